This design comes from an exercise in tuning for small area, a short achievable clock period and few clock cycles on the open sky130 flow, not from production work. Function was checked by simulation only, so behaviour that the tests miss may differ from the original. Runs are listed by start time; runs that overlapped did not see each other's results, and the first one shown may already differ from the original design. Not every run is shown, and edits may drop behaviour that the tests do not exercise. Power figures rest on the tool's default switching activity, not on a simulated workload.

==> design.v <==
`timescale 1ns / 1ps
module Proccessor(
    input         clk,
    input         reset,
    output [31:0] imem_addr,
    input  [31:0] imem_rdata,
    output [31:0] dmem_addr,
    output [31:0] dmem_wdata,
    output [3:0]  dmem_wstrb,
    input  [31:0] dmem_rdata
);
    reg         started;         
    reg  [31:2] pc;              
    reg  [31:0] ir;
    always @(posedge clk or posedge reset)
        if (reset) started <= 1'b0;
        else       started <= 1'b1;
    wire [4:0] opc = ir[6:2];
    wire [2:0] f3  = ir[14:12];
    wire [4:0] rs1a = ir[19:15];
    wire [4:0] rs2a = ir[24:20];
    wire [4:0] rda  = ir[11:7];
    wire is_lui   = opc == 5'b01101;
    wire is_auipc = opc == 5'b00101;
    wire is_jal   = opc == 5'b11011;
    wire is_jalr  = opc == 5'b11001;
    wire is_br    = opc == 5'b11000;
    wire is_load  = opc == 5'b00000;
    wire is_store = opc == 5'b01000;
    wire is_opi   = opc == 5'b00100;
    wire is_opr   = opc == 5'b01100;
    wire is_alu   = is_opi | is_opr;
    wire [31:0] imm_i = {{21{ir[31]}}, ir[30:20]};
    wire [31:0] imm_s = {{21{ir[31]}}, ir[30:25], ir[11:7]};
    wire [31:0] imm_b = {{20{ir[31]}}, ir[7], ir[30:25], ir[11:8], 1'b0};
    wire [31:0] imm_u = {ir[31:12], 12'b0};
    wire [31:0] imm_j = {{12{ir[31]}}, ir[19:12], ir[20], ir[30:21], 1'b0};
    wire        rf_we;
    wire [31:0] wb;
    wire [31:0] rfq [0:31];
    assign rfq[0] = 32'b0;
    genvar gi;
    generate
        for (gi = 1; gi < 32; gi = gi + 1) begin : g_rf
            reg [31:0] r;
            always @(posedge clk)
                if (rf_we && rda == gi) r <= wb;
            assign rfq[gi] = r;
        end
    endgenerate
    wire [31:0] rs1 = rfq[rs1a];
    wire [31:0] rs2 = rfq[rs2a];
    wire use_rs2 = is_opr | is_br;
    wire [31:0] opb = use_rs2 ? rs2 : (is_store ? imm_s : imm_i);
    wire do_sub = is_br | (is_alu & (f3 == 3'b010 || f3 == 3'b011)) |
                  (is_opr & f3 == 3'b000 & ir[30]);
    wire [31:0] opb_x = do_sub ? ~opb : opb;
    wire [32:0] sum = {1'b0, rs1} + {1'b0, opb_x} + {32'b0, do_sub};
    wire cf = sum[32];
    wire sf = sum[31];
    wire vf = (rs1[31] ^ opb_x[31] ^ sum[31] ^ cf);
    wire lt_s = sf ^ vf;
    wire lt_u = ~cf;
    wire        shl = ~f3[2];
    wire [4:0]  shamt = opb[4:0];
    wire [31:0] rs1_rev;
    wire [31:0] sh_r;
    wire [31:0] sh_rev;
    generate
        for (gi = 0; gi < 32; gi = gi + 1) begin : g_rev
            assign rs1_rev[gi] = rs1[31 - gi];
            assign sh_rev[gi]  = sh_r[31 - gi];
        end
    endgenerate
    wire [31:0] sh_in = shl ? rs1_rev : rs1;
    wire        sh_fill = ir[30] & rs1[31] & ~shl;
    wire [32:0] sh_full = $signed({sh_fill, sh_in}) >>> shamt;
    assign sh_r = sh_full[31:0];
    wire [31:0] sh_res = shl ? sh_rev : sh_r;
    reg [31:0] alu_res;
    always @(*) begin
        case (f3)
            3'b000: alu_res = sum[31:0];
            3'b001: alu_res = sh_res;
            3'b010: alu_res = {31'b0, lt_s};
            3'b011: alu_res = {31'b0, lt_u};
            3'b100: alu_res = rs1 ^ opb;
            3'b101: alu_res = sh_res;
            3'b110: alu_res = rs1 | opb;
            default: alu_res = rs1 & opb;
        endcase
    end
    wire eq = rs1 == rs2;
    reg  br_cond;
    always @(*) begin
        case (f3)
            3'b000: br_cond = eq;
            3'b001: br_cond = ~eq;
            3'b100: br_cond = lt_s;
            3'b101: br_cond = ~lt_s;
            3'b110: br_cond = lt_u;
            3'b111: br_cond = ~lt_u;
            default: br_cond = 1'b0;
        endcase
    end
    wire [31:0] pc_imm = is_jal ? imm_j : (is_br ? imm_b : imm_u);
    wire [31:0] pc_t = {pc, 2'b00} + pc_imm;
    wire [31:2] pc_4 = pc + 30'd1;
    wire        take = is_jal | (is_br & br_cond);
    wire [31:0] next_pc = ~started ? 32'b0 :
                          is_jalr ? {sum[31:1], 1'b0} :
                          take    ? pc_t : {pc_4, 2'b00};
    assign imem_addr = next_pc;
    always @(posedge clk) begin
        ir <= imem_rdata;
        pc <= next_pc[31:2];
    end
    wire [1:0] lo = sum[1:0];
    assign dmem_addr = sum[31:0];
    assign dmem_wdata = f3[1] ? rs2 : f3[0] ? {2{rs2[15:0]}} : {4{rs2[7:0]}};
    wire [3:0] st_mask = f3[1] ? 4'b1111 :
                         f3[0] ? (lo[1] ? 4'b1100 : 4'b0011) :
                                 (4'b0001 << lo);
    assign dmem_wstrb = (started & is_store) ? st_mask : 4'b0000;
    wire [31:0] rsh = dmem_rdata >> {lo, 3'b000};
    wire [31:0] ld = f3[1] ? dmem_rdata :
                     f3[0] ? {{16{rsh[15] & ~f3[2]}}, rsh[15:0]} :
                             {{24{rsh[7] & ~f3[2]}}, rsh[7:0]};
    assign wb = is_alu   ? alu_res :
                is_load  ? ld :
                is_lui   ? imm_u :
                is_auipc ? pc_t : {pc_4, 2'b00};
    assign rf_we = started & (is_alu | is_load | is_lui | is_auipc | is_jal | is_jalr) &
                   (rda != 5'd0);
endmodule
==> run.sh <==
#!/bin/bash
# synth_recipe.tcl (not shown) runs the flow's synth.tcl, then flattens the netlist and writes it again
# the make line also repeats each setting of config.mk as NAME=value (left out here)
make -C /OpenROAD-flow-scripts/flow DESIGN_CONFIG=/design/flow/config.mk WORK_HOME=/design/flow/orfs CLKGATE_MAP_FILE= SYNTH_SCRIPT=/design/flow/synth_recipe.tcl finish
==> config.mk <==
export PLATFORM = sky130hd
export DESIGN_NAME = Proccessor
export DESIGN_NICKNAME = Proccessor
export VERILOG_FILES = /design/flow/design.v
export SDC_FILE = /design/flow/constraint.sdc
export NUM_CORES = 4
export LEC_CHECK = 0
export CAP_MARGIN = 20
export CORE_MARGIN = 2
export CORE_UTILIZATION = 30
export PLACE_DENSITY = 0.35
export SLEW_MARGIN = 20
==> constraint.sdc <==
create_clock -name core_clock -period 18.0 [get_ports {clk}]
set_input_delay 3.6000 -clock core_clock [delete_from_list [all_inputs] [get_ports {clk}]]
set_output_delay 3.6000 -clock core_clock [all_outputs]
set_load 0.01 [all_outputs]
==> results of run 1 <==
## worst max-delay path by stage
stage,end,slack [ns],cells after the start
global route,imem_addr[17],2.68,28
global placement,imem_addr[17],3.98,28
detailed placement,imem_addr[17],4.02,28
finish,imem_addr[17],2.98,28
CTS,imem_addr[17],3.11,28
floorplan,imem_addr[30],7.55,28
## where the power goes
group	switching [W]	internal (W)
logic	0.00102	0.000422
clock network	0.00115	0.00156
registers	0.0000211	0.00272
## synth_stat cells, types with 21 or more instances
cell and instances:
ha_1 125, a221oi_1 56, xor2_1 47, buf_2 97, a32oi_1 25, a31oi_1 29
nor2_1 289, or4_1 47, nand4_1 136, a2111oi_0 105, a21o_1 50, xnor2_1 103
nor2b_1 21, a211oi_1 29, edfxtp_1 992, o22ai_1 35, dfxtp_1 60, nand3_1 338
a21oi_1 202, nor4_1 26, a222oi_1 21, clkbuf_1 258, nor3_1 42, mux2i_1 99
nand2_1 233, o21ai_0 121, buf_1 33, and3_1 408, inv_1 112, mux4_2 23
a22o_1 40, a22oi_1 524
## tightest hold or removal path: stages (launching register included)
cell     delay [ns]
dfrtp_1        0.35
buf_4          0.22
o21ai_0        0.11
a21oi_1        0.08
## cells by family (layout without fill, tap and decap cells)
family | Yosys count | in the layout | synth area share [%]
buffers and inverters | 541 | 821 | 4.090
AO/OA/AOI/OAI | 1425 | 1425 | 18.17
other | 2 | 21 | 0.01308
AND/OR/NAND/NOR | 1682 | 1682 | 15.70
adder cells (fa/ha/maj) | 127 | 127 | 2.793
multiplexers | 135 | 135 | 2.887
flip-flops | 1053 | 1053 | 54.01
XOR/XNOR | 151 | 151 | 2.336
## cells in the final DEF (no fill, tap or decap), types with 20 or more instances in the layout
cell             netlist  layout
dfxtp_1               60      50
clkinv_2               1      21
or4_1                 47      47
a2111oi_0            105     103
and3_1               408     406
xor2_1                47      47
o21ai_0              121     119
ha_1                 125     125
a21oi_1              202     197
nand4_1              136     136
a211oi_1              29      28
a32oi_1               25      24
clkinv_1               3      21
nor2_4                 0      92
a21o_1                50      50
nor2_1               289     200
nor4_1                26      24
mux4_2                23      23
nand3b_1              20      20
a221oi_1              56      56
inv_1                112     110
nor3_1                42      39
o22ai_1               35      34
a222oi_1              21      21
clkbuf_1             258      30
xnor2_1              103     102
clkbuf_16              0     139
a22oi_1              524     524
mux2i_1               99      99
a22o_1                40      40
nand3_1              338     338
nand2_1              233     233
clkdlybuf4s50_1        0     162
edfxtp_1             992     992
a31oi_1               29      27
buf_4                 18     301
## through the flow
step | setup WS (ns) | std cells | utilization, % | hold WS (ns)
3_3_place_gp | 3.980 | 7667 | 33.38 | 0.8055
4_1_cts | 3.105 | 7907 | 35.66 | 0.8159
3_5_place_dp | 4.021 | 7672 | 33.43 | 0.8037
5_1_grt | 2.684 | 7909 | 35.67 | 0.8583
2_1_floorplan | 7.547 | 5116 | - | 0.6807
6_report | 2.982 | 7926 | 35.69 | 0.8088
## registers in the layout, summed over array words and instances (netlist names)
name,cells
g_rf.r,992
pc,30
ir,30
started,1
## routing by layer
metal	GRT usage [%]	up-vias	wire [µm]
met5	0	-	46
met4	25.32	6	29960
met3	9.315	1149	41220
met2	60.31	4309	172300
met1	49.57	28050	148900
li1	-	20800	-
## final cells by class
type	count	area (µm²)
diodes	19	47.55
clock buffers	172	3632
clock inverters	63	611.8
fillers	18860	122300
inverters	118	444.2
multi-input cells	3522	24980
flip-flops and latches	1053	31030
well taps	2511	3142
repair buffers	468	3981
==> impl_results.md, run 1 <==
* CP dominant cell by count: buf_4
* Number of enable flip-flop cells after synthesis at 992
* Family with the most delay on the worst path: compound AO/OA/AOI/OAI gates
* Critical path class: reg2out
* Sequential share of the synthesized area at approximately 54%
* Worst setup SP type: register
* Initial Utilization at 30.20%
* Clock sink total at 1053
* Worst Max-Slew Pin Slew at about 1.3 ns
* Peak VDD IR at 0.00009467 V
* First DRT Iteration DRCs at 9123
* Mapped Cells at a little over 5000
* Global-route wire length before repair at 506.4 mm
* Core ar. at between 0.15 and 0.2 mm²
* Worst Skew at approximately 0.055 ns
* CTS tree: built
* R2R Path End: pc[17]$_DFF_P_
* Synth top area share at approximately half
* CP required at between 10 and 15 ns
* Mean post-synth cell area at ~11 µm²
* Crit path buffers/inverters at 7
* Crit path from: ir[22]$_DFF_P_
* Synth area leader: edfxtp_1
* DR vias at 54320
* HP Class: reg2reg
* Pwr Density at around 100 mW/mm²
* Port Buffer Count at 162
* Tmin final at about 15 ns
* Max Cap Viol at 0
* Die X at 441.5 µm
* WHS Endpoint: pc[30]$_DFF_P_
* Row cnt at 160
* Initial antenna violation count at 33
* Worst R2R Start: ir[22]$_DFF_P_
* Slowest CP cell: dfxtp_1
* Mapped cell area at 0.05743 mm²
* Area Overhead vs Synth at 18.19%
* Reg2reg setup slack at 7.89 ns
* Power Total at slightly below 0.007 W
* CP max FO at 40
* Number of post-CTS setup repair buffers at 0
* Finished Cell Area at 0.06787 mm²
* Outcome: complete, no violations
* Crit share post-route at 83.43%
* Top cells by area, synth: edfxtp_1 (52%), a22oi_1 (6.9%), and3_1 (4.4%)
* Vias in the first global route at 50580
* Post-CTS Resized at 0
* Synth async-reset ratio at less than 1%
* Top Ports at 166
* GRT Util Overall at 39.31%
* Layout Nets at 5488
* Reg2reg path depth at 27
* Antenna Nets Post-Route at 0
* Max clock buf depth at 3
* Drc violations at 0
* Slew Limit Fails at 0
* Crit path largest cell delay at 0.70 ns
* Achievable Freq at 66.59 MHz
* Clk root buf: clkbuf_16
* Via density at 6.853
* RSZ-0062 raised after global routing: no
* Worst hold path startpoint: started$_DFF_PP0_
* Crit end category: output port
* Routed len/inst at 49.50 µm
* Final Hold Vio Count at 0
* Synth Net Count at about 5300
* Yosys warns at 1
* Hold Path Stages at 3
* Crit path arrival time at around 11 ns
* Post-DP HPWL at 250.1 mm
* Cts bufs inserted at roughly 130
* Final WL at 392.4 mm
* Post-CTS Hold Buffers at 0
* Leakage at about 25 nW
* Drt pass-1 iters at 7
* CTS H-Tree Depth at 4
* Clk Latency, worst-skew pair at 0.84 ns
* Library cells used by synthesis at 106
* Share of cells above drive strength 1 at 13.57%
* Clock-pin slew on the worst setup and hold paths at 0.06 ns
* Ys flop type: edfxtp_1
* Placement Cell Area at between 0.06 and 0.07 mm²
* Pin count of the biggest net entering global routing at 54
* Die height at ~440 µm
* Synthesis-stage register bit count at about 1100
* Total gr overflow at 0
* Setup_tns at 0 ns
* Worst relative slew slack at 11.15%
* GPL Wtd Cong at 0.9549
* Final setup viols at 0
* Die area at ~0.19 mm²
Testbench counts, summed over its fixed seeds: cycles 50,846.
==> inputs of run 2 (changes only) <==
--- a/design.v
+++ b/design.v
@@ -48,8 +48,15 @@
             assign rfq[gi] = r;
         end
     endgenerate
-    wire [31:0] rs1 = rfq[rs1a];
-    wire [31:0] rs2 = rfq[rs2a];
+    wire [4:0]  f_rs1 = imem_rdata[19:15];
+    wire [4:0]  f_rs2 = imem_rdata[24:20];
+    wire        byp1 = rf_we & (rda == f_rs1);
+    wire        byp2 = rf_we & (rda == f_rs2);
+    reg  [31:0] rs1, rs2;
+    always @(posedge clk) begin
+        rs1 <= byp1 ? wb : rfq[f_rs1];
+        rs2 <= byp2 ? wb : rfq[f_rs2];
+    end
     wire use_rs2 = is_opr | is_br;
     wire [31:0] opb = use_rs2 ? rs2 : (is_store ? imm_s : imm_i);
     wire do_sub = is_br | (is_alu & (f3 == 3'b010 || f3 == 3'b011)) |
==> impl_results.md, run 2 <==
* Outcome: complete, no violations
* Crit path from: ir[3]$_DFF_P_
* Final hold slack at 0.6934 ns
* Setup_tns at 0 ns
* Max Cap Viol at 0
* Routed len/inst at 48.53 µm
* Tmin final at 11.78 ns
* Biggest regs: g_rf.r (992), rs1 (32), rs2 (32)
* Drt pass-1 iters at 8
* Clk root buf: clkbuf_16
* R2R Path End: g_rf[28].r[25]$_DFFE_PP_
* Synth area leader: edfxtp_1
* Top Ports at 166
* Mapped Cells at 4904
* CTS tree: built
* Number of post-CTS setup repair buffers at 0
* Synth top area share at 51.69%
* Cell Count, Final, Fillers Out at 7704
* Synth top cells by count: edfxtp_1 (992), a22oi_1 (355), a221oi_1 (294), clkbuf_1 (293), a22o_1 (288)
* Worst setup path end: imem_addr[31]
* Die X at ~440 µm
* Crit end category: output port
* Mapped cell area at 0.05763 mm²
* Post-CTS Resized at 0
* Worst Max-Slew Pin Slew at approximately 1.3 ns
* Share of cells above drive strength 1 at 12.88%
* Vias in the first global route at 49830
* Final Hold Vio Count at 0
* Library cells used by synthesis at approximately 110
* Peak VDD IR at 0.00007984 V
* Number of enable flip-flop cells after synthesis at 992
* Worst relative slew slack at around 9.6%
* HP Class: reg2reg
* Post-DP HPWL at ~230 mm
* Initial antenna violation count at 22
* Post-CTS Hold Buffers at 0
* Max clock buf depth at 3
* Layout Nets at 5275
* Initial Utilization at 30.24%
* Via density at 6.869
* Critical path class: reg2out
* Commonest non-fill, non-tap cell in the layout: edfxtp_1
* Sequential share of the synthesized area at 56.04%
* Top reg by flops: g_rf.r
* Die area at 0.1956 mm²
* Achievable Freq at 84.90 MHz
* Row cnt at 160
* Power Total at 0.007188 W
* Yosys warns at 1
* Final core utilization at 35.76%
* Global-route wire length before repair at 485.9 mm
* Synth Net Count at 5098
* Total gr overflow at 0
* Reg2reg path depth at 17
* Crit share post-route at 65.44%
* Mean post-synth cell area at 11.75 µm²
* Synthesis-stage register bit count at 1117
* Synth async-reset ratio at less than 1%
* Worst R2R Start: ir[6]$_DFF_P_
* Pin count of the biggest net entering global routing at 56
* GRT Util Overall at a little under two fifths
* Crit path arrival time at slightly above 8 ns
* Clock-pin slew on the worst setup and hold paths at roughly 0.060 ns
* Port Buffer Count at 162
* Max FFs per register at 992
* Antenna Nets Post-Route at 0
* CTS H-Tree Depth at 4
* Cts bufs inserted at 134
* Filler cells at 18840
* Reg2reg setup slack at around 11 ns
* Drc violations at 0
* Final WL at 373.9 mm
* First DRT Iteration DRCs at 8651
* DR vias at 52920
* Final setup viols at 0
* Clk Latency, worst-skew pair at between 0.8 and 0.9 ns
* RSZ-0062 raised after global routing: no
* Ys flop type: edfxtp_1
* Clock sink total at approximately 1100
* Area Overhead vs Synth at 18.25%
* Leakage at 22.77 nW
* Count leader, synth: edfxtp_1
* CP required at 14.40 ns
* Core ar. at 0.1906 mm²
* Pwr Density at 105.5 mW/mm²
* Worst setup SP type: register
* DP Cell Count at about 7500
* Top cells by area, synth: edfxtp_1 (52%), a22oi_1 (4.6%), a221oi_1 (4.5%)
* Worst Skew at 0.03555 ns
* GPL Wtd Cong at between 0.9 and 1
* Die height at 442.3 µm
* Most frequent cells in the layout: edfxtp_1 (992), a22oi_1 (354), a221oi_1 (294)
* Slew Limit Fails at 0
* CP max FO at 50
==> run 2: changes by cell type after synthesis, sizes merged, moves of 49 or more <==
cell	change
a2111oi	-109
a221oi	+240
a22o	+249
a22oi	-169
and3	-393
buf	-75
dfxtp	+64
nand3	-100
nor2	-53
nor3	+57
o21ai	+101
xnor2	-49
xor2	+50
==> run 2: where the power goes <==
group | internal (W) | switching (W)
clock | 0.00161 | 0.00118
combinational | 0.000432 | 0.000983
sequential | 0.00289 | 0.0000896
total | 0.00494 | 0.00225
==> run 2: logic make-up (layout without fill, tap and decap cells) <==
family | count (synthesis) | count (layout) | synth area share (%)
adders and majority gates | 128 | 128 | 2.805
and+or+nand+nor | 1100 | 1100 | 9.514
AOI/OAI and AO/OA | 1830 | 1830 | 24.11
DFF | 1117 | 1117 | 56.04
other | 2 | 9 | 0.01303
muxes | 90 | 90 | 1.720
buffers and inverters | 485 | 767 | 3.450
xor gates and xnor gates | 152 | 152 | 2.343
==> run 2: layer usage <==
metal / global-route usage [%] / wire, µm / up-vias / part of all wire (%)
met5: 0 / 48 / - / 0.013
met4: 20.46 / 24740 / 8 / 6.6
met3: 7.737 / 34910 / 952 / 9.3
met2: 58.66 / 169100 / 3985 / 45
met1: 46.79 / 145100 / 27520 / 39
li1: - / - / 20450 / -
==> run 2: worst min path at each step <==
stage	startpoint	endpoint	slack (ns)	depth (start not counted)
final	g_rf[25].r[19]$_DFFE_PP_	rs1[19]$_DFF_P_	0.69	4
after detailed placement	g_rf[28].r[18]$_DFFE_PP_	rs1[18]$_DFF_P_	0.69	4
after global routing	g_rf[28].r[18]$_DFFE_PP_	rs1[18]$_DFF_P_	0.72	4
after floorplan	g_rf[27].r[14]$_DFFE_PP_	rs1[14]$_DFF_P_	0.58	4
after CTS	g_rf[25].r[19]$_DFFE_PP_	rs1[19]$_DFF_P_	0.69	4
after global placement	g_rf[25].r[19]$_DFFE_PP_	rs1[19]$_DFF_P_	0.68	4
==> run 2: cell type report <==
type,count,area [µm²],area share [%]
Clock buffer,170,3697,5.426
Tap cell,2511,3142,4.610
Clock inverter,71,688.2,1.010
Antenna cell,7,17.52,0.02570
Multi-Input combinational cell,3302,24270,35.61
Sequential cell,1117,32300,47.40
Inverter,102,387.9,0.5692
Timing Repair Buffer,424,3643,5.347
==> run 2: critical path, stage by stage (launching register included) <==
cell and delay (ns):
dfxtp_1 0.81, or3_1 0.33, nor2_4 0.12, a31oi_4 0.45, buf_4 0.51, nand2_1 0.12
and2_1 0.20, fa_1 0.45, a211oi_1 0.25, o21bai_1 0.21, o41ai_4 0.50, a211oi_2 0.18
o21ai_1 0.28, a211oi_1 0.14, o311ai_2 0.61, nand2_2 0.06, buf_4 0.35, o311ai_0 1.01
clkdlybuf4s50_1 0.71
==> run 2: stage by stage <==
| stage | setup WS [ns] | area (µm²) |
|---|---|---|
| final | 6.221 | 68150 |
| after global routing | 5.929 | 68130 |
| after CTS | 6.233 | 68120 |
| after detailed placement | 7.143 | 63740 |
| after global placement | 7.159 | 63660 |
| after floorplan | 9.628 | 57630 |
Testbench counts for the RTL of run 2, summed over its fixed seeds: cycles 50,846.
==> inputs of run 3 (changes only) <==
==> design.v (replaced) <==
`timescale 1ns / 1ps
module Proccessor(
    input         clk,
    input         reset,
    output [31:0] imem_addr,
    input  [31:0] imem_rdata,
    output [31:0] dmem_addr,
    output [31:0] dmem_wdata,
    output [3:0]  dmem_wstrb,
    input  [31:0] dmem_rdata
);
    wire [31:0] fw = imem_rdata;
    wire [4:0]  f_opc = fw[6:2];
    wire [2:0]  f_f3  = fw[14:12];
    wire [4:0]  f_rs1 = fw[19:15];
    wire [4:0]  f_rs2 = fw[24:20];
    wire [4:0]  f_rd  = fw[11:7];
    wire f_lui   = f_opc == 5'b01101;
    wire f_auipc = f_opc == 5'b00101;
    wire f_jal   = f_opc == 5'b11011;
    wire f_jalr  = f_opc == 5'b11001;
    wire f_br    = f_opc == 5'b11000;
    wire f_load  = f_opc == 5'b00000;
    wire f_store = f_opc == 5'b01000;
    wire f_opi   = f_opc == 5'b00100;
    wire f_opr   = f_opc == 5'b01100;
    wire f_alu   = f_opi | f_opr;
    wire f_wr    = (f_alu | f_load | f_lui | f_auipc | f_jal | f_jalr) & (f_rd != 5'd0);
    wire f_sub   = f_br | (f_alu & (f_f3 == 3'b010 || f_f3 == 3'b011)) |
                   (f_opr & f_f3 == 3'b000 & fw[30]);
    wire [31:0] f_imm = f_store ? {{21{fw[31]}}, fw[30:25], fw[11:7]}
                                : {{21{fw[31]}}, fw[30:20]};
    reg  [31:0] ir;                  
    reg  [31:2] pc;                  
    reg  [31:0] a;                   
    reg  [31:0] b;                   
    reg  [31:0] sd;                  
    reg  [4:0]  sa;                  
    reg         c_sub, c_alu, c_load, c_lui, c_auipc;
    reg         c_wr, c_store, c_jal, c_br, c_jalr;    
    reg         started;             
    wire [4:0] rd = ir[11:7];
    wire [2:0] f3 = ir[14:12];
    wire [31:0] wb;
    wire [31:0] rfq [0:31];
    assign rfq[0] = 32'b0;
    genvar gi;
    generate
        for (gi = 1; gi < 32; gi = gi + 1) begin : g_rf
            reg [31:0] r;
            always @(posedge clk)
                if (c_wr && rd == gi) r <= wb;
            assign rfq[gi] = r;
        end
    endgenerate
    wire [31:0] r1 = (c_wr && rd == f_rs1) ? wb : rfq[f_rs1];
    wire [31:0] r2 = (c_wr && rd == f_rs2) ? wb : rfq[f_rs2];
    wire [31:0] f_b = (f_opr | f_br) ? r2 : f_imm;
    wire [31:0] f_sd = f_f3[1] ? r2 : f_f3[0] ? {2{r2[15:0]}} : {4{r2[7:0]}};
    always @(posedge clk) begin
        ir      <= fw;
        a       <= r1;
        b       <= f_sub ? ~f_b : f_b;
        sd      <= f_sd;
        sa      <= f_b[4:0];
        c_sub   <= f_sub;
        c_alu   <= f_alu;
        c_load  <= f_load;
        c_lui   <= f_lui;
        c_auipc <= f_auipc;
    end
    always @(posedge clk or posedge reset)
        if (reset) begin
            started <= 1'b0;
            c_wr    <= 1'b0;
            c_store <= 1'b0;
            c_jal   <= 1'b0;
            c_br    <= 1'b0;
            c_jalr  <= 1'b0;
        end else begin
            started <= 1'b1;
            c_wr    <= f_wr;
            c_store <= f_store;
            c_jal   <= f_jal;
            c_br    <= f_br;
            c_jalr  <= f_jalr;
        end
    wire [33:0] sum_x = {1'b0, a, 1'b1} + {1'b0, b, c_sub};
    wire [32:0] sum = sum_x[33:1];
    wire lt_u = ~sum[32];
    wire lt_s = (a[31] == b[31]) ? a[31] : lt_u;
    wire eq   = &(a ^ b);            
    wire        shl = ~f3[2];
    wire [4:0]  shamt = sa;
    wire [31:0] a_rev;
    wire [31:0] sh_r;
    wire [31:0] sh_rev;
    generate
        for (gi = 0; gi < 32; gi = gi + 1) begin : g_rev
            assign a_rev[gi]  = a[31 - gi];
            assign sh_rev[gi] = sh_r[31 - gi];
        end
    endgenerate
    wire [31:0] sh_in = shl ? a_rev : a;
    wire        sh_fill = ir[30] & a[31] & ~shl;
    wire [32:0] sh_full = $signed({sh_fill, sh_in}) >>> shamt;
    assign sh_r = sh_full[31:0];
    wire [31:0] sh_res = shl ? sh_rev : sh_r;
    reg [31:0] alu_res;
    always @(*) begin
        case (f3)
            3'b000: alu_res = sum[31:0];
            3'b001: alu_res = sh_res;
            3'b010: alu_res = {31'b0, lt_s};
            3'b011: alu_res = {31'b0, lt_u};
            3'b100: alu_res = a ^ b;
            3'b101: alu_res = sh_res;
            3'b110: alu_res = a | b;
            default: alu_res = a & b;
        endcase
    end
    wire cond = f3[2] ? ((f3[1] ? lt_u : lt_s) ^ f3[0]) : (eq ^ f3[0]);
    wire take = c_jal | (c_br & cond);
    wire [31:0] imm_b = {{20{ir[31]}}, ir[7], ir[30:25], ir[11:8], 1'b0};
    wire [31:0] imm_u = {ir[31:12], 12'b0};
    wire [31:0] imm_j = {{12{ir[31]}}, ir[19:12], ir[20], ir[30:21], 1'b0};
    wire [31:0] pc_imm = c_jal ? imm_j : (c_br ? imm_b : imm_u);
    wire [31:0] pc_t = {pc, 2'b00} + pc_imm;
    wire [31:2] pc_4 = pc + 30'd1;
    wire [31:0] seq  = c_jalr ? {sum[31:1], 1'b0} : (started ? {pc_4, 2'b00} : 32'b0);
    wire [31:0] next_pc = take ? pc_t : seq;
    assign imem_addr = next_pc;
    always @(posedge clk)
        pc <= next_pc[31:2];
    wire [1:0] lo = sum[1:0];
    assign dmem_addr  = sum[31:0];
    assign dmem_wdata = sd;
    wire [3:0] st_mask = f3[1] ? 4'b1111 :
                         f3[0] ? (lo[1] ? 4'b1100 : 4'b0011) :
                                 (4'b0001 << lo);
    assign dmem_wstrb = c_store ? st_mask : 4'b0000;
    wire [31:0] rsh = dmem_rdata >> {lo, 3'b000};
    wire [31:0] ld = f3[1] ? dmem_rdata :
                     f3[0] ? {{16{rsh[15] & ~f3[2]}}, rsh[15:0]} :
                             {{24{rsh[7] & ~f3[2]}}, rsh[7:0]};
    assign wb = c_alu   ? alu_res :
                c_load  ? ld :
                c_lui   ? imm_u :
                c_auipc ? pc_t : {pc_4, 2'b00};
endmodule
==> flow/run.sh (new file) <==
#!/bin/bash
# Own layout flow: the standard synthesis and layout, with the timing
# repair steps asked to leave extra setup slack (the SDC is unchanged).
set -euo pipefail
bash standard.sh synth > run_synth.log 2>&1
bash standard.sh SETUP_SLACK_MARGIN=12 finish > run_layout.log 2>&1
==> standard.sh (new file) <==
#!/bin/bash
# synth_recipe.tcl (not shown) runs the flow's synth.tcl, then flattens the netlist and writes it again
# the make line also repeats each setting of config.mk as NAME=value (left out here)
make -C /OpenROAD-flow-scripts/flow DESIGN_CONFIG=/design/flow/config.mk WORK_HOME=/design/flow/orfs CLKGATE_MAP_FILE= SYNTH_SCRIPT=/design/flow/synth_recipe.tcl "${@:-finish}"
removed: run.sh
==> impl_results.md, run 3 <==
* Outcome: complete, no violations
* Number of enable flip-flop cells after synthesis at 992
* Peak VDD IR at 0.00009884 V
* Crit path largest cell delay at 0.39 ns
* Internal power at about 0.0057 W
* Comb pwr share at about 27%
* Mapped Cells at 5179
* Achievable Freq at 127.7 MHz
* Top reg by flops: g_rf.r
* Clk Latency, worst-skew pair at a little over 0.8 ns
* DR vias at 55970
* Final Hold Vio Count at 0
* Max FFs per register at slightly below 1000
* Met2 WL at 180.4 mm
* Post-CTS Hold Buffers at 0
* Clock sink total at roughly 1200
* Mapped cell area at 0.05927 mm²
* Placement Cell Area at ~0.066 mm²
* Top Ports at 166
* Yosys warns at 1
* Antenna Nets Post-Route at 0
* Post-DP HPWL at 245.4 mm
* Crit path from: b[19]$_DFF_P_
* Library cells used by synthesis at 97
* Die area at 0.2011 mm²
* Worst R2R Start: sa[0]$_DFF_P_
* Top cells by area, synth: edfxtp_1 (50%), a22oi_1 (8.3%), dfxtp_1 (5.4%)
* Hold Path Stages at 4
* Worst Skew at about 0.031 ns
* Mean post-synth cell area at 11.44 µm²
* Most frequent cells in the layout: edfxtp_1 (992), a22oi_1 (648), buf_4 (428)
* GPL Wtd Cong at ~0.97
* CTS H-Tree Depth at 4
* Leakage at 26.63 nW
* CP required at between 10 and 15 ns
* Wire length on met1 at 149.4 mm
* Die X at 448.5 µm
* Count leader, synth: edfxtp_1
* Clk root buf: clkbuf_16
* Final setup viols at 0
* Crit end category: output port
* Synth async-reset ratio at 0.5177%
* Port Buffer Count at approximately 160
* Crit share post-route at 43.51%
* Area of the multi-input gates at 0.02820 mm²
* Total gr overflow at 0
* Ys flop type: edfxtp_1
* CTS tree: built
* Drt pass-1 iters at 8
* Clock-pin slew on the worst setup and hold paths at 0.05 ns
* Slowest CP cell: dfxtp_2
* Clock share of power at 35.5%
* Worst Max-Slew Pin Slew at 1.256 ns
* WL met3 at 34.28 mm
* Tmin final at 7.832 ns
* NetSw at 0.002692 W
* Family with the most delay on the worst path: compound AO/OA/AOI/OAI gates
* HP Class: reg2reg
* Crit path buffers/inverters at 7
* Share of cells above drive strength 1 at 27.63%
* Max clock buf depth at 3
* Synth top cells by count: edfxtp_1 (992), a22oi_1 (656), nand2_1 (389), clkbuf_1 (331), nor2_1 (297)
* RSZ-0062 raised after global routing: yes
* Final WL at 395.9 mm
* Cts bufs inserted at 141
* CP max FO at 8
* Register area at between 0.03 and 0.04 mm²
* Vias in the first global route at 53080
* Layout Nets at 5851
* Filler cells at roughly 19000
* Slew Limit Fails at 0
* GRT Util Overall at about two fifths
* Die height at 448.5 µm
* Core ar. at 0.1968 mm²
* Synth area leader: edfxtp_1
* CP dominant cell by count: buf_6
* Worst hold path startpoint: g_rf[24].r[26]$_DFFE_PP_
* Global-route wire length before repair at 514.2 mm
* Critical-path cell list: inv_1 -> ha_4 -> nand4_1 -> nor3_4 -> nand3_4 -> a211oi_4 -> o21bai_2 -> a22oi_2 -> buf_6 -> buf_6 -> o2111ai_4 -> o2111a_2 -> buf_6 -> buf_12 -> buf_16 -> o21ai_4 -> buf_6
* Worst setup SP type: register
* Row cnt at 163
* Routed len/inst at 46.87 µm
* Critical path class: reg2out
* Pwr Density at 108.1 mW/mm²
* Seq pwr share at a little under two fifths
* Synth top area share at 50.26%
* Via density at between 6 and 7
* Initial Utilization at 30.11%
* Drc violations at 0
* Pin count of the biggest net entering global routing at between 50 and 60
* Worst relative slew slack at 16.24%
* Setup_tns at 0 ns
* Sequential share of the synthesized area at between 50% and 60%
* Max Cap Viol at 0
* Synthesis-stage register bit count at 1159
* Area Overhead vs Synth at 30.96%
* Initial antenna violation count at 17
* Crit path arrival time at 4.23 ns
* First DRT Iteration DRCs at 8136
* Commonest non-fill, non-tap cell in the layout: edfxtp_1
* Synth Net Count at 5342
* Max Used Layer: met5
* Finished Cell Area at 0.07761 mm²
* Critical Path Stages at 17
* Reg2reg path depth at 12
* Sw frac at 32.08%
## run 3: cell count changes after synthesis, sizes merged, moves of 49 or more
cell / before / now
a221oi: 297 / 160
nand3: 238 / 148
nor2: 243 / 297
a22o: 289 / 163
a21oi: 203 / 262
mux4: 6 / 62
a22oi: 355 / 657
nand2: 218 / 389
xor2: 97 / 48
## run 3: layer usage
metal,track usage (%),vias to the layer above
li1,-,21830
met1,47.14,28900
met2,61.88,4015
met3,7.522,1206
met4,24.18,12
met5,0,-
## run 3: power by group through the flow
stage          registers, W  clock network, W  logic, W
6_report            0.00312           0.00298   0.00229
3_3_place_gp        0.00321                 0   0.00165
4_1_cts             0.00312           0.00301   0.00209
3_5_place_dp        0.00321                 0   0.00164
2_1_floorplan       0.00314                 0  0.000820
5_1_grt             0.00313           0.00311   0.00234
## run 3: final cells by class
| cell class | count | area share (%) |
|---|---|---|
| sequential | 1159 | 42.90 |
| multi-input combinational | 3497 | 36.33 |
| timing repair buffer | 767 | 9.768 |
| clock buffer | 185 | 5.070 |
| tap | 2640 | 4.256 |
| clock inverter | 72 | 0.9930 |
| inverter | 122 | 0.6609 |
| antenna | 5 | 0.01612 |
## run 3: path summary, 6_finish.rpt
check	endpoint	slack [ns]
setup reg to reg	b[3]$_DFF_P_	12.10
hold / removal	a[26]$_DFF_P_	0.72
setup / recovery	imem_addr[23]	10.17
hold reg to reg	a[26]$_DFF_P_	0.72
max in group asynchronous	c_jal$_DFF_PP0_	14.57
min in group asynchronous	started$_DFF_PP0_	3.09
## run 3: through the flow
| stage | setup slack, ns | hold WS, ns | utilization (%) | std cells | total power, W |
|---|---|---|---|---|---|
| final | 10.17 | 0.7236 | 39.44 | 8447 | 0.008391 |
| after CTS | 10.25 | 0.7238 | 38.57 | 8351 | 0.008216 |
| after detailed placement | 8.479 | 0.6968 | 33.60 | 7828 | 0.004842 |
| after floorplan | 11.44 | 0.6040 | - | 5179 | 0.003962 |
| after global routing | 10.14 | 0.7777 | 39.43 | 8444 | 0.008569 |
| after global placement | 8.540 | 0.7246 | 33.56 | 7825 | 0.004853 |
## run 3: tightest hold or removal path, delay by kind of cell, from the launching register on
| family | cells | cell delay (ns) |
|---|---|---|
| and+or+nand+nor | 2 | 0.11 |
| AOI/OAI and AO/OA | 2 | 0.21 |
| DFF | 1 | 0.37 |
## run 3: cell families after synthesis
| family | share of synthesized area, % |
|---|---|
| DFF | 55.95 |
| buffers and inverters | 3.433 |
| muxes | 4.060 |
| and+or+nand+nor | 10.09 |
| adders and majority gates | 2.073 |
| xor gates and xnor gates | 1.788 |
| AOI/OAI and AO/OA | 22.59 |
| other | 0.01267 |
## run 3: timing repair
| item | 4_1_cts | 5_1_grt |
|---|---|---|
| pin swaps | 136 | 92 |
| setup endpoints to repair | 261 | 244 |
| gates cloned | 7 | 3 |
| setup buffers | 259 | 88 |
| resized for setup | 909 | 240 |
Testbench counts for the RTL of run 3, summed over its fixed seeds: cycles 50,846.
==> inputs of run 4 (changes only) <==
==> design.v (replaced) <==
`timescale 1ns / 1ps
module Proccessor(
    input         clk,
    input         reset,
    output [31:0] imem_addr,
    input  [31:0] imem_rdata,
    output [31:0] dmem_addr,
    output [31:0] dmem_wdata,
    output [3:0]  dmem_wstrb,
    input  [31:0] dmem_rdata
);
    reg  [4:0]  rd;                  
    reg  [2:0]  f3;                  
    reg         c_sra;               
    reg  [31:0] a;                   
    reg  [31:0] b;                   
    reg  [4:0]  sa;                  
    reg  [31:0] addr;                
    reg  [31:1] bt;                  
    reg  [31:2] pc4;                 
    reg         c_sub, c_alu, c_load, c_auipc;
    reg         c_wr, c_take, c_jalr;    
    reg  [3:0]  wstrb;                   
    reg         started;             
    wire [31:0] next_pc = ~started ? 32'b0 :
                          c_take  ? {bt, 1'b0} :
                          c_jalr  ? {addr[31:1], 1'b0} : {pc4, 2'b00};
    assign imem_addr = next_pc;
    wire [31:0] fw = imem_rdata;
    wire [4:0]  f_opc = fw[6:2];
    wire [2:0]  f_f3  = fw[14:12];
    wire [4:0]  f_rs1 = fw[19:15];
    wire [4:0]  f_rs2 = fw[24:20];
    wire [4:0]  f_rd  = fw[11:7];
    wire f_lui   = f_opc == 5'b01101;
    wire f_auipc = f_opc == 5'b00101;
    wire f_jal   = f_opc == 5'b11011;
    wire f_jalr  = f_opc == 5'b11001;
    wire f_br    = f_opc == 5'b11000;
    wire f_load  = f_opc == 5'b00000;
    wire f_store = f_opc == 5'b01000;
    wire f_opi   = f_opc == 5'b00100;
    wire f_opr   = f_opc == 5'b01100;
    wire f_alu   = f_opi | f_opr | f_lui;
    wire f_wr    = (f_alu | f_load | f_auipc | f_jal | f_jalr) & (f_rd != 5'd0);
    wire f_arith = f_opi | f_opr;
    wire f_sub   = (f_arith & (f_f3 == 3'b010 || f_f3 == 3'b011)) |
                   (f_opr & f_f3 == 3'b000 & fw[30]);
    wire [31:0] f_imm_i = {{21{fw[31]}}, fw[30:20]};
    wire [31:0] f_imm_s = {{21{fw[31]}}, fw[30:25], fw[11:7]};
    wire [31:0] f_imm_b = {{20{fw[31]}}, fw[7], fw[30:25], fw[11:8], 1'b0};
    wire [31:0] f_imm_u = {fw[31:12], 12'b0};
    wire [31:0] f_imm_j = {{12{fw[31]}}, fw[19:12], fw[20], fw[30:21], 1'b0};
    wire [31:0] wb;
    wire [31:0] rfq [0:31];
    assign rfq[0] = 32'b0;
    genvar gi;
    generate
        for (gi = 1; gi < 32; gi = gi + 1) begin : g_rf
            reg [31:0] r;
            always @(posedge clk)
                if (c_wr && rd == gi) r <= wb;
            assign rfq[gi] = r;
        end
    endgenerate
    wire [31:0] r1 = (c_wr && rd == f_rs1) ? wb : rfq[f_rs1];
    wire [31:0] r2 = (c_wr && rd == f_rs2) ? wb : rfq[f_rs2];
    wire [31:0] f_b    = f_opr ? r2 : f_lui ? f_imm_u : f_imm_i;
    wire [31:0] f_bx   = f_sub ? ~f_b : f_b;
    wire [31:0] f_sd   = f_f3[1] ? r2 : f_f3[0] ? {2{r2[15:0]}} : {4{r2[7:0]}};
    wire [31:0] f_addr = r1 + (f_store ? f_imm_s : f_imm_i);
    wire [31:0] f_bimm = f_jal ? f_imm_j : (f_br ? f_imm_b : f_imm_u);
    wire [31:1] f_bt   = next_pc[31:1] + f_bimm[31:1];
    wire [31:2] f_pc4  = next_pc[31:2] + 30'd1;
    wire [31:0] cg0 = r1 & ~r2;
    wire [31:0] cl0 = ~r1 & r2;
    wire [15:0] cg1, cl1;
    wire [7:0]  cg2, cl2;
    wire [3:0]  cg3, cl3;
    wire [1:0]  cg4, cl4;
    generate
        for (gi = 0; gi < 16; gi = gi + 1) begin : g_c1
            assign cg1[gi] = cg0[2*gi+1] | ~cl0[2*gi+1] & cg0[2*gi];
            assign cl1[gi] = cl0[2*gi+1] | ~cg0[2*gi+1] & cl0[2*gi];
        end
        for (gi = 0; gi < 8; gi = gi + 1) begin : g_c2
            assign cg2[gi] = cg1[2*gi+1] | ~cl1[2*gi+1] & cg1[2*gi];
            assign cl2[gi] = cl1[2*gi+1] | ~cg1[2*gi+1] & cl1[2*gi];
        end
        for (gi = 0; gi < 4; gi = gi + 1) begin : g_c3
            assign cg3[gi] = cg2[2*gi+1] | ~cl2[2*gi+1] & cg2[2*gi];
            assign cl3[gi] = cl2[2*gi+1] | ~cg2[2*gi+1] & cl2[2*gi];
        end
        for (gi = 0; gi < 2; gi = gi + 1) begin : g_c4
            assign cg4[gi] = cg3[2*gi+1] | ~cl3[2*gi+1] & cg3[2*gi];
            assign cl4[gi] = cl3[2*gi+1] | ~cg3[2*gi+1] & cl3[2*gi];
        end
    endgenerate
    wire gt_u = cg4[1] | ~cl4[1] & cg4[0];
    wire lt_u = cl4[1] | ~cg4[1] & cl4[0];
    wire eq   = ~(gt_u | lt_u);
    wire lt_s = (r1[31] ^ r2[31]) ? r1[31] : lt_u;
    wire f_cond = f_f3[2] ? ((f_f3[1] ? lt_u : lt_s) ^ f_f3[0]) : (eq ^ f_f3[0]);
    wire f_take = f_jal | (f_br & f_cond);
    wire [3:0] f_mask = f_f3[1] ? 4'b1111 :
                        f_f3[0] ? (f_addr[1] ? 4'b1100 : 4'b0011) :
                                  (4'b0001 << f_addr[1:0]);
    always @(posedge clk) begin
        rd      <= f_rd;
        f3      <= f_lui ? 3'b000 : f_f3;
        c_sra   <= fw[30];
        a       <= f_lui ? 32'b0 : r1;
        b       <= f_store ? f_sd : f_bx;
        sa      <= f_b[4:0];
        addr    <= f_addr;
        bt      <= f_bt;
        pc4     <= f_pc4;
        c_sub   <= f_sub;
        c_alu   <= f_alu;
        c_load  <= f_load;
        c_auipc <= f_auipc;
    end
    always @(posedge clk or posedge reset)
        if (reset) begin
            started <= 1'b0;
            c_wr    <= 1'b0;
            c_take  <= 1'b0;
            c_jalr  <= 1'b0;
            wstrb   <= 4'b0000;
        end else begin
            started <= 1'b1;
            c_wr    <= f_wr;
            c_take  <= f_take;
            c_jalr  <= f_jalr;
            wstrb   <= f_store ? f_mask : 4'b0000;
        end
    wire [33:0] sum_x = {1'b0, a, 1'b1} + {1'b0, b, c_sub};
    wire [32:0] sum = sum_x[33:1];
    wire s_lt_u = ~sum[32];
    wire s_lt_s = (a[31] == b[31]) ? a[31] : s_lt_u;
    wire        shl = ~f3[2];
    wire [31:0] a_rev;
    wire [31:0] sh_r;
    wire [31:0] sh_rev;
    generate
        for (gi = 0; gi < 32; gi = gi + 1) begin : g_rev
            assign a_rev[gi]  = a[31 - gi];
            assign sh_rev[gi] = sh_r[31 - gi];
        end
    endgenerate
    wire [31:0] sh_in = shl ? a_rev : a;
    wire        sh_fill = c_sra & a[31] & ~shl;
    wire [32:0] sh_full = $signed({sh_fill, sh_in}) >>> sa;
    assign sh_r = sh_full[31:0];
    wire [31:0] sh_res = shl ? sh_rev : sh_r;
    reg [31:0] alu_res;
    always @(*) begin
        case (f3)
            3'b000: alu_res = sum[31:0];
            3'b001: alu_res = sh_res;
            3'b010: alu_res = {31'b0, s_lt_s};
            3'b011: alu_res = {31'b0, s_lt_u};
            3'b100: alu_res = a ^ b;
            3'b101: alu_res = sh_res;
            3'b110: alu_res = a | b;
            default: alu_res = a & b;
        endcase
    end
    assign dmem_addr  = addr;
    assign dmem_wdata = b;
    assign dmem_wstrb = wstrb;
    wire [1:0]  lo  = addr[1:0];
    wire [31:0] rsh = dmem_rdata >> {lo, 3'b000};
    wire [31:0] ld = f3[1] ? dmem_rdata :
                     f3[0] ? {{16{rsh[15] & ~f3[2]}}, rsh[15:0]} :
                             {{24{rsh[7] & ~f3[2]}}, rsh[7:0]};
    assign wb = c_alu   ? alu_res :
                c_load  ? ld :
                c_auipc ? {bt, 1'b0} : {pc4, 2'b00};
endmodule
==> flow/run.sh (replaced) <==
#!/bin/bash
# Own layout flow: the standard synthesis and layout (standard.sh), with
# the timing repair steps asked to leave extra setup slack. The SDC, clock
# period and every other step are unchanged.
set -euo pipefail
bash standard.sh synth > run_synth.log 2>&1
bash standard.sh SETUP_SLACK_MARGIN=11 finish > run_layout.log 2>&1
--- a/config.mk
+++ b/config.mk
@@ -5,8 +5,9 @@
 export SDC_FILE = /design/flow/constraint.sdc
 export NUM_CORES = 4
 export LEC_CHECK = 0
+export ABC_AREA = 1
 export CAP_MARGIN = 20
 export CORE_MARGIN = 2
-export CORE_UTILIZATION = 30
-export PLACE_DENSITY = 0.35
+export CORE_UTILIZATION = 50
+export PLACE_DENSITY = 0.6
 export SLEW_MARGIN = 20
==> impl_results.md, run 4 <==
* Final core utilization at around 60%
* Worst R2R Start: f3[2]$_SDFF_PN0_
* Slew Limit Fails at 0
* Top reg by flops: g_rf.r
* GPL Wtd Cong at about 1.1
* Crit path arrival time at 8.48 ns
* Vias in the first global route at 57410
* Most frequent cells in the layout: nand2_1 (1762), edfxtp_1 (992), inv_1 (833)
* Clk root buf: clkbuf_16
* RSZ-0062 raised after global routing: yes
* Critical path class: in2reg
* Number of enable flip-flop cells after synthesis at 992
* Comb pwr share at 20.8%
* Global-route wire length before repair at 459.4 mm
* Crit path from: imem_rdata[19]
* Peak VDD IR at between 0.0001 and 0.00015 V
* Clk Latency, worst-skew pair at 0.82 ns
* CTS H-Tree Depth at 4
* Cts bufs inserted at 131
* Top Ports at approximately 170
* CTS tree: built
* Outcome: complete, no violations
* Die area at roughly 0.13 mm²
* Synth area leader: edfxtp_1
* Mapped Cells at 7179
* Clock sink total at 1175
* Worst setup margin at 10.22 ns
* First DRT Iteration DRCs at between 10000 and 15000
* Ys flop type: edfxtp_1
* Area Overhead vs Synth at 22.04%
* Synth top area share at 46.85%
* Commonest non-fill, non-tap cell in the layout: nand2_1
* NetSw at around 0.0024 W
* Final setup viols at 0
* Via density at 6.774
* Row cnt at 130
* Seq pwr share at 42.7%
* Worst hold path startpoint: bt[2]$_DFF_P_
* Max Cap Viol at 0
* Setup_tns at 0 ns
* Pwr Density at 96.37 mW/mm²
* Setup slack after placement at 7.424 ns
* Worst relative slew slack at 11.58%
* Synth top cells by count: nand2_1 (1836), edfxtp_1 (992), inv_1 (851), nand3_1 (485), o21ai_0 (441)
* Leakage at 31.33 nW
* Initial Utilization at slightly above 50%
* Synthesis-stage register bit count at between 1000 and 1500
* Post-DP HPWL at 208.7 mm
* Library cells used by synthesis at 75
* Initial antenna violation count at 30
* Pin count of the biggest net entering global routing at 57
* Sequential share of the synthesized area at 52.67%
* Clock share of power at between 30 and 40%
* Count leader, synth: nand2_1
* Filler cells at 10670
* Finished Cell Area at 0.07760 mm²
* CP max FO at 8
* DR vias at 63850
* CP dominant cell by count: nand2_2
* Port Buffer Count at between 150 and 200
* Top cells by area, synth: edfxtp_1 (47%), nand2_1 (11%), dfxtp_1 (5.5%)
* CP required at 18.70 ns
* Crit path largest cell delay at 0.58 ns
* Yosys warns at 1
* Sw frac at around a third
* Layout Nets at 7837
* Antenna Nets Post-Route at 0
* Die X at 360.6 µm
* Synth async-reset ratio at 0.6809%
* Drt pass-1 iters at 10
* Worst setup SP type: primary input
* Share of cells above drive strength 1 at 15.01%
* Mean post-synth cell area at 8.857 µm²
* Tmin final at approximately 7.8 ns
* Achievable Freq at 128.6 MHz
* Slowest CP cell: nand3b_1
* Drc violations at 0
* Final WL at 344.8 mm
* Clock-pin slew on the worst setup and hold paths at ~0.05 ns
* Synth Net Count at about 7400
* Die height at 360.6 µm
* Placement Cell Area at 0.06744 mm²
* Routed len/inst at 36.59 µm
* Core ar. at 0.1259 mm²
* R2R Path End: addr[30]$_DFF_P_
* Worst Max-Slew Pin Slew at around 1.3 ns
* Reg2reg path depth at 38
* Mapped cell area at 0.06359 mm²
* Internal power at 0.005116 W
* GRT Util Overall at 51.71%
* Max clock buf depth at 3
* Crit end category: register
* Max FFs per register at approximately 1000
* Crit share post-route at between 40% and 50%
* Reg2reg setup slack at 11.60 ns
* Worst setup path end: addr[28]$_DFF_P_
* Total gr overflow at 0
* Worst Skew at 0.04760 ns
* HP Class: reg2reg
* Final Hold Vio Count at 0
run 4: kinds of logic after synthesis:
| family | synth area share (%) |
|---|---|
| other cells | 0.01181 |
| simple gates | 21.12 |
| buf+inv | 8.038 |
| compound gates | 13.93 |
| xor+xnor | 1.612 |
| flops | 52.67 |
| fa+ha+maj | 2.613 |
run 4: critical path: cells and delay by family:
kind | cells | cell delay [ns]
XOR/XNOR | 1 | 0.16
buffers and inverters | 8 | 0.97
AO/OA/AOI/OAI | 9 | 1.18
AND/OR/NAND/NOR | 11 | 2.22
adder cells (fa/ha/maj) | 1 | 0.28
run 4: metrics by stage:
step	hold WS [ns]	power, W	std cells
6_report	0.5630	0.007478	9425
4_1_cts	0.5611	0.007312	9328
3_5_place_dp	0.5577	0.004527	8834
5_1_grt	0.6300	0.007624	9402
3_3_place_gp	0.5457	0.004518	8834
2_1_floorplan	0.5251	0.003925	7179
run 4: what timing repair did:
item,CTS,global route
resized for setup,621,111
cloned,17,0
hold buffers,0,0
setup endpoints to repair,100,25
pin swaps,114,75
buffers inserted,236,69
run 4: area by class of cell:
class | instances | area, µm² | share of cell area, %
Antenna cell | 27 | 67.56 | 0.08707
Clock buffer | 163 | 3398 | 4.379
Clock inverter | 78 | 853.3 | 1.100
Inverter | 937 | 3958 | 5.100
Multi-Input combinational cell | 4758 | 27150 | 34.99
Sequential cell | 1175 | 33490 | 43.16
Tap cell | 1650 | 2064 | 2.660
Timing Repair Buffer | 633 | 6570 | 8.466
Timing Repair inverter | 4 | 42.54 | 0.05482
run 4: worst min-delay path by stage:
stage                      to  cells past startpoint
3_3_place_gp   pc4[2]$_DFF_P_                      3
5_1_grt        pc4[2]$_DFF_P_                      3
2_1_floorplan  pc4[2]$_DFF_P_                      3
3_5_place_dp   pc4[2]$_DFF_P_                      3
6_report       pc4[2]$_DFF_P_                      3
4_1_cts        pc4[2]$_DFF_P_                      3
run 4: per-layer routing:
metal	wire [µm]	part of all wire [%]	global-route usage, %	vias up
met5	1077	0.31	4.070	-
met2	137000	40	71.58	5937
li1	-	-	-	25990
met3	55320	16	23.57	1715
met4	39740	12	46.55	22
met1	111600	32	59.34	30190
run 4: power by group through the flow:
stage	clock network, W	registers [W]	logic, W
final	0.00273	0.00319	0.00156
after global routing	0.00281	0.00319	0.00162
after CTS	0.00271	0.00319	0.00142
after detailed placement	0	0.00324	0.00128
after global placement	0	0.00324	0.00127
after floorplan	0	0.00320	0.000729
Testbench counts for the RTL of run 4, summed over its fixed seeds: cycles 50,846.
==> inputs of run 5 (changes only) <==
--- a/design.v
+++ b/design.v
@@ -15,15 +15,35 @@
     reg  [31:0] a;                   
     reg  [31:0] b;                   
     reg  [4:0]  sa;                  
-    reg  [31:0] addr;                
-    reg  [31:1] bt;                  
+    reg  [11:0] addr_lo;
+    reg         addr_inc, addr_dec;
+    reg  [15:1] bt_lo;
+    reg  [31:16] bt_hi0, bt_hi1;
+    reg         bt_c;
     reg  [31:2] pc4;                 
+    reg  [3:0]  cmp_g, cmp_l;
+    reg         s1_neg, s_diff;
     reg         c_sub, c_alu, c_load, c_auipc;
-    reg         c_wr, c_take, c_jalr;    
+    reg         c_wr, c_jal, c_br, c_jalr;    
     reg  [3:0]  wstrb;                   
     reg         started;             
+    wire [31:12] a_inc = a[31:12] + 20'd1;
+    wire [31:12] a_dec = a[31:12] - 20'd1;
+    wire [31:12] addr_hi = addr_inc ? a_inc : addr_dec ? a_dec : a[31:12];
+    wire [31:0]  addr = {addr_hi, addr_lo};
+    wire [31:1]  bt = {bt_c ? bt_hi1 : bt_hi0, bt_lo};
+    wire cg_hi = cmp_g[3] | ~cmp_l[3] & cmp_g[2];
+    wire cl_hi = cmp_l[3] | ~cmp_g[3] & cmp_l[2];
+    wire cg_lo = cmp_g[1] | ~cmp_l[1] & cmp_g[0];
+    wire cl_lo = cmp_l[1] | ~cmp_g[1] & cmp_l[0];
+    wire e_gt_u = cg_hi | ~cl_hi & cg_lo;
+    wire e_lt_u = cl_hi | ~cg_hi & cl_lo;
+    wire e_eq   = ~(e_gt_u | e_lt_u);
+    wire e_lt_s = s_diff ? s1_neg : e_lt_u;
+    wire cond = f3[2] ? ((f3[1] ? e_lt_u : e_lt_s) ^ f3[0]) : (e_eq ^ f3[0]);
+    wire take = c_jal | (c_br & cond);
     wire [31:0] next_pc = ~started ? 32'b0 :
-                          c_take  ? {bt, 1'b0} :
+                          take    ? {bt, 1'b0} :
                           c_jalr  ? {addr[31:1], 1'b0} : {pc4, 2'b00};
     assign imem_addr = next_pc;
     wire [31:0] fw = imem_rdata;
@@ -68,16 +88,19 @@
     wire [31:0] f_b    = f_opr ? r2 : f_lui ? f_imm_u : f_imm_i;
     wire [31:0] f_bx   = f_sub ? ~f_b : f_b;
     wire [31:0] f_sd   = f_f3[1] ? r2 : f_f3[0] ? {2{r2[15:0]}} : {4{r2[7:0]}};
-    wire [31:0] f_addr = r1 + (f_store ? f_imm_s : f_imm_i);
+    wire [11:0] f_ofs    = f_store ? f_imm_s[11:0] : f_imm_i[11:0];
+    wire [12:0] f_addr_l = {1'b0, r1[11:0]} + {1'b0, f_ofs};
+    wire [1:0]  f_lo     = f_addr_l[1:0];
     wire [31:0] f_bimm = f_jal ? f_imm_j : (f_br ? f_imm_b : f_imm_u);
-    wire [31:1] f_bt   = next_pc[31:1] + f_bimm[31:1];
+    wire [16:1]  f_bt_l  = {1'b0, next_pc[15:1]} + {1'b0, f_bimm[15:1]};
+    wire [31:16] f_bt_h0 = next_pc[31:16] + f_bimm[31:16];
+    wire [31:16] f_bt_h1 = next_pc[31:16] + f_bimm[31:16] + 16'd1;
     wire [31:2] f_pc4  = next_pc[31:2] + 30'd1;
     wire [31:0] cg0 = r1 & ~r2;
     wire [31:0] cl0 = ~r1 & r2;
     wire [15:0] cg1, cl1;
     wire [7:0]  cg2, cl2;
     wire [3:0]  cg3, cl3;
-    wire [1:0]  cg4, cl4;
     generate
         for (gi = 0; gi < 16; gi = gi + 1) begin : g_c1
             assign cg1[gi] = cg0[2*gi+1] | ~cl0[2*gi+1] & cg0[2*gi];
@@ -91,20 +114,10 @@
             assign cg3[gi] = cg2[2*gi+1] | ~cl2[2*gi+1] & cg2[2*gi];
             assign cl3[gi] = cl2[2*gi+1] | ~cg2[2*gi+1] & cl2[2*gi];
         end
-        for (gi = 0; gi < 2; gi = gi + 1) begin : g_c4
-            assign cg4[gi] = cg3[2*gi+1] | ~cl3[2*gi+1] & cg3[2*gi];
-            assign cl4[gi] = cl3[2*gi+1] | ~cg3[2*gi+1] & cl3[2*gi];
-        end
     endgenerate
-    wire gt_u = cg4[1] | ~cl4[1] & cg4[0];
-    wire lt_u = cl4[1] | ~cg4[1] & cl4[0];
-    wire eq   = ~(gt_u | lt_u);
-    wire lt_s = (r1[31] ^ r2[31]) ? r1[31] : lt_u;
-    wire f_cond = f_f3[2] ? ((f_f3[1] ? lt_u : lt_s) ^ f_f3[0]) : (eq ^ f_f3[0]);
-    wire f_take = f_jal | (f_br & f_cond);
     wire [3:0] f_mask = f_f3[1] ? 4'b1111 :
-                        f_f3[0] ? (f_addr[1] ? 4'b1100 : 4'b0011) :
-                                  (4'b0001 << f_addr[1:0]);
+                        f_f3[0] ? (f_lo[1] ? 4'b1100 : 4'b0011) :
+                                  (4'b0001 << f_lo);
     always @(posedge clk) begin
         rd      <= f_rd;
         f3      <= f_lui ? 3'b000 : f_f3;
@@ -112,9 +125,18 @@
         a       <= f_lui ? 32'b0 : r1;
         b       <= f_store ? f_sd : f_bx;
         sa      <= f_b[4:0];
-        addr    <= f_addr;
-        bt      <= f_bt;
+        addr_lo <= f_addr_l[11:0];
+        addr_inc <= f_addr_l[12] & ~f_ofs[11];
+        addr_dec <= ~f_addr_l[12] & f_ofs[11];
+        bt_lo   <= f_bt_l[15:1];
+        bt_c    <= f_bt_l[16];
+        bt_hi0  <= f_bt_h0;
+        bt_hi1  <= f_bt_h1;
         pc4     <= f_pc4;
+        cmp_g   <= cg3;
+        cmp_l   <= cl3;
+        s1_neg  <= r1[31];
+        s_diff  <= r1[31] ^ r2[31];
         c_sub   <= f_sub;
         c_alu   <= f_alu;
         c_load  <= f_load;
@@ -124,13 +146,15 @@
         if (reset) begin
             started <= 1'b0;
             c_wr    <= 1'b0;
-            c_take  <= 1'b0;
+            c_jal   <= 1'b0;
+            c_br    <= 1'b0;
             c_jalr  <= 1'b0;
             wstrb   <= 4'b0000;
         end else begin
             started <= 1'b1;
             c_wr    <= f_wr;
-            c_take  <= f_take;
+            c_jal   <= f_jal;
+            c_br    <= f_br;
             c_jalr  <= f_jalr;
             wstrb   <= f_store ? f_mask : 4'b0000;
         end
==> flow/run.sh (replaced) <==
#!/bin/bash
# Own layout flow: the standard synthesis and layout (standard.sh), with
# the timing repair steps asked to leave extra setup slack, and the port
# buffers made with buf_4 cells rather than the default choice. The SDC,
# clock period and every other step are unchanged.
set -euo pipefail
bash standard.sh synth > run_synth.log 2>&1
bash standard.sh SETUP_SLACK_MARGIN=11 "BUFFER_PORTS_ARGS=-buffer_cell sky130_fd_sc_hd__buf_4" finish > run_layout.log 2>&1
--- a/config.mk
+++ b/config.mk
@@ -8,6 +8,6 @@
 export ABC_AREA = 1
 export CAP_MARGIN = 20
 export CORE_MARGIN = 2
-export CORE_UTILIZATION = 50
-export PLACE_DENSITY = 0.6
+export CORE_UTILIZATION = 40
+export PLACE_DENSITY = 0.5
 export SLEW_MARGIN = 20
==> impl_results.md, run 5 <==
* Die X at 400.5 µm
* Top reg by flops: g_rf.r
* First DRT Iteration DRCs at 7911
* Crit end category: register
* Synth Net Count at roughly 7100
* Family with the most delay on the worst path: simple AND/OR/NAND/NOR gates
* Tmin final at 7.095 ns
* Critical-path cell list: buf_4 -> inv_1 -> nand2_2 -> nor2_1 -> nand2_1 -> buf_4 -> inv_2 -> nand2_1 -> o21ai_0 -> nor4_1 -> nand3_1 -> o21ai_1 -> nand2_1 -> nand2_1 -> o21ai_0 -> xor2_1 -> nand2_1 -> o21ai_0
* Reg2reg setup slack at 12.38 ns
* Port Buffer Count at 162
* GRT Util Overall at between 30% and 40%
* Core ar. at 0.1562 mm²
* Crit path arrival time at 7.60 ns
* Global-route wire length before repair at 433.3 mm
* Number of enable flip-flop cells after synthesis at 992
* Hold Path Stages at 3
* Outcome: complete, no violations
* Sequential share of the synthesized area at between 50% and 60%
* Via density at 6.205
* Initial Utilization at 40.26%
* Antenna Nets Post-Route at 0
* Routed len/inst at 33.80 µm
* Most frequent cells in the layout: nand2_1 (1628), edfxtp_1 (992), inv_1 (791)
* Filler cells at 15060
* Row cnt at 145
* WHS Endpoint: pc4[2]$_DFF_P_
* Synth Area in Adders at 2.336%
* Setup_tns at 0 ns
* Total gr overflow at 0
* Post-synthesis compound-gate area fraction at 15.91%
* Pwr Density at 99.75 mW/mm²
* Cts bufs inserted at 137
* Crit path buffers/inverters at 4
* Commonest non-fill, non-tap cell in the layout: nand2_1
* Drt pass-1 iters at 8
* Max clock buf depth at 3
* Mapped Cells at 6962
* Mapped cell area at ~0.063 mm²
* CTS H-Tree Depth at 4
* Ys flop type: edfxtp_1
* Slowest CP cell: nor4_1
* GPL Wtd Cong at just over 1
* Post-DP HPWL at 215.9 mm
* Pin count of the biggest net entering global routing at 56
* Clk Latency, worst-skew pair at slightly above 0.8 ns
* RSZ-0062 raised after global routing: yes
* XOR/XNOR Fraction of Synth Area at 1.464%
* Mean post-synth cell area at 9.033 µm²
* Leakage at 29.61 nW
* Synth top area share at 47.37%
* Multiplexer share of the synthesized area at 0.1592%
* Clock-pin slew on the worst setup and hold paths at ~0.060 ns
* Post-CTS Hold Buffers at 0
* R2R Path End: addr_inc$_DFF_P_
* Synthesis-stage register bit count at between 1000 and 1500
* Critical path class: in2reg
* Worst R2R Start: f3[2]$_SDFF_PP0_
* Drc violations at 0
* HP Class: reg2reg
* Clock sink total at 1185
* Initial antenna violation count at 13
* Die area at 0.1604 mm²
* Post-Synth Simple-Gate Area at a little under a fifth
* Final Hold Vio Count at 0
* Final hold slack at 0.6279 ns
* Layout Nets at 7431
* CTS tree: built
* Crit share post-route at 39.42%
* CP dominant cell by count: nand2_1
* Vias in the first global route at 54350
* DP Cell Count at roughly 9000
* Largest family of logic cells by synthesized area: simple AND/OR/NAND/NOR gates
* Count leader, synth: nand2_1
* DR vias at 58450
* Reg2reg path depth at 30
* Max Cap Viol at 0
* CP max FO at 17
* Synth top cells by count: nand2_1 (1655), edfxtp_1 (992), inv_1 (816), o21ai_0 (440), nand3_1 (430)
* Area Overhead vs Synth at 18.11%
* Worst setup SP type: primary input
* Synth async-reset ratio at less than 1%
* Worst relative slew slack at a little over a tenth
* Clk root buf: clkbuf_16
* CP required at 18.51 ns
* Crit path largest cell delay at 0.56 ns
* Top Ports at 166
* Worst Skew at 0.07709 ns
* Cell Count, Final, Fillers Out at ~9400
* Share of cells above drive strength 1 at 14.27%
* Max FFs per register at around 1000
* Top cells by area, synth: edfxtp_1 (47%), nand2_1 (9.9%), dfxtp_1 (5.9%)
* Library cells used by synthesis at 71
* Die height at 400.5 µm
* Slew Limit Fails at 0
* Biggest regs: g_rf.r (992), a (32), b (32)
* Final WL at 318.4 mm
* Achievable Freq at 140.9 MHz
* Worst hold path startpoint: bt_lo[2]$_DFF_P_
* Yosys warns at 1
* Synth area leader: edfxtp_1
* Worst Max-Slew Pin Slew at around 1.3 ns
* Peak VDD IR at 0.00008908 V
* Final setup viols at 0
-- run 5: cell count changes after synthesis, moves of 14 or more --
cell / previous run / this run
buf_4: 30 / 10
a2111oi_0: 10 / 35
nand3_1: 485 / 430
o2111ai_1: 72 / 48
a22o_1: 28 / 45
inv_2: 77 / 39
a221oi_1: 120 / 219
inv_1: 851 / 816
clkbuf_1: 102 / 184
buf_6: 19 / 5
nor3_1: 83 / 50
ha_1: 128 / 111
nand2_1: 1836 / 1655
buf_2: 133 / 88
-- run 5: how the worst max path moves through the flow --
stage	start	endpoint	slack (ns)	depth (start not counted)
final	imem_rdata[23]	b[7]$_DFF_P_	10.90	18
after global placement	imem_rdata[19]	addr_inc$_DFF_P_	8.78	26
after detailed placement	imem_rdata[19]	addr_inc$_DFF_P_	8.71	25
after global routing	a[13]$_SDFF_PP0_	imem_addr[28]	10.92	15
after CTS	f3[2]$_SDFF_PP0_	imem_addr[7]	10.99	13
after floorplan	imem_rdata[16]	addr_dec$_DFF_P_	11.15	24
-- run 5: cells by family after synthesis --
kind of cell | count (synthesis)
other | 2
adder cells (fa/ha/maj) | 115
flip-flops | 1185
multiplexers | 10
XOR/XNOR | 103
buffers and inverters | 1191
AND/OR/NAND/NOR | 2820
AO/OA/AOI/OAI | 1536
-- run 5: worst min-delay path, cell delays in order (launching register included) --
cell and delay [ns]:
dfxtp_1 0.31, nor2_1 0.12, nor2_2 0.12, inv_1 0.06
-- run 5: report_power, final --
group / switching (W) / leakage, nW / internal, W / total [W]
clock: 0.00122 / 2.16 / 0.00159 / 0.00281
sequential: 0.000106 / 10.7 / 0.00309 / 0.00320
combinational: 0.00101 / 16.8 / 0.000386 / 0.00139
-- run 5: metal layers --
| metal | global-route usage (%) | wire length (µm) | vias up |
|---|---|---|---|
| li1 | - | - | 25150 |
| met1 | 47.49 | 117800 | 28730 |
| met2 | 60.04 | 141100 | 3721 |
| met3 | 9.810 | 34400 | 836 |
| met4 | 25.60 | 24990 | 8 |
| met5 | 0 | 63 | - |
-- run 5: area by class of cell --
type / instances / area, µm² / area share (%)
inverters: 869 / 3368 / 4.535
multi-input cells: 4587 / 26060 / 35.09
clock inverters: 67 / 820.8 / 1.105
well taps: 2058 / 2575 / 3.467
flip-flops and latches: 1185 / 33720 / 45.40
clock buffers: 179 / 3677 / 4.951
diodes: 4 / 10.01 / 0.01348
repair buffers: 470 / 4040 / 5.439
-- run 5: through the flow --
stage	util, %	setup WS [ns]	area, µm²	power (W)
after floorplan	-	11.15	62890	0.003904
after global placement	43.18	8.781	67450	0.004537
after detailed placement	43.20	8.710	67490	0.004544
after CTS	46.87	10.99	73210	0.007356
after global routing	47.54	10.92	74270	0.007616
final	47.55	10.90	74280	0.007409
-- run 5: repair_timing --
item                       in CTS  in global routing
resized for setup             208                157
gates cloned                    1                  2
buffers inserted               36                 41
setup endpoints to repair     103                 67
pin swaps                      24                 47
Testbench counts for the RTL of run 5, summed over its fixed seeds: cycles 50,846.
==> inputs of run 6 (changes only) <==
--- a/design.v
+++ b/design.v
@@ -23,7 +23,7 @@
     reg  [31:2] pc4;                 
     reg  [3:0]  cmp_g, cmp_l;
     reg         s1_neg, s_diff;
-    reg         c_sub, c_alu, c_load, c_auipc;
+    reg         c_sub, c_alu, c_lui, c_load, c_auipc;
     reg         c_wr, c_jal, c_br, c_jalr;    
     reg  [3:0]  wstrb;                   
     reg         started;             
@@ -42,9 +42,11 @@
     wire e_lt_s = s_diff ? s1_neg : e_lt_u;
     wire cond = f3[2] ? ((f3[1] ? e_lt_u : e_lt_s) ^ f3[0]) : (e_eq ^ f3[0]);
     wire take = c_jal | (c_br & cond);
-    wire [31:0] next_pc = ~started ? 32'b0 :
-                          take    ? {bt, 1'b0} :
-                          c_jalr  ? {addr[31:1], 1'b0} : {pc4, 2'b00};
+    wire        sel_j = c_jalr & started;
+    wire        sel_s = ~c_jalr & started & ~take;
+    wire [31:0] next_pc = ({32{sel_j}} & {addr[31:1], 1'b0}) |
+                          ({32{take}}  & {bt, 1'b0}) |
+                          ({32{sel_s}} & {pc4, 2'b00});
     assign imem_addr = next_pc;
     wire [31:0] fw = imem_rdata;
     wire [4:0]  f_opc = fw[6:2];
@@ -61,10 +63,9 @@
     wire f_store = f_opc == 5'b01000;
     wire f_opi   = f_opc == 5'b00100;
     wire f_opr   = f_opc == 5'b01100;
-    wire f_alu   = f_opi | f_opr | f_lui;
-    wire f_wr    = (f_alu | f_load | f_auipc | f_jal | f_jalr) & (f_rd != 5'd0);
-    wire f_arith = f_opi | f_opr;
-    wire f_sub   = (f_arith & (f_f3 == 3'b010 || f_f3 == 3'b011)) |
+    wire f_alu   = f_opi | f_opr;
+    wire f_wr    = (f_alu | f_lui | f_load | f_auipc | f_jal | f_jalr) & (f_rd != 5'd0);
+    wire f_sub   = (f_alu & (f_f3 == 3'b010 || f_f3 == 3'b011)) |
                    (f_opr & f_f3 == 3'b000 & fw[30]);
     wire [31:0] f_imm_i = {{21{fw[31]}}, fw[30:20]};
     wire [31:0] f_imm_s = {{21{fw[31]}}, fw[30:25], fw[11:7]};
@@ -85,9 +86,7 @@
     endgenerate
     wire [31:0] r1 = (c_wr && rd == f_rs1) ? wb : rfq[f_rs1];
     wire [31:0] r2 = (c_wr && rd == f_rs2) ? wb : rfq[f_rs2];
-    wire [31:0] f_b    = f_opr ? r2 : f_lui ? f_imm_u : f_imm_i;
-    wire [31:0] f_bx   = f_sub ? ~f_b : f_b;
-    wire [31:0] f_sd   = f_f3[1] ? r2 : f_f3[0] ? {2{r2[15:0]}} : {4{r2[7:0]}};
+    wire [31:0] f_b    = (f_opr | f_store) ? r2 : f_lui ? f_imm_u : f_imm_i;
     wire [11:0] f_ofs    = f_store ? f_imm_s[11:0] : f_imm_i[11:0];
     wire [12:0] f_addr_l = {1'b0, r1[11:0]} + {1'b0, f_ofs};
     wire [1:0]  f_lo     = f_addr_l[1:0];
@@ -120,10 +119,10 @@
                                   (4'b0001 << f_lo);
     always @(posedge clk) begin
         rd      <= f_rd;
-        f3      <= f_lui ? 3'b000 : f_f3;
+        f3      <= f_f3;
         c_sra   <= fw[30];
-        a       <= f_lui ? 32'b0 : r1;
-        b       <= f_store ? f_sd : f_bx;
+        a       <= r1;
+        b       <= f_b;
         sa      <= f_b[4:0];
         addr_lo <= f_addr_l[11:0];
         addr_inc <= f_addr_l[12] & ~f_ofs[11];
@@ -139,6 +138,7 @@
         s_diff  <= r1[31] ^ r2[31];
         c_sub   <= f_sub;
         c_alu   <= f_alu;
+        c_lui   <= f_lui;
         c_load  <= f_load;
         c_auipc <= f_auipc;
     end
@@ -158,10 +158,11 @@
             c_jalr  <= f_jalr;
             wstrb   <= f_store ? f_mask : 4'b0000;
         end
-    wire [33:0] sum_x = {1'b0, a, 1'b1} + {1'b0, b, c_sub};
+    wire [31:0] bx = c_sub ? ~b : b;
+    wire [33:0] sum_x = {1'b0, a, 1'b1} + {1'b0, bx, c_sub};
     wire [32:0] sum = sum_x[33:1];
     wire s_lt_u = ~sum[32];
-    wire s_lt_s = (a[31] == b[31]) ? a[31] : s_lt_u;
+    wire s_lt_s = (a[31] == bx[31]) ? a[31] : s_lt_u;
     wire        shl = ~f3[2];
     wire [31:0] a_rev;
     wire [31:0] sh_r;
@@ -191,7 +192,7 @@
         endcase
     end
     assign dmem_addr  = addr;
-    assign dmem_wdata = b;
+    assign dmem_wdata = f3[1] ? b : f3[0] ? {2{b[15:0]}} : {4{b[7:0]}};
     assign dmem_wstrb = wstrb;
     wire [1:0]  lo  = addr[1:0];
     wire [31:0] rsh = dmem_rdata >> {lo, 3'b000};
@@ -199,6 +200,7 @@
                      f3[0] ? {{16{rsh[15] & ~f3[2]}}, rsh[15:0]} :
                              {{24{rsh[7] & ~f3[2]}}, rsh[7:0]};
     assign wb = c_alu   ? alu_res :
+                c_lui   ? b :
                 c_load  ? ld :
                 c_auipc ? {bt, 1'b0} : {pc4, 2'b00};
 endmodule
--- a/config.mk
+++ b/config.mk
@@ -9,5 +9,7 @@
 export CAP_MARGIN = 20
 export CORE_MARGIN = 2
 export CORE_UTILIZATION = 40
+export CTS_BUF_LIST = sky130_fd_sc_hd__clkbuf_8
+export CTS_CLUSTER_SIZE = 30
 export PLACE_DENSITY = 0.5
 export SLEW_MARGIN = 20
==> impl_results.md, run 6 <==
* Crit path buffers/inverters at 5
* Crit share post-route at around two fifths
* Antenna Nets Post-Route at 0
* CP dominant cell by count: nand2_1
* DR vias at about 57000
* Die X at 399.8 µm
* Final WL at 314.9 mm
* Via density at 6.139
* Biggest regs: g_rf.r (992), a (32), pc4 (30)
* Comb pwr share at 19.6%
* Cts bufs inserted at between 200 and 250
* Clock sink total at 1180
* GRT Util Overall at 38.50%
* Slowest CP cell: o31ai_1
* Pin count of the biggest net entering global routing at about 100
* Yosys warns at 1
* CTS H-Tree Depth at 4
* GPL Wtd Cong at 1.009
* Synth top area share at 47.54%
* CTS tree: built
* RSZ-0062 raised after global routing: yes
* Core ar. at 0.1558 mm²
* Worst setup SP type: primary input
* Leakage at 29.21 nW
* Initial Utilization at 40.20%
* Mean post-synth cell area at between 9 and 10 µm²
* CP max FO at 18
* Crit path arrival time at 8.08 ns
* Worst Max-Slew Pin Slew at 1.239 ns
* Mapped Cells at 6782
* Clock-pin slew on the worst setup and hold paths at 0.06 ns
* Final setup viols at 0
* Cell Count, Final, Fillers Out at around 9400
* Seq pwr share at between 40% and 50%
* Hold Path Stages at 2
* Slew Limit Fails at 0
* Worst R2R Start: c_sub$_DFF_P_
* Area Overhead vs Synth at 16.20%
* Peak VDD IR at 0.00006244 V
* DP Cell Count at 8921
* Critical path class: in2reg
* Ys flop type: edfxtp_1
* Number of enable flip-flop cells after synthesis at just under 1000
* Row cnt at 145
* Port Buffer Count at 162
* Crit path from: imem_rdata[16]
* Achievable Freq at 137.9 MHz
* Vias in the first global route at 53170
* Share of cells above drive strength 1 at 14.55%
* Crit end category: register
* Register area at 0.03364 mm²
* Pwr Density at 94.63 mW/mm²
* Global-route wire length before repair at 424.2 mm
* Max clock buf depth at 3
* Top cells by area, synth: edfxtp_1 (48%), nand2_1 (9.7%), dfxtp_1 (5.7%)
* Final core utilization at 46.72%
* Clk Latency, worst-skew pair at roughly 0.98 ns
* R2R Path End: addr_inc$_DFF_P_
* Sw frac at 33.19%
* HP Class: reg2reg
* Worst hold path startpoint: bt_lo[2]$_DFF_P_
* Reg2reg path depth at 30
* CP required at 18.82 ns
* Setup slack after placement at 8.642 ns
* Setup_tns at 0 ns
* Die area at 0.1598 mm²
* Reg2reg setup slack at 12.02 ns
* Drc violations at 0
* Mapped cell area at 0.06266 mm²
* Worst relative slew slack at 16.70%
* Worst setup margin at 10.75 ns
* Tmin final at 7.253 ns
* Synth top cells by count: nand2_1 (1617), edfxtp_1 (992), inv_1 (759), nand3_1 (400), nor2_1 (371)
* Initial antenna violation count at 10
* NetSw at roughly 0.0023 W
* Critical-path cell list: buf_4 -> inv_4 -> nand2_2 -> nor2_1 -> nand2_1 -> buf_6 -> inv_4 -> a22o_1 -> a221oi_1 -> nand4_1 -> o31ai_1 -> nand2_1 -> ha_1 -> a21oi_1 -> o21bai_1 -> nand2_1 -> inv_1
* Area of the multi-input gates at 0.02593 mm²
* Synth Net Count at 6994
* Count leader, synth: nand2_1
* Routed len/inst at about 34 µm
* Most frequent cells in the layout: nand2_1 (1589), edfxtp_1 (992), inv_1 (812)
* WHS Endpoint: pc4[2]$_DFF_P_
* Top reg by flops: g_rf.r
* Placement Cell Area at 0.06721 mm²
* Synth area leader: edfxtp_1
* Top Ports at 166
* First DRT Iteration DRCs at 8133
* Internal power at 0.004603 W
* Layout Nets at 7346
* Outcome: complete, no violations
* Post-CTS Hold Buffers at 0
* Drt pass-1 iters at 9
* Sequential share of the synthesized area at 53.62%
* Max Cap Viol at 0
* Crit path largest cell delay at 1.09 ns
* Synthesis-stage register bit count at 1180
* Synth async-reset ratio at 0.7627%
* Clk root buf: clkbuf_8
* Filler cells at between 10000 and 15000
* Worst Skew at a little over 0.07 ns
* Final Hold Vio Count at 0
* Post-DP HPWL at 210.1 mm
* Family with the most delay on the worst path: compound AO/OA/AOI/OAI gates
* Total gr overflow at 0
* Library cells used by synthesis at 80
* Commonest non-fill, non-tap cell in the layout: nand2_1
* Finished Cell Area at 0.07280 mm²
* Die height at 399.8 µm
* Max FFs per register at 992
* Clock share of power at 33.8%
==> run 6: power groups by stage <==
| stage | combinational (W) | sequential [W] | clock (W) |
|---|---|---|---|
| 6_report | 0.00135 | 0.00321 | 0.00233 |
| 5_1_grt | 0.00143 | 0.00321 | 0.00247 |
| 4_1_cts | 0.00129 | 0.00320 | 0.00235 |
| 3_5_place_dp | 0.00125 | 0.00326 | 0 |
| 3_3_place_gp | 0.00125 | 0.00326 | 0 |
| 2_1_floorplan | 0.000700 | 0.00319 | 0 |
==> run 6: area by class of cell <==
type                            count  share of cell area (%)
Clock inverter                    156                   1.136
Clock buffer                      215                   4.064
Sequential cell                  1180                   46.21
Antenna cell                        8                 0.02750
Multi-Input combinational cell   4481                   35.61
Tap cell                         2058                   3.537
Inverter                          827                   4.424
Timing Repair Buffer              440                   4.989
==> run 6: what timing repair did <==
action,in CTS,in global routing
pin swaps,27,39
resized for setup,158,132
gates cloned,1,2
buffers inserted,27,35
setup endpoints to repair,79,41
==> run 6: worst max path at each step <==
stage                                     end  slack, ns  depth (start not counted)
after floorplan              cmp_l[3]$_DFF_P_      11.07                         19
after global placement    addr_lo[11]$_DFF_P_       8.69                         22
after detailed placement  addr_lo[11]$_DFF_P_       8.64                         22
after CTS                 addr_lo[11]$_DFF_P_      10.92                         28
after global routing            imem_addr[30]      10.95                         13
final                        addr_inc$_DFF_P_      10.75                         17
==> run 6: logic make-up (layout without fill, tap and decap cells) <==
logic type	count (synthesis)	count (layout)	synth area share (%)
buffers and inverters	1123	1638	7.053
adders and majority gates	146	146	2.952
AOI/OAI and AO/OA	1460	1460	15.62
and+or+nand+nor	2740	2742	18.86
xor gates and xnor gates	120	120	1.701
muxes	11	11	0.1757
other	2	10	0.01199
DFF	1180	1180	53.62
==> run 6: routing by layer <==
layer / GRT usage, % / share of wire, % / up-vias
li1: - / - / 24890
met1: 47.34 / 37 / 28100
met2: 59.80 / 44 / 3643
met3: 9.333 / 11 / 850
met4: 26.36 / 8.2 / 2
met5: 0 / 0.0041 / -
==> run 6: worst reg2reg max path, delay by kind of cell (launching register included) <==
family,cells,cell delay (ns)
fa+ha+maj,3,1.09
compound gates,10,1.74
buf+inv,4,1.01
xor+xnor,1,0.21
flops,1,0.31
simple gates,12,1.55
==> run 6: per-stage QoR <==
step / hold WS [ns] / power, W
finish: 0.6203 / 0.006889
CTS: 0.5923 / 0.006841
detailed placement: 0.6256 / 0.004507
global placement: 0.6277 / 0.004503
floorplan: 0.5964 / 0.003885
global route: 0.6143 / 0.007111
Testbench counts for the RTL of run 6, summed over its fixed seeds: cycles 50,846.
==> inputs of run 7 (changes only) <==
--- a/config.mk
+++ b/config.mk
@@ -8,8 +8,8 @@
 export ABC_AREA = 1
 export CAP_MARGIN = 20
 export CORE_MARGIN = 2
-export CORE_UTILIZATION = 40
+export CORE_UTILIZATION = 45
 export CTS_BUF_LIST = sky130_fd_sc_hd__clkbuf_8
 export CTS_CLUSTER_SIZE = 30
-export PLACE_DENSITY = 0.5
+export PLACE_DENSITY = 0.55
 export SLEW_MARGIN = 20
==> impl_results.md, run 7 <==
* Cts bufs inserted at 202
* Synth area leader: edfxtp_1
* Peak VDD IR at 0.00007072 V
* Pin count of the biggest net entering global routing at 100
* Count leader, synth: nand2_1
* Synth top cells by count: nand2_1 (1617), edfxtp_1 (992), inv_1 (759), nand3_1 (400), nor2_1 (371)
* Most frequent cells in the layout: nand2_1 (1603), edfxtp_1 (992), inv_1 (815)
* Critical-path cell list: buf_4 -> nand2_1 -> nor2_1 -> nand2_1 -> buf_6 -> inv_2 -> nand2_1 -> nand3_1 -> nor3_1 -> nand4_1 -> nand2_1 -> nand2_1 -> ha_1 -> nand2_1 -> o21ai_2 -> nand3_1 -> nand2_1 -> nand3_1 -> nand2_1 -> a21oi_2 -> o21bai_1 -> nor2_1
* Vias in the first global route at 53460
* Synth async-reset ratio at 0.7627%
* CP max FO at 14
* Via density at 6.399
* Max clock buf depth at 3
* Leakage at slightly below 30 nW
* Filler cells at 12840
* Synthesis-stage register bit count at 1180
* Clock-pin slew on the worst setup and hold paths at 0.06 ns
* HP Class: reg2reg
* Crit share post-route at between 30% and 40%
* Synth Net Count at 6994
* Routed len/inst at 33.12 µm
* Number of enable flip-flop cells after synthesis at 992
* Final core utilization at between 50% and 60%
* Ys flop type: edfxtp_1
* Worst setup margin at 10.84 ns
* Core ar. at 0.1378 mm²
* Final setup viols at 0
* Family with the most delay on the worst path: simple AND/OR/NAND/NOR gates
* Worst Skew at 0.09998 ns
* Antenna Nets Post-Route at 0
* Synth top area share at 47.54%
* Final Hold Vio Count at 0
* Crit end category: register
* Post-CTS Hold Buffers at 0
* Total gr overflow at 0
* Critical path class: in2reg
* Drc violations at 0
* Mapped cell area at 0.06266 mm²
* Area Overhead vs Synth at 15.22%
* Share of cells above drive strength 1 at 14.20%
* Cell Count, Final, Fillers Out at 9093
* Pwr Density at 95.10 mW/mm²
* Final WL at 301.1 mm
* Setup_tns at 0 ns
* Top cells by area, synth: edfxtp_1 (48%), nand2_1 (9.7%), dfxtp_1 (5.7%)
* Clk Latency, worst-skew pair at 0.97 ns
* Crit path arrival time at 7.94 ns
* Drt pass-1 iters at 7
* Worst Max-Slew Pin Slew at around 1.3 ns
* DP Cell Count at between 8000 and 9000
* Commonest non-fill, non-tap cell in the layout: nand2_1
* First DRT Iteration DRCs at 9049
* Worst relative slew slack at 12.38%
* Crit path largest cell delay at 0.91 ns
* Achievable Freq at 139.7 MHz
* Die height at 377.1 µm
* Port Buffer Count at 162
* Initial antenna violation count at 17
* DR vias at about 58000
* Worst setup SP type: primary input
* Slew Limit Fails at 0
* Outcome: complete, no violations
* Mean post-synth cell area at 9.238 µm²
* CP required at 18.78 ns
* GPL Wtd Cong at 1.051
* Clock sink total at 1180
* Top Ports at approximately 170
* Slowest CP cell: nor3_1
* Tmin final at roughly 7 ns
* Setup slack after placement at 9.162 ns
* Sequential share of the synthesized area at 53.62%
* Max Cap Viol at 0
* Library cells used by synthesis at 80
* Clk root buf: clkbuf_8
* Crit path buffers/inverters at 3
* Die X at 377.1 µm
* Yosys warns at 1
* Reg2reg setup slack at 12.41 ns
* Global-route wire length before repair at between 400 and 500 mm
* Post-DP HPWL at a little over 200 mm
* Row cnt at 136
* RSZ-0062 raised after global routing: yes
* Top reg by flops: g_rf.r
* Biggest regs: g_rf.r (992), a (32), pc4 (30)
* CP dominant cell by count: nand2_1
* Max FFs per register at ~990
* Initial Utilization at 45.46%
* Layout Nets at 7340
* GRT Util Overall at 41.50%
* Die area at between 0.1 and 0.15 mm²
* Mapped Cells at 6782
* CTS tree: built
* CTS H-Tree Depth at 4
run 7: cell count changes in the layout (fill, tap and decap cells not counted), sizes merged:
| cell | before | now |
|---|---|---|
| inv | 880 | 879 |
| diode | 8 | 3 |
| clkbuf | 216 | 220 |
| clkinv | 89 | 87 |
| buf | 439 | 433 |
| bufinv | 1 | 3 |
run 7: area by class of cell:
| class | instances | area, µm² | share of cell area, % |
|---|---|---|---|
| Clock inverter | 155 | 842.1 | 1.166 |
| Antenna cell | 3 | 7.507 | 0.01040 |
| Inverter | 827 | 3241 | 4.489 |
| Clock buffer | 217 | 2987 | 4.137 |
| Timing Repair Buffer | 436 | 3513 | 4.867 |
| Tap cell | 1794 | 2245 | 3.109 |
| Multi-Input combinational cell | 4481 | 25720 | 35.62 |
| Sequential cell | 1180 | 33640 | 46.60 |
run 7: timing repair:
| action | in CTS | in global routing |
|---|---|---|
| buffers inserted | 25 | 29 |
| resized for setup | 135 | 104 |
| cloned | 1 | 2 |
| pin swaps | 15 | 20 |
| setup endpoints to repair | 70 | 49 |
run 7: logic make-up (layout without fill, tap and decap cells):
| kind of cell | count (synthesis) | in the layout | share of synthesized area, % |
|---|---|---|---|
| XOR/XNOR | 120 | 120 | 1.701 |
| flip-flops | 1180 | 1180 | 53.62 |
| other | 2 | 5 | 0.01199 |
| adder cells (fa/ha/maj) | 146 | 146 | 2.952 |
| AO/OA/AOI/OAI | 1460 | 1460 | 15.62 |
| AND/OR/NAND/NOR | 2740 | 2742 | 18.86 |
| buffers and inverters | 1123 | 1635 | 7.053 |
| multiplexers | 11 | 11 | 0.1757 |
run 7: power breakdown:
group / switching, W / leakage [nW] / internal, W / total, W
logic: 0.000949 / 16.2 / 0.000377 / 0.00133
registers: 0.000119 / 10.8 / 0.00309 / 0.00321
clock network: 0.00117 / 2.21 / 0.00116 / 0.00233
run 7: final timing paths:
| kind | endpoint | start | depth (start not counted) |
|---|---|---|---|
| max | addr_dec$_DFF_P_ | imem_rdata[15] | 22 |
| min | pc4[2]$_DFF_P_ | pc4[2]$_DFF_P_ | 2 |
| max reg2reg | addr_lo[11]$_DFF_P_ | addr_lo[0]$_DFF_P_ | 23 |
| min reg2reg | pc4[2]$_DFF_P_ | pc4[2]$_DFF_P_ | 2 |
| max in group asynchronous | wstrb[0]$_DFF_PP0_ | reset | 2 |
| min in group asynchronous | c_wr$_DFF_PP0_ | reset | 2 |
run 7: metal layers:
metal	vias up	GRT usage [%]	part of all wire [%]
met5	-	0	0.027
met4	12	32.13	9.3
met3	974	11.60	12
met2	4378	61.34	42
met1	27940	51.33	36
li1	24880	-	-
run 7: through the flow:
| step | cell area [µm²] | hold WS (ns) | total power (W) |
|---|---|---|---|
| finish | 72190 | 0.6081 | 0.006865 |
| floorplan | 62660 | 0.5964 | 0.003885 |
| global placement | 66870 | 0.6397 | 0.004477 |
| CTS | 71500 | 0.6071 | 0.006810 |
| global route | 72190 | 0.6380 | 0.007080 |
| detailed placement | 66880 | 0.6484 | 0.004486 |
run 7: worst reg2reg max path, delay by kind of cell (launching register included):
kind,cells,cell delay [ns]
compound gates,8,2.20
flops,1,0.81
simple gates,10,1.45
xor+xnor,1,0.15
fa+ha+maj,1,0.29
buf+inv,3,0.62
==> inputs of run 8 (changes only) <==
--- a/config.mk
+++ b/config.mk
@@ -8,8 +8,8 @@
 export ABC_AREA = 1
 export CAP_MARGIN = 20
 export CORE_MARGIN = 2
-export CORE_UTILIZATION = 45
+export CORE_UTILIZATION = 48
 export CTS_BUF_LIST = sky130_fd_sc_hd__clkbuf_8
 export CTS_CLUSTER_SIZE = 30
-export PLACE_DENSITY = 0.55
+export PLACE_DENSITY = 0.58
 export SLEW_MARGIN = 20
==> impl_results.md, run 8 <==
* Outcome: complete, no violations
* Library cells used by synthesis at 80
* Commonest non-fill, non-tap cell in the layout: nand2_1
* Die area at between 0.1 and 0.15 mm²
* Initial Utilization at 48.39%
* Cts bufs inserted at between 150 and 200
* Initial antenna violation count at 16
* Crit path arrival time at between 8 and 9 ns
* Critical path class: in2reg
* RSZ-0062 raised after global routing: yes
* Via density at about 6.5
* Synthesis-stage register bit count at 1180
* Mapped cell area at ~0.063 mm²
* Pwr Density at 94.09 mW/mm²
* Top cells by area, synth: edfxtp_1 (48%), nand2_1 (9.7%), dfxtp_1 (5.7%)
* Global-route wire length before repair at 412.0 mm
* HP Class: reg2reg
* Number of enable flip-flop cells after synthesis at 992
* Ys flop type: edfxtp_1
* Post-Synth Simple-Gate Area at a little under a fifth
* Drt pass-1 iters at 7
* Count leader, synth: nand2_1
* Achievable Freq at 138.3 MHz
* Synth Area in Adders at 2.952%
* Reg2reg path depth at 26
* Clock sink total at 1180
* Cell Count, Final, Fillers Out at 9056
* Clk root buf: clkbuf_8
* Core ar. at about 0.13 mm²
* Final WL at 304.4 mm
* First DRT Iteration DRCs at 8798
* Post-DP HPWL at 203.0 mm
* Largest family of logic cells by synthesized area: simple AND/OR/NAND/NOR gates
* Biggest regs: g_rf.r (992), a (32), pc4 (30)
* Die height at 365.3 µm
* Pin count of the biggest net entering global routing at 58
* Final setup viols at 0
* GPL Wtd Cong at approximately 1.0
* Clock-pin slew on the worst setup and hold paths at 0.07 ns
* Synth Net Count at between 6000 and 7000
* Row cnt at 132
* Total gr overflow at 0
* Vias in the first global route at ~54000
* Top Ports at approximately 170
* Post-CTS Hold Buffers at 0
* Clk Latency, worst-skew pair at approximately 0.97 ns
* Max Used Layer: met5
* Drc violations at 0
* Worst relative slew slack at 16.43%
* WL met3 at between 30 and 40 mm
* CP max FO at 17
* Wire length on met1 at 107.6 mm
* Port Buffer Count at 162
* Mean post-synth cell area at 9.238 µm²
* Max FFs per register at slightly below 1000
* Worst Max-Slew Pin Slew at 1.254 ns
* Post-synthesis compound-gate area fraction at 15.62%
* Area Overhead vs Synth at 15.39%
* Sequential share of the synthesized area at between 50% and 60%
* CP required at 18.83 ns
* Synth area leader: edfxtp_1
* Multiplexer share of the synthesized area at 0.1757%
* Worst setup SP type: primary input
* Tmin final at 7.233 ns
* Synth async-reset ratio at 0.7627%
* Slew Limit Fails at 0
* Final core utilization at 55.84%
* Crit end category: register
* Crit share post-route at roughly 40%
* Peak VDD IR at a little under 0.00008 V
* DP Cell Count at 8613
* Share of cells above drive strength 1 at 14.52%
* Top reg by flops: g_rf.r
* DR vias at between 50000 and 60000
* Antenna Nets Post-Route at 0
* Layout Nets at between 7000 and 8000
* Synth top cells by count: nand2_1 (1617), edfxtp_1 (992), inv_1 (759), nand3_1 (400), nor2_1 (371)
* Synth top area share at 47.54%
* Met2 WL at 129.3 mm
* Hold Path Stages at 2
* Setup_tns at 0 ns
* Final Hold Vio Count at 0
* Die X at 365.3 µm
* Yosys warns at 1
* Max clock buf depth at 3
* GRT Util Overall at between 40% and 50%
* CTS tree: built
* CTS H-Tree Depth at 4
* Most frequent cells in the layout: nand2_1 (1594), edfxtp_1 (992), inv_1 (810)
* Routed len/inst at 33.61 µm
* XOR/XNOR Fraction of Synth Area at 1.701%
* Leakage at 29.13 nW
* Max Cap Viol at 0
* Worst Skew at 0.06671 ns
* Mapped Cells at 6782
run 8: cell counts after synthesis:
Identical to the previous run, type by type.
run 8: through the flow:
stage,power (W),setup WS [ns],hold slack [ns],area (µm²)
after global placement,0.004492,8.965,0.6074,66830
final,0.006803,10.77,0.6167,72300
after CTS,0.006713,10.96,0.6196,71270
after floorplan,0.003885,11.07,0.5964,62660
after detailed placement,0.004498,8.931,0.6173,66850
after global routing,0.006995,10.90,0.6564,72270
run 8: routing by layer:
metal  GRT usage, %  vias up
met5         0.1816        -
met4          35.42       10
met3          13.47     1070
met2          65.75     4558
met1          55.07    28270
li1               -    24930
run 8: critical path, stage by stage:
cell	delay, ns
buf_4	0.20
buf_6	0.21
nand4_1	0.11
buf_4	0.40
clkinv_1	0.41
buf_4	0.37
nand2_1	0.10
o21ai_0	0.08
nor4_1	0.90
nand4_1	0.52
mux2i_1	0.57
nand2_1	0.09
nand2_1	0.08
nand2_1	0.05
nor2_1	0.09
nor2_1	0.06
nand2_1	0.06
nand2_1	0.05
run 8: logic make-up after synthesis:
| family | Yosys count |
|---|---|
| compound gates | 1460 |
| xor+xnor | 120 |
| fa+ha+maj | 146 |
| buf+inv | 1123 |
| flops | 1180 |
| mux | 11 |
| other cells | 2 |
| simple gates | 2740 |
run 8: worst paths after layout:
path                           startpoint                 end  slack (ns)
min in group asynchronous           reset    c_jalr$_DFF_PP0_        2.69
max in group asynchronous           reset  wstrb[2]$_DFF_PP0_       14.98
max reg2reg                 f3[1]$_DFF_P_    addr_dec$_DFF_P_       12.21
min                        pc4[2]$_DFF_P_      pc4[2]$_DFF_P_        0.62
max                        imem_rdata[24]    cmp_l[0]$_DFF_P_       10.77
min reg2reg                pc4[2]$_DFF_P_      pc4[2]$_DFF_P_        0.62
run 8: report_power, final:
| part | internal [W] | switching, W | total [W] |
|---|---|---|---|
| Sequential | 0.00309 | 0.000110 | 0.00320 |
| Clock | 0.00109 | 0.00115 | 0.00224 |
| Combinational | 0.000388 | 0.000980 | 0.00137 |
| Total | 0.00456 | 0.00224 | 0.00680 |
run 8: repair_timing:
item / CTS / global route
setup endpoints to repair: 71 / 47
pin swaps: 17 / 32
gates resized for setup: 151 / 132
setup buffers: 23 / 55
cloned: 1 / 1
run 8: layout make-up:
class	instances	area (µm²)
Inverter	827	3276
Fill cell	11850	57180
Antenna cell	14	35.03
Clock inverter	139	694.4
Tap cell	1742	2180
Sequential cell	1180	33630
Clock buffer	209	2877
Timing Repair Buffer	465	3764
Multi-Input combinational cell	4480	25850
==> inputs of run 9 (changes only) <==
==> run.sh (new file) <==
#!/bin/bash
# synth_recipe.tcl (not shown) runs the flow's synth.tcl, then flattens the netlist and writes it again
# the make line also repeats each setting of config.mk as NAME=value (left out here)
make -C /OpenROAD-flow-scripts/flow DESIGN_CONFIG=/design/flow/config.mk WORK_HOME=/design/flow/orfs CLKGATE_MAP_FILE= SYNTH_SCRIPT=/design/flow/synth_recipe.tcl finish
--- a/config.mk
+++ b/config.mk
@@ -8,8 +8,9 @@
 export ABC_AREA = 1
 export CAP_MARGIN = 20
 export CORE_MARGIN = 2
-export CORE_UTILIZATION = 48
+export CORE_UTILIZATION = 45
 export CTS_BUF_LIST = sky130_fd_sc_hd__clkbuf_8
 export CTS_CLUSTER_SIZE = 30
-export PLACE_DENSITY = 0.58
+export PLACE_DENSITY = 0.55
+export SETUP_SLACK_MARGIN = 5
 export SLEW_MARGIN = 20
removed: flow/run.sh
removed: standard.sh
==> impl_results.md, run 9 <==
* Worst setup SP type: primary input
* Synth Net Count at 6994
* Synthesis-stage register bit count at 1180
* Final Hold Vio Count at 0
* Commonest non-fill, non-tap cell in the layout: nand2_1
* Crit end category: register
* Die area at 0.1422 mm²
* Slew Limit Fails at 0
* CP required at 18.89 ns
* Ys flop type: edfxtp_1
* Synth async-reset ratio at less than 1%
* Crit share post-route at 51.06%
* Register area at 0.03360 mm²
* Worst R2R Start: f3[1]$_DFF_P_
* Max clock buf depth at 3
* Mapped cell area at between 0.06 and 0.07 mm²
* Max FFs per register at 992
* Core ar. at 0.1378 mm²
* Pwr Density at 95.71 mW/mm²
* Crit path from: imem_rdata[18]
* Row cnt at approximately 140
* Mean post-synth cell area at 9.238 µm²
* Count leader, synth: nand2_1
* Share of cells above drive strength 1 at 9.924%
* Worst hold path startpoint: bt_lo[14]$_DFF_P_
* Post-DP HPWL at 208.0 mm
* CTS tree: built
* Filler cells at around 13000
* Achievable Freq at 108.8 MHz
* Setup slack after placement at 8.217 ns
* Worst Skew at between 0.07 and 0.08 ns
* Top Ports at about 170
* Pin count of the biggest net entering global routing at 57
* Sequential share of the synthesized area at 53.62%
* Drt pass-1 iters at 6
* Top reg by flops: g_rf.r
* Die X at 377.1 µm
* Post-CTS Hold Buffers at 0
* Vias in the first global route at between 50000 and 60000
* Most frequent cells in the layout: nand2_1 (1616), edfxtp_1 (992), inv_1 (821)
* Via density at roughly 6.4
* Number of enable flip-flop cells after synthesis at approximately 990
* First DRT Iteration DRCs at 7876
* GPL Wtd Cong at 1.028
* Worst setup margin at 8.810 ns
* Setup_tns at 0 ns
* Antenna Nets Post-Route at 0
* Clk Latency, worst-skew pair at approximately 0.99 ns
* Port Buffer Count at approximately 160
* Clock-pin slew on the worst setup and hold paths at 0.07 ns
* Cts bufs inserted at 199
* Library cells used by synthesis at 80
* Tmin final at 9.190 ns
* Max Cap Viol at 0
* Biggest regs: g_rf.r (992), a (32), pc4 (30)
* Mapped Cells at 6782
* HP Class: reg2reg
* Clk root buf: clkbuf_8
* RSZ-0062 raised after global routing: no
* Placement Cell Area at 0.06740 mm²
* Die height at 377.1 µm
* Area of the multi-input gates at 0.02510 mm²
* Clock sink total at 1180
* Leakage at between 20 and 30 nW
* CTS H-Tree Depth at 4
* Drc violations at 0
* Outcome: complete, no violations
* Area Overhead vs Synth at 13.53%
* Routed len/inst at around 34 µm
* Post-CTS Resized at 0
* Top cells by area, synth: edfxtp_1 (48%), nand2_1 (9.7%), dfxtp_1 (5.7%)
* Worst relative slew slack at 6.157%
* Crit path arrival time at 10.08 ns
* Total gr overflow at 0
* Critical path class: in2reg
* Initial Utilization at 45.46%
* Synth top area share at 47.54%
* Final setup viols at 0
* DR vias at between 50000 and 60000
* Peak VDD IR at 0.00007450 V
* Final WL at roughly 300 mm
* Worst Max-Slew Pin Slew at 1.404 ns
* Synth top cells by count: nand2_1 (1617), edfxtp_1 (992), inv_1 (759), nand3_1 (400), nor2_1 (371)
* Yosys warns at 1
* Finished Cell Area at 0.07113 mm²
* Synth area leader: edfxtp_1
* GRT Util Overall at 41.98%
* Global-route wire length before repair at 413.6 mm
* CP max FO at 13
* Layout Nets at approximately 7300
* Power Total at 0.006808 W
* Number of post-CTS setup repair buffers at 0
* Initial antenna violation count at 15
-- run 9: cell count changes in the layout (fill, tap and decap cells not counted), sizes merged, moves of 2 or more --
cell           previous run  this run
diode                    14         8
clkinv                   71        90
inv                     874       889
clkdlybuf4s50             0       161
buf                     462       235
clkbuf                  212       204
clkinvlp                 20         4
bufinv                    1         3
-- run 9: through the flow --
| stage | instances | utilization [%] | hold WS, ns |
|---|---|---|---|
| after global routing | 9040 | 51.59 | 0.6805 |
| final | 9047 | 51.61 | 0.6585 |
| after global placement | 8674 | 48.89 | 0.6378 |
| after floorplan | 6782 | - | 0.5964 |
| after detailed placement | 8675 | 48.90 | 0.6417 |
| after CTS | 9038 | 51.57 | 0.6551 |
-- run 9: layer usage --
| metal | track usage (%) | part of all wire [%] | wire [µm] |
|---|---|---|---|
| met5 | 0 | 0.0082 | 25 |
| met3 | 11.36 | 12 | 36800 |
| met2 | 62.81 | 43 | 131300 |
| met1 | 51.89 | 36 | 110000 |
| met4 | 31.49 | 8.7 | 26650 |
-- run 9: final timing paths --
path | to | slack (ns) | cells past startpoint
worst max-delay path | addr_inc$_DFF_P_ | 8.81 | 25
worst min-delay path | pc4[14]$_DFF_P_ | 0.66 | 3
worst max register to register | addr_dec$_DFF_P_ | 11.75 | 26
worst min register to register | pc4[14]$_DFF_P_ | 0.66 | 3
max in group asynchronous | wstrb[1]$_DFF_PP0_ | 14.68 | 2
min in group asynchronous | c_wr$_DFF_PP0_ | 2.96 | 2
-- run 9: critical path, cell delays in order --
cell and delay, ns:
clkdlybuf4s50_1 0.89, nor2_1 0.21, inv_2 0.11, nor2_1 0.05, buf_4 0.21, nand2_1 0.64, buf_4 0.38, inv_2 0.28
a221oi_1 0.37, nand4_1 0.44, o21ai_1 0.67, nand2_1 0.38, ha_1 0.44, nand2_1 0.08, nor2_1 0.04, a211oi_1 0.32
o21ai_0 0.20, nand3_1 0.11, nand2_1 0.08, nand3_1 0.07, nand2_1 0.08, a21oi_1 0.17, o21bai_1 0.12, nand2_1 0.08
inv_1 0.04
-- run 9: layout make-up --
type	instances	area share [%]
clock inverter	159	1.219
sequential	1180	47.24
multi-input combinational	4479	35.29
timing repair buffer	396	4.749
antenna	8	0.02814
tap	1794	3.156
clock buffer	204	3.947
inverter	827	4.378
-- run 9: power breakdown --
group	switching, W	internal (W)	total [W]
combinational	0.000950	0.000373	0.00132
clock	0.00118	0.00111	0.00229
sequential	0.000111	0.00308	0.00319
total	0.00224	0.00457	0.00681
-- run 9: cells by family after synthesis --
| family | after synthesis | share of synthesized area, % |
|---|---|---|
| buffers and inverters | 1123 | 7.053 |
| muxes | 11 | 0.1757 |
| AOI/OAI and AO/OA | 1460 | 15.62 |
| xor gates and xnor gates | 120 | 1.701 |
| and+or+nand+nor | 2740 | 18.86 |
| other | 2 | 0.01199 |
| adders and majority gates | 146 | 2.952 |
| DFF | 1180 | 53.62 |
==> inputs of run 10 (changes only) <==
--- a/design.v
+++ b/design.v
@@ -84,8 +84,29 @@
             assign rfq[gi] = r;
         end
     endgenerate
-    wire [31:0] r1 = (c_wr && rd == f_rs1) ? wb : rfq[f_rs1];
-    wire [31:0] r2 = (c_wr && rd == f_rs2) ? wb : rfq[f_rs2];
+    wire [7:0]  s1_lo = 8'b1 << f_rs1[2:0];
+    wire [3:0]  s1_hi = 4'b1 << f_rs1[4:3];
+    wire [7:0]  s2_lo = 8'b1 << f_rs2[2:0];
+    wire [3:0]  s2_hi = 4'b1 << f_rs2[4:3];
+    reg  [31:0] g1 [0:3];
+    reg  [31:0] g2 [0:3];
+    integer gj, gk;
+    always @(*) begin
+        for (gj = 0; gj < 4; gj = gj + 1) begin
+            g1[gj] = 32'b0;
+            g2[gj] = 32'b0;
+            for (gk = 0; gk < 8; gk = gk + 1) begin
+                g1[gj] = g1[gj] | (rfq[8*gj+gk] & {32{s1_lo[gk]}});
+                g2[gj] = g2[gj] | (rfq[8*gj+gk] & {32{s2_lo[gk]}});
+            end
+        end
+    end
+    wire [31:0] rd1 = (g1[0] & {32{s1_hi[0]}}) | (g1[1] & {32{s1_hi[1]}}) |
+                      (g1[2] & {32{s1_hi[2]}}) | (g1[3] & {32{s1_hi[3]}});
+    wire [31:0] rd2 = (g2[0] & {32{s2_hi[0]}}) | (g2[1] & {32{s2_hi[1]}}) |
+                      (g2[2] & {32{s2_hi[2]}}) | (g2[3] & {32{s2_hi[3]}});
+    wire [31:0] r1 = (c_wr && rd == f_rs1) ? wb : rd1;
+    wire [31:0] r2 = (c_wr && rd == f_rs2) ? wb : rd2;
     wire [31:0] f_b    = (f_opr | f_store) ? r2 : f_lui ? f_imm_u : f_imm_i;
     wire [11:0] f_ofs    = f_store ? f_imm_s[11:0] : f_imm_i[11:0];
     wire [12:0] f_addr_l = {1'b0, r1[11:0]} + {1'b0, f_ofs};
==> flow/run.sh (new file) <==
#!/bin/bash
# Own layout flow: the standard synthesis and layout (standard.sh), with
# the timing repair steps asked to leave extra setup slack, and the port
# buffers made with buf_4 cells rather than the default choice. The SDC,
# clock period and every other step are unchanged.
set -euo pipefail
bash standard.sh synth > run_synth.log 2>&1
bash standard.sh SETUP_SLACK_MARGIN=11 "BUFFER_PORTS_ARGS=-buffer_cell sky130_fd_sc_hd__buf_4" finish > run_layout.log 2>&1
==> standard.sh (new file) <==
#!/bin/bash
# synth_recipe.tcl (not shown) runs the flow's synth.tcl, then flattens the netlist and writes it again
# the make line also repeats each setting of config.mk as NAME=value (left out here)
make -C /OpenROAD-flow-scripts/flow DESIGN_CONFIG=/design/flow/config.mk WORK_HOME=/design/flow/orfs CLKGATE_MAP_FILE= SYNTH_SCRIPT=/design/flow/synth_recipe.tcl "${@:-finish}"
--- a/config.mk
+++ b/config.mk
@@ -12,5 +12,4 @@
 export CTS_BUF_LIST = sky130_fd_sc_hd__clkbuf_8
 export CTS_CLUSTER_SIZE = 30
 export PLACE_DENSITY = 0.55
-export SETUP_SLACK_MARGIN = 5
 export SLEW_MARGIN = 20
removed: run.sh
==> impl_results.md, run 10 <==
* Outcome: complete, no violations
* Synth Area in Adders at 2.925%
* Final WL at 299.8 mm
* Global-route wire length before repair at 408.8 mm
* Mapped Cells at 6990
* Worst Skew at 0.07239 ns
* Critical path class: in2reg
* Routed len/inst at 32.50 µm
* Power Total at 0.006786 W
* XOR/XNOR Fraction of Synth Area at 1.621%
* Share of cells above drive strength 1 at 11.90%
* Cell Count, Final, Fillers Out at 9225
* RSZ-0062 raised after global routing: yes
* Pin count of the biggest net entering global routing at 90
* Worst setup path end: cmp_l[3]$_DFF_P_
* Top reg by flops: g_rf.r
* Antenna Nets Post-Route at 0
* Slew Limit Fails at 0
* First DRT Iteration DRCs at ~8700
* Die area at between 0.1 and 0.15 mm²
* Clk Latency, worst-skew pair at 0.99 ns
* Port Buffer Count at roughly 160
* Worst relative slew slack at 22.70%
* Total gr overflow at 0
* Top cells by area, synth: edfxtp_1 (47%), nand2_1 (10%), dfxtp_1 (5.7%)
* Mean post-synth cell area at about 9 µm²
* Max clock buf depth at 3
* DR vias at 59070
* Setup_tns at 0 ns
* Synthesis-stage register bit count at 1180
* Sequential share of the synthesized area at 53.15%
* Vias in the first global route at 54300
* Count leader, synth: nand2_1
* Mapped cell area at roughly 0.063 mm²
* Crit path arrival time at 7.87 ns
* Placement Cell Area at roughly 0.067 mm²
* GRT Util Overall at about two fifths
* Synth top cells by count: nand2_1 (1707), edfxtp_1 (992), inv_1 (787), o21ai_0 (407), nor2_1 (396)
* Drc violations at 0
* Yosys warns at 3
* Area Overhead vs Synth at 13.67%
* Pwr Density at 94.44 mW/mm²
* Layout Nets at 7397
* Reg2reg setup slack at approximately 12 ns
* CTS H-Tree Depth at 4
* Largest family of logic cells by synthesized area: simple AND/OR/NAND/NOR gates
* Clock-pin slew on the worst setup and hold paths at around 0.060 ns
* Top Ports at 166
* Cts bufs inserted at 200
* Leakage at 28.80 nW
* Synth area leader: edfxtp_1
* Worst setup SP type: primary input
* Die X at ~380 µm
* Achievable Freq at approximately 140 MHz
* R2R Path End: addr_inc$_DFF_P_
* Peak VDD IR at roughly 0.000065 V
* Crit share post-route at 38.86%
* CTS tree: built
* Number of enable flip-flop cells after synthesis at 992
* Via density at 6.403
* Synth Net Count at 7202
* Core ar. at 0.1395 mm²
* Synth async-reset ratio at 0.7627%
* Final Hold Vio Count at 0
* Clk root buf: clkbuf_8
* Die height at 378.8 µm
* Drt pass-1 iters at 6
* Final core utilization at roughly half
* Commonest non-fill, non-tap cell in the layout: nand2_1
* Clock sink total at between 1000 and 1500
* Tmin final at 6.996 ns
* CP max FO at 41
* Multiplexer share of the synthesized area at 0.06333%
* Biggest regs: g_rf.r (992), a (32), pc4 (30)
* GPL Wtd Cong at 1.030
* Crit path from: imem_rdata[20]
* Initial antenna violation count at 10
* Post-DP HPWL at roughly 180 mm
* Worst Max-Slew Pin Slew at 1.157 ns
* Max Cap Viol at 0
* DP Cell Count at 8804
* Post-CTS Hold Buffers at 0
* Most frequent cells in the layout: nand2_1 (1687), edfxtp_1 (992), inv_1 (834)
* Library cells used by synthesis at 73
* Max FFs per register at 992
* Initial Utilization at between 40% and 50%
* Post-Synth Simple-Gate Area at 17.92%
* Reg2reg path depth at 35
* HP Class: reg2reg
* Post-synthesis compound-gate area fraction at 16.91%
* Worst R2R Start: c_sub$_DFF_P_
* Row cnt at 137
* Synth top area share at between 40% and 50%
* Finished Cell Area at 0.07186 mm²
* Crit end category: register
* Ys flop type: edfxtp_1
* CP required at between 15 and 20 ns
* Final setup viols at 0
run 10: cell count changes after synthesis, sizes merged, moves of 41 or more:
| cell | previous run | this run |
|---|---|---|
| a21oi | 189 | 243 |
| a22oi | 45 | 99 |
| clkbuf | 171 | 259 |
| nand2 | 1647 | 1717 |
| nand4 | 134 | 93 |
| nor4 | 65 | 16 |
| o221ai | 40 | 82 |
run 10: worst min-delay path by stage:
stage | start | end | slack [ns] | cells after the start
after floorplan | pc4[30]$_DFF_P_ | pc4[30]$_DFF_P_ | 0.54 | 2
after global placement | pc4[30]$_DFF_P_ | pc4[30]$_DFF_P_ | 0.56 | 2
after detailed placement | pc4[30]$_DFF_P_ | pc4[30]$_DFF_P_ | 0.57 | 2
after CTS | pc4[2]$_DFF_P_ | pc4[2]$_DFF_P_ | 0.58 | 2
after global routing | pc4[2]$_DFF_P_ | pc4[2]$_DFF_P_ | 0.59 | 2
final | pc4[2]$_DFF_P_ | pc4[2]$_DFF_P_ | 0.54 | 2
run 10: critical path, cell delays in order:
cell and delay [ns]:
buf_4 0.21, nand3_4 0.41, inv_4 0.75, buf_4 0.80
a221oi_1 0.18, o211ai_1 0.17, inv_1 0.07, o221ai_1 0.66
o21ai_0 0.41, nor2_1 0.18, nand2_1 0.06, nand2_1 0.05
nand2_1 0.05, nand2_1 0.06, nand2_1 0.06, nand2_1 0.07
run 10: cells by family after synthesis:
logic type / count (synthesis)
xor gates and xnor gates: 117
DFF: 1180
and+or+nand+nor: 2723
adders and majority gates: 146
buffers and inverters: 1208
other: 2
AOI/OAI and AO/OA: 1610
muxes: 4
run 10: report_power, final:
part / switching (W) / internal [W] / leakage (nW)
combinational: 0.000956 / 0.000368 / 15.9
clock: 0.00117 / 0.00113 / 2.11
sequential: 0.0000895 / 0.00308 / 10.8
run 10: stage by stage:
stage	setup slack [ns]	hold slack, ns
global placement	8.831	0.5637
CTS	10.99	0.5832
detailed placement	8.940	0.5702
global route	10.89	0.5920
finish	11.00	0.5432
floorplan	11.04	0.5446
run 10: area by class of cell:
| class | count | area [µm²] |
|---|---|---|
| Fill cell | 13180 | 67670 |
| Sequential cell | 1180 | 33630 |
| Multi-Input combinational cell | 4605 | 25860 |
| Inverter | 820 | 3212 |
| Timing Repair Buffer | 378 | 3114 |
| Clock buffer | 210 | 2890 |
| Tap cell | 1876 | 2347 |
| Clock inverter | 149 | 790.8 |
| Antenna cell | 7 | 17.52 |
run 10: layer usage:
layer  global-route usage (%)  vias to the layer above  routed length [µm]
met5                        0                        -                  41
met4                    25.29                        6               22590
met3                    9.728                     1065               37280
met2                    61.88                     4479              129400
met1                    52.26                    28340              110500
li1                         -                    25180                   -
run 10: what timing repair did:
action / in CTS / in global routing
setup endpoints to repair: 54 / 38
buffers inserted: 27 / 20
resized for setup: 99 / 87
gates cloned: 2 / 6
pin swaps: 13 / 10
Testbench counts for the RTL of run 10, summed over its fixed seeds: cycles 50,846.
==> inputs of run 11 (changes only) <==
--- a/design.v
+++ b/design.v
@@ -17,19 +17,19 @@
     reg  [4:0]  sa;                  
     reg  [11:0] addr_lo;
     reg         addr_inc, addr_dec;
+    reg  [31:13] inc_m, dec_m;
     reg  [15:1] bt_lo;
     reg  [31:16] bt_hi0, bt_hi1;
     reg         bt_c;
     reg  [31:2] pc4;                 
     reg  [3:0]  cmp_g, cmp_l;
-    reg         s1_neg, s_diff;
+    reg         k_take, p_eq, p_ne, p_lt, p_ge;
     reg         c_sub, c_alu, c_lui, c_load, c_auipc;
-    reg         c_wr, c_jal, c_br, c_jalr;    
+    reg         c_wr, c_jalr;    
     reg  [3:0]  wstrb;                   
     reg         started;             
-    wire [31:12] a_inc = a[31:12] + 20'd1;
-    wire [31:12] a_dec = a[31:12] - 20'd1;
-    wire [31:12] addr_hi = addr_inc ? a_inc : addr_dec ? a_dec : a[31:12];
+    wire [31:12] flip = {({19{addr_inc}} & inc_m) | ({19{addr_dec}} & dec_m), addr_inc | addr_dec};
+    wire [31:12] addr_hi = a[31:12] ^ flip;
     wire [31:0]  addr = {addr_hi, addr_lo};
     wire [31:1]  bt = {bt_c ? bt_hi1 : bt_hi0, bt_lo};
     wire cg_hi = cmp_g[3] | ~cmp_l[3] & cmp_g[2];
@@ -39,9 +39,7 @@
     wire e_gt_u = cg_hi | ~cl_hi & cg_lo;
     wire e_lt_u = cl_hi | ~cg_hi & cl_lo;
     wire e_eq   = ~(e_gt_u | e_lt_u);
-    wire e_lt_s = s_diff ? s1_neg : e_lt_u;
-    wire cond = f3[2] ? ((f3[1] ? e_lt_u : e_lt_s) ^ f3[0]) : (e_eq ^ f3[0]);
-    wire take = c_jal | (c_br & cond);
+    wire take = k_take | (p_eq & e_eq) | (p_ne & ~e_eq) | (p_lt & e_lt_u) | (p_ge & ~e_lt_u);
     wire        sel_j = c_jalr & started;
     wire        sel_s = ~c_jalr & started & ~take;
     wire [31:0] next_pc = ({32{sel_j}} & {addr[31:1], 1'b0}) |
@@ -111,6 +109,15 @@
     wire [11:0] f_ofs    = f_store ? f_imm_s[11:0] : f_imm_i[11:0];
     wire [12:0] f_addr_l = {1'b0, r1[11:0]} + {1'b0, f_ofs};
     wire [1:0]  f_lo     = f_addr_l[1:0];
+    wire [31:13] f_inc_m, f_dec_m;
+    assign f_inc_m[13] = r1[12];
+    assign f_dec_m[13] = ~r1[12];
+    generate
+        for (gi = 14; gi < 32; gi = gi + 1) begin : g_m
+            assign f_inc_m[gi] = &r1[gi-1:12];
+            assign f_dec_m[gi] = ~|r1[gi-1:12];
+        end
+    endgenerate
     wire [31:0] f_bimm = f_jal ? f_imm_j : (f_br ? f_imm_b : f_imm_u);
     wire [16:1]  f_bt_l  = {1'b0, next_pc[15:1]} + {1'b0, f_bimm[15:1]};
     wire [31:16] f_bt_h0 = next_pc[31:16] + f_bimm[31:16];
@@ -135,6 +142,7 @@
             assign cl3[gi] = cl2[2*gi+1] | ~cg2[2*gi+1] & cl2[2*gi];
         end
     endgenerate
+    wire f_sdiff = r1[31] ^ r2[31];
     wire [3:0] f_mask = f_f3[1] ? 4'b1111 :
                         f_f3[0] ? (f_lo[1] ? 4'b1100 : 4'b0011) :
                                   (4'b0001 << f_lo);
@@ -148,6 +156,8 @@
         addr_lo <= f_addr_l[11:0];
         addr_inc <= f_addr_l[12] & ~f_ofs[11];
         addr_dec <= ~f_addr_l[12] & f_ofs[11];
+        inc_m   <= f_inc_m;
+        dec_m   <= f_dec_m;
         bt_lo   <= f_bt_l[15:1];
         bt_c    <= f_bt_l[16];
         bt_hi0  <= f_bt_h0;
@@ -155,8 +165,6 @@
         pc4     <= f_pc4;
         cmp_g   <= cg3;
         cmp_l   <= cl3;
-        s1_neg  <= r1[31];
-        s_diff  <= r1[31] ^ r2[31];
         c_sub   <= f_sub;
         c_alu   <= f_alu;
         c_lui   <= f_lui;
@@ -167,16 +175,22 @@
         if (reset) begin
             started <= 1'b0;
             c_wr    <= 1'b0;
-            c_jal   <= 1'b0;
-            c_br    <= 1'b0;
             c_jalr  <= 1'b0;
+            k_take  <= 1'b0;
+            p_eq    <= 1'b0;
+            p_ne    <= 1'b0;
+            p_lt    <= 1'b0;
+            p_ge    <= 1'b0;
             wstrb   <= 4'b0000;
         end else begin
             started <= 1'b1;
             c_wr    <= f_wr;
-            c_jal   <= f_jal;
-            c_br    <= f_br;
             c_jalr  <= f_jalr;
+            k_take  <= f_jal | (f_br & f_f3[2] & ~f_f3[1] & f_sdiff & (r1[31] ^ f_f3[0]));
+            p_eq    <= f_br & (f_f3 == 3'b000);
+            p_ne    <= f_br & (f_f3 == 3'b001);
+            p_lt    <= f_br & f_f3[2] & (f_f3[1] | ~f_sdiff) & ~f_f3[0];
+            p_ge    <= f_br & f_f3[2] & (f_f3[1] | ~f_sdiff) & f_f3[0];
             wstrb   <= f_store ? f_mask : 4'b0000;
         end
     wire [31:0] bx = c_sub ? ~b : b;
--- a/flow/run.sh
+++ b/flow/run.sh
@@ -5,4 +5,4 @@
 # clock period and every other step are unchanged.
 set -euo pipefail
 bash standard.sh synth > run_synth.log 2>&1
-bash standard.sh SETUP_SLACK_MARGIN=11 "BUFFER_PORTS_ARGS=-buffer_cell sky130_fd_sc_hd__buf_4" finish > run_layout.log 2>&1
+bash standard.sh SETUP_SLACK_MARGIN=11.5 "BUFFER_PORTS_ARGS=-buffer_cell sky130_fd_sc_hd__buf_4" finish > run_layout.log 2>&1
==> impl_results.md, run 11 <==
* Worst hold path startpoint: pc4[13]$_DFF_P_
* Mapped cell area at 0.06495 mm²
* Core ar. at 0.1435 mm²
* Slowest CP cell: buf_8
* Family with the most delay on the worst path: simple AND/OR/NAND/NOR gates
* Die X at around 380 µm
* Crit share post-route at 36.70%
* Antenna Nets Post-Route at 0
* Biggest regs: g_rf.r (992), a (31), pc4 (30)
* Via density at 6.423
* Max FFs per register at 992
* Filler cells at 13200
* GPL Wtd Cong at 1.026
* CP required at ~19 ns
* Setup_tns at 0 ns
* Clock sink total at 1219
* Critical path class: in2reg
* Critical Path Stages at 17
* Final setup viols at 0
* Critical-path cell list: buf_4 -> nor2_1 -> nand2_2 -> buf_6 -> inv_4 -> buf_6 -> buf_8 -> nand2_1 -> o2111ai_1 -> o21ai_0 -> nand4_1 -> o21ai_0 -> or2_2 -> nand2_1 -> nor2_1 -> nor2_1 -> nand2_1
* Sequential share of the synthesized area at a little over half
* Hold Path Stages at 3
* Port Buffer Count at 162
* Leakage at 31.08 nW
* Yosys warns at 3
* Reg2reg path depth at 35
* Max clock buf depth at 3
* CTS tree: built
* Synth top area share at 45.86%
* Final WL at 314.0 mm
* Initial Utilization at 45.27%
* Tmin final at 6.606 ns
* Most frequent cells in the layout: nand2_1 (1671), edfxtp_1 (992), inv_1 (879)
* Synthesis-stage register bit count at 1219
* Drc violations at 0
* Worst setup SP type: primary input
* GRT Util Overall at about two fifths
* Layout Nets at 7706
* Share of cells above drive strength 1 at 14.55%
* Power Total at 0.007163 W
* CTS H-Tree Depth at 4
* First DRT Iteration DRCs at 9868
* Row cnt at 139
* Clock-pin slew on the worst setup and hold paths at 0.07 ns
* Ys flop type: edfxtp_1
* Pwr Density at 94.23 mW/mm²
* Clk Latency, worst-skew pair at between 0.9 and 1 ns
* Synth area leader: edfxtp_1
* Drt pass-1 iters at 7
* Outcome: complete, no violations
* Worst Skew at 0.07773 ns
* Peak VDD IR at just over 0.00006 V
* Mean post-synth cell area at 9.046 µm²
* Final Hold Vio Count at 0
* Cts bufs inserted at approximately 200
* Mapped Cells at 7180
* Top Ports at between 150 and 200
* DR vias at roughly 62000
* Count leader, synth: nand2_1
* Area Overhead vs Synth at 17.03%
* Crit path largest cell delay at 0.41 ns
* Synth async-reset ratio at less than 1%
* Synth top cells by count: nand2_1 (1710), edfxtp_1 (992), inv_1 (838), nand3_1 (497), o21ai_0 (390)
* Crit path buffers/inverters at 5
* Commonest non-fill, non-tap cell in the layout: nand2_1
* Initial antenna violation count at 17
* Library cells used by synthesis at 77
* Synth Net Count at 7388
* RSZ-0062 raised after global routing: yes
* Vias in the first global route at 56800
* WHS Endpoint: pc4[13]$_DFF_P_
* Achievable Freq at 151.4 MHz
* Global-route wire length before repair at ~430 mm
* Number of enable flip-flop cells after synthesis at ~1000
* HP Class: reg2reg
* R2R Path End: addr_inc$_DFF_P_
* Worst Max-Slew Pin Slew at between 1 and 1.5 ns
* Worst R2R Start: c_sub$_DFF_P_
* Total gr overflow at 0
* CP max FO at 37
* Routed len/inst at 32.79 µm
* Post-DP HPWL at between 150 and 200 mm
* Clk root buf: clkbuf_8
* Max Cap Viol at 0
* Pin count of the biggest net entering global routing at 80
* Slew Limit Fails at 0
* Top cells by area, synth: edfxtp_1 (46%), nand2_1 (9.9%), dfxtp_1 (6.6%)
* Crit path arrival time at 7.40 ns
* Top reg by flops: g_rf.r
* Crit end category: register
* Die height at 383.9 µm
* Reg2reg setup slack at 11.69 ns
* Worst relative slew slack at around 17%
* Die area at 0.1474 mm²
## run 11: stage by stage
stage                     worst slack (ns)  instance area [µm²]  hold slack, ns  util (%)  cells
final                                11.39                76020          0.6813     52.98   9577
after detailed placement             8.914                68580          0.6240     47.79   9018
after global placement               8.867                68570          0.6132     47.79   9018
after CTS                            11.40                74620          0.6600     52.00   9492
after global routing                 11.37                76010          0.7064     52.97   9573
after floorplan                      11.02                65130          0.5831         -   7180
## run 11: how the worst max path moves through the flow
stage,start,end,slack [ns]
after floorplan,imem_rdata[15],addr_dec$_DFF_P_,11.02
after global placement,imem_rdata[16],addr_inc$_DFF_P_,8.87
after detailed placement,imem_rdata[16],addr_inc$_DFF_P_,8.91
after CTS,inc_m[13]$_DFF_P_,imem_addr[13],11.40
after global routing,imem_rdata[16],addr_inc$_DFF_P_,11.37
final,imem_rdata[21],cmp_g[1]$_DFF_P_,11.39
## run 11: final cells by class
type                    count  area [µm²]  area share, %
diodes                      6       15.01        0.01975
clock buffers             224        3083          4.056
flip-flops and latches   1219       34410          45.26
well taps                1903        2381          3.132
inverters                 882        3540          4.656
multi-input cells        4700       26980          35.49
repair inverters            2       27.53        0.03621
clock inverters           154       958.4          1.261
repair buffers            487        4626          6.085
## run 11: worst reg2reg max path: cells and delay by family (launching register included)
family | cells | cell delay, ns
buffers and inverters | 4 | 0.51
adders and majority gates | 3 | 0.90
xor gates and xnor gates | 1 | 0.71
AOI/OAI and AO/OA | 8 | 1.08
DFF | 1 | 0.32
and+or+nand+nor | 19 | 2.73
## run 11: timing repair
item                                    CTS  global route
endpoints found under the setup margin  141            74
pin swaps                                46            57
hold buffers                              0             0
cloned                                   11             8
buffers inserted                         85            70
resized for setup                       224           155
## run 11: where the power goes
part           switching, W  internal, W
combinational      0.000987     0.000414
sequential         0.000109      0.00317
clock               0.00122      0.00127
## run 11: logic make-up (layout without fill, tap and decap cells)
family	count (synthesis)	in the layout	share of synthesized area (%)
muxes	15	15	0.2447
DFF	1219	1219	52.95
other	2	8	0.01156
AOI/OAI and AO/OA	1588	1588	16.23
adders and majority gates	142	142	2.770
and+or+nand+nor	2828	2834	18.49
buffers and inverters	1267	1749	7.696
xor gates and xnor gates	119	119	1.605
## run 11: layer usage
metal  vias up  part of all wire (%)  track usage (%)
met4        14                   7.9            27.33
li1      26010                     -                -
met3      1218                    14            11.53
met5         -                 0.081                0
met2      4812                    43            62.35
met1     29470                    36            52.10
Testbench counts for the RTL of run 11, summed over its fixed seeds: cycles 50,846.

[afterwards: timing with drivers on the ports]
No port has a modelled driver above. Below, the same layouts with a new extraction and two added sets of constraints.
Step 1 assumes that a clkbuf_16 drives the clock port and a buf_2 every other input.
Step 2 adds t to the input delays and takes it off the output delays; t is the mean of the earliest and latest rising clock arrival at the registers after step 1. Input paths then give back, and output paths get back, about the clock's delay inside the block.
a / b / c = ideal / step 1 / step 2; a / b = the first two.
run	t, ns	setup WS [ns]	latest minus earliest clock arrival (ns)	worst register clock-pin slew, ns
run 1	0.905	2.982 / 2.894 / 3.798	0.055 / 0.055	0.09 / 0.09
run 2	0.885	6.221 / 6.138 / 7.023	0.036 / 0.035	0.07 / 0.07
run 3	0.890	10.168 / 10.079 / 10.969	0.033 / 0.034	0.07 / 0.07
run 4	0.881	10.224 / 10.244 / 9.364	0.057 / 0.057	0.08 / 0.08
run 5	0.865	10.905 / 10.836 / 9.971	0.077 / 0.078	0.07 / 0.07
run 6	1.020	10.747 / 10.759 / 9.739	0.072 / 0.072	0.07 / 0.07
run 7	0.996	10.844 / 10.897 / 9.901	0.100 / 0.100	0.07 / 0.07
run 8	1.020	10.767 / 10.830 / 9.809	0.066 / 0.067	0.07 / 0.07
run 9	1.042	8.810 / 8.865 / 7.823	0.070 / 0.070	0.07 / 0.07
run 10	1.026	11.004 / 10.936 / 9.976	0.073 / 0.072	0.09 / 0.09
run 11	1.014	11.394 / 11.246 / 10.232	0.078 / 0.079	0.08 / 0.08
After both steps every run listed still meets setup and hold. For run 11, which loses most, drivers alone change the setup slack by -0.148 ns; drivers and shift together by -1.162 ns.
